From an optimization exercise on the open Yosys and OpenROAD flow, aimed at small area and few clock cycles; shortcuts taken in it are not production practice.
At most, simulation tests tie the RTL to the original design; equivalence was not proved.
The runs stand in the order in which they began. Some may have run side by side, so a run need not build on the results above it, and the first need not be the original design.
Not every run is shown, and edits may drop behaviour that the tests do not exercise.
No functional check of the RTL was part of runs 1 to 3.
Power figures rest on the tool's default switching activity, not on a simulated workload.

File: flow/config.mk
export PLATFORM = sky130hd
export DESIGN_NAME = async_mmap
export DESIGN_NICKNAME = async_mmap
export VERILOG_FILES = /design/flow/design.v
export SDC_FILE = /design/flow/constraint.sdc
export NUM_CORES = 4
export LEC_CHECK = 0
export CAP_MARGIN = 20
export CORE_MARGIN = 2
export CORE_UTILIZATION = 35
export PLACE_DENSITY = 0.5
export SLEW_MARGIN = 20
File: flow/constraint.sdc
create_clock -name core_clock -period 8.0 [get_ports {clk}]
set_input_delay 1.6000 -clock core_clock [delete_from_list [all_inputs] [get_ports {clk}]]
set_output_delay 1.6000 -clock core_clock [all_outputs]
set_load 0.01 [all_outputs]
File: flow/design.v
`default_nettype none
module async_mmap #(
  parameter LenWidth  = 5,    
  parameter QueueLog  = 2,    
  parameter RdDepthLog = 0    
) (
  input wire clk,
  input wire rst,  
  input wire [63:0] offset,
  output wire        m_axi_AWVALID,
  input  wire        m_axi_AWREADY,
  output wire [31:0] m_axi_AWADDR,
  output wire [0:0]  m_axi_AWID,
  output wire [7:0]  m_axi_AWLEN,
  output wire [2:0]  m_axi_AWSIZE,
  output wire [1:0]  m_axi_AWBURST,
  output wire [0:0]  m_axi_AWLOCK,
  output wire [3:0]  m_axi_AWCACHE,
  output wire [2:0]  m_axi_AWPROT,
  output wire [3:0]  m_axi_AWQOS,
  output wire        m_axi_WVALID,
  input  wire        m_axi_WREADY,
  output wire [31:0] m_axi_WDATA,
  output wire [3:0]  m_axi_WSTRB,
  output wire        m_axi_WLAST,
  input  wire       m_axi_BVALID,
  output wire       m_axi_BREADY,
  input  wire [1:0] m_axi_BRESP,
  input  wire [0:0] m_axi_BID,
  output wire        m_axi_ARVALID,
  input  wire        m_axi_ARREADY,
  output wire [31:0] m_axi_ARADDR,
  output wire [0:0]  m_axi_ARID,
  output wire [7:0]  m_axi_ARLEN,
  output wire [2:0]  m_axi_ARSIZE,
  output wire [1:0]  m_axi_ARBURST,
  output wire [0:0]  m_axi_ARLOCK,
  output wire [3:0]  m_axi_ARCACHE,
  output wire [2:0]  m_axi_ARPROT,
  output wire [3:0]  m_axi_ARQOS,
  input  wire        m_axi_RVALID,
  output wire        m_axi_RREADY,
  input  wire [31:0] m_axi_RDATA,
  input  wire        m_axi_RLAST,
  input  wire [0:0]  m_axi_RID,
  input  wire [1:0]  m_axi_RRESP,
  input  wire [31:0] read_addr_din,
  input  wire        read_addr_write,
  output wire        read_addr_full_n,
  output wire [31:0] read_data_dout,
  input  wire        read_data_read,
  output wire        read_data_empty_n,
  input  wire [31:0] write_addr_din,
  input  wire        write_addr_write,
  output wire        write_addr_full_n,
  input  wire [31:0] write_data_din,
  input  wire        write_data_write,
  output wire        write_data_full_n,
  output wire [7:0] write_resp_dout,
  input  wire       write_resp_read,
  output wire       write_resp_empty_n
);
  localparam QD = 1 << QueueLog;
  wire ar_free;
  wire [29:0] ar_word;
  wire [LenWidth-1:0] ar_len;
  wire ar_valid;
  burst_former #(.LenWidth(LenWidth)) read_burst (
    .clk(clk), .rst(rst), .base(offset[31:2]),
    .din(read_addr_din[29:0]), .write(read_addr_write), .full_n(read_addr_full_n),
    .room(1'b1), .emit(), .emit_len(),
    .valid(ar_valid), .ready(m_axi_ARREADY), .word(ar_word), .len(ar_len)
  );
  assign m_axi_ARVALID = ar_valid;
  assign m_axi_ARADDR  = {ar_word, offset[1:0]};
  assign m_axi_ARID    = 1'b0;
  assign m_axi_ARLEN   = {{(8-LenWidth){1'b0}}, ar_len};
  assign m_axi_ARSIZE  = 3'd2;
  assign m_axi_ARBURST = 2'd1;
  assign m_axi_ARLOCK  = 1'b0;
  assign m_axi_ARCACHE = 4'b0011;
  assign m_axi_ARPROT  = 3'd0;
  assign m_axi_ARQOS   = 4'd0;
  generate
    if (RdDepthLog == 0) begin : rd_pass
      assign read_data_dout    = m_axi_RDATA;
      assign read_data_empty_n = m_axi_RVALID;
      assign m_axi_RREADY      = read_data_read;
    end else begin : rd_fifo
      localparam RD = 1 << RdDepthLog;
      reg [31:0] mem [0:RD-1];
      reg [RdDepthLog:0] wp, rp;
      wire [RdDepthLog:0] used = wp - rp;
      wire full  = used[RdDepthLog];
      wire push  = m_axi_RVALID && !full;
      wire pop   = read_data_read && (wp != rp);
      always @(posedge clk) begin
        if (rst) begin
          wp <= 0;
          rp <= 0;
        end else begin
          if (push) wp <= wp + 1'b1;
          if (pop)  rp <= rp + 1'b1;
        end
        if (push) mem[wp[RdDepthLog-1:0]] <= m_axi_RDATA;
      end
      assign m_axi_RREADY      = !full;
      assign read_data_empty_n = wp != rp;
      assign read_data_dout    = mem[rp[RdDepthLog-1:0]];
    end
  endgenerate
  reg  [LenWidth-1:0] q_len [0:QD-1];    
  reg  [QueueLog:0]   q_tail, q_w, q_b;   
  wire [QueueLog:0] q_used = q_tail - q_b;
  wire q_room = !q_used[QueueLog];
  wire aw_emit;
  wire [29:0] aw_word;
  wire [LenWidth-1:0] aw_len;
  wire aw_valid;
  wire [LenWidth-1:0] aw_len_next;
  burst_former #(.LenWidth(LenWidth)) write_burst (
    .clk(clk), .rst(rst), .base(offset[31:2]),
    .din(write_addr_din[29:0]), .write(write_addr_write), .full_n(write_addr_full_n),
    .room(q_room), .emit(aw_emit), .emit_len(aw_len_next),
    .valid(aw_valid), .ready(m_axi_AWREADY), .word(aw_word), .len(aw_len)
  );
  assign m_axi_AWVALID = aw_valid;
  assign m_axi_AWADDR  = {aw_word, offset[1:0]};
  assign m_axi_AWID    = 1'b0;
  assign m_axi_AWLEN   = {{(8-LenWidth){1'b0}}, aw_len};
  assign m_axi_AWSIZE  = 3'd2;
  assign m_axi_AWBURST = 2'd1;
  assign m_axi_AWLOCK  = 1'b0;
  assign m_axi_AWCACHE = 4'b0011;
  assign m_axi_AWPROT  = 3'd0;
  assign m_axi_AWQOS   = 4'd0;
  reg        wd_valid;
  reg [31:0] wd_data;
  reg [LenWidth-1:0] w_beat;
  reg        b_done;    
  wire w_known = q_w != q_tail;
  wire w_last  = w_beat == q_len[q_w[QueueLog-1:0]];
  wire w_hs    = wd_valid && w_known && m_axi_WREADY;
  wire d_push  = write_data_write;
  wire b_hs    = m_axi_BVALID && !b_done;
  wire r_pop   = write_resp_read && b_done;
  assign write_data_full_n = !wd_valid || w_hs;
  assign m_axi_WVALID = wd_valid && w_known;
  assign m_axi_WDATA  = wd_data;
  assign m_axi_WSTRB  = 4'b1111;
  assign m_axi_WLAST  = w_last;
  assign m_axi_BREADY = !b_done;
  assign write_resp_empty_n = b_done;
  assign write_resp_dout = {{(8-LenWidth){1'b0}}, q_len[q_b[QueueLog-1:0]]};
  always @(posedge clk) begin
    if (rst) begin
      wd_valid <= 1'b0;
      w_beat   <= {LenWidth{1'b0}};
      q_tail   <= {(QueueLog+1){1'b0}};
      q_w      <= {(QueueLog+1){1'b0}};
      q_b      <= {(QueueLog+1){1'b0}};
      b_done   <= 1'b0;
    end else begin
      if (d_push) wd_valid <= 1'b1;
      else if (w_hs) wd_valid <= 1'b0;
      if (w_hs) begin
        if (w_last) begin
          w_beat <= {LenWidth{1'b0}};
          q_w <= q_w + 1'b1;
        end else begin
          w_beat <= w_beat + 1'b1;
        end
      end
      if (aw_emit) q_tail <= q_tail + 1'b1;
      if (b_hs) b_done <= 1'b1;
      else if (r_pop) b_done <= 1'b0;
      if (r_pop) q_b <= q_b + 1'b1;
    end
    if (d_push) wd_data <= write_data_din;
    if (aw_emit) q_len[q_tail[QueueLog-1:0]] <= aw_len_next;
  end
  wire _unused = &{1'b0, offset[63:32], read_addr_din[31:30], write_addr_din[31:30],
                   m_axi_BRESP, m_axi_BID, m_axi_RLAST, m_axi_RID, m_axi_RRESP, 1'b0};
endmodule   
module burst_former #(
  parameter LenWidth = 5
) (
  input  wire        clk,
  input  wire        rst,
  input  wire [29:0] base,       
  input  wire [29:0] din,        
  input  wire        write,
  output wire        full_n,
  input  wire        room,       
  output wire        emit,       
  output wire [LenWidth-1:0] emit_len,
  output reg                 valid,
  input  wire                ready,
  output reg  [29:0]         word,
  output reg  [LenWidth-1:0] len
);
  reg                run;        
  reg [29:0]         run_addr;   
  reg [LenWidth-1:0] run_len;    
  wire slot   = (!valid || ready) && room;
  wire extend = run && din == run_addr + run_len + 1'b1 && ~&run_len;
  assign full_n = slot;
  assign emit   = run && slot && !(write && extend);
  assign emit_len = run_len;
  always @(posedge clk) begin
    if (rst) begin
      run   <= 1'b0;
      valid <= 1'b0;
    end else begin
      if (write) run <= 1'b1;
      else if (emit) run <= 1'b0;
      if (emit) valid <= 1'b1;
      else if (ready) valid <= 1'b0;
    end
    if (write) begin
      if (extend) begin
        run_len <= run_len + 1'b1;
      end else begin
        run_addr <= din;
        run_len  <= {LenWidth{1'b0}};
      end
    end
    if (emit) begin
      word <= base + run_addr;
      len  <= run_len;
    end
  end
endmodule   
`default_nettype wire
File: flow/run.sh
#!/bin/bash
# synth_recipe.tcl (not shown) runs the flow's synth.tcl, then flattens the netlist and writes it again
# the make line also repeats each setting of config.mk as NAME=value (left out here)
make -C /OpenROAD-flow-scripts/flow DESIGN_CONFIG=/design/flow/config.mk WORK_HOME=/design/flow/orfs CLKGATE_MAP_FILE= SYNTH_SCRIPT=/design/flow/synth_recipe.tcl finish
==> results of run 1 <==
-- cell type report --
class / count / area [um^2]
diodes: 5 / 12.5
clock buffers: 41 / 820
well taps: 468 / 586
repair buffers: 252 / 2520
multi-input cells: 816 / 5960
fillers: 3409 / 20000
flip-flops and latches: 216 / 6250
inverters: 46 / 173
clock inverters: 9 / 111
-- state kept, by name (all words and copies together) (netlist names), 3 cells and up, named ones only --
name and cells:
q_b 3, q_len 20, q_tail 3, q_w 3, read_burst.len 5, read_burst.run_addr 30
read_burst.run_len 5, read_burst.word 30, w_beat 5, wd_data 32, write_burst.len 5, write_burst.run_addr 30
write_burst.run_len 5, write_burst.word 30
-- worst min-delay path, cell delays in order (launching register included) --
cell,delay (ns)
dfxtp_1,0.35
a21oi_1,0.07
nor2_1,0.07
-- cells by family (layout without fill, tap and decap cells) --
group / after synthesis / in the layout / share of synthesized area, %
and+or+nand+nor: 294 / 294 / 11.9
adders and majority gates: 84 / 84 / 8.39
AOI/OAI and AO/OA: 211 / 211 / 10.9
other: 2 / 54 / 0.0583
buffers and inverters: 146 / 348 / 6.79
muxes: 27 / 27 / 3.18
DFF: 216 / 216 / 48.5
xor gates and xnor gates: 151 / 151 / 10.3
-- worst paths after layout --
| kind | to | slack [ns] | cells after the start |
|---|---|---|---|
| max | q_len[2][0]$_DFFE_PP_ | 2.53 | 12 |
| min | write_burst.run$_SDFFE_PP0P_ | 0.52 | 2 |
| max reg2reg | q_len[2][0]$_DFFE_PP_ | 2.75 | 15 |
| min reg2reg | write_burst.run$_SDFFE_PP0P_ | 0.52 | 2 |
-- report_power, final --
group          internal (mW)  total, mW  switching [mW]
Sequential              1.34       1.40          0.0634
Clock                  0.771       1.26           0.492
Combinational          0.349      0.697           0.348
Total                   2.46       3.36           0.903
-- cell usage in the layout, fill, tap and decap left out, types with 12 or more instances in the layout --
cell             count
conb_1              49
and3_1              13
nand4_1             16
nor3_1              13
o21a_1              13
clkdlybuf4s50_1    247
nor2_1              71
clkbuf_16           28
dfxtp_1             24
xor2_1              57
ha_1                80
a21o_1              38
xnor2_1             94
edfxtp_1           192
a21oi_1             56
o21ai_0             30
mux2i_1             12
nand3_1             28
and2_1              18
nand2_1             61
nor2b_1             13
inv_1               46
-- layer usage --
layer	GRT usage [%]	part of all wire, %	vias to the layer above
met3	3.13	5.8	55
met2	29.9	47	296
met4	6.45	3.0	0
li1	-	-	4491
met5	0	0	-
met1	21.9	44	4343
-- per-stage QoR --
step	instances	utilization, %	hold WS (ns)	area, um^2	power, mW
after floorplan	1178	-	0.461	13100	1.86
after global placement	1797	42.4	0.513	15500	2.12
after detailed placement	1797	42.4	0.514	15500	2.13
after CTS	1847	45.0	0.531	16400	3.42
after global routing	1852	45.1	0.554	16400	3.52
final	1853	45.1	0.524	16400	3.36
==> flow_metrics.env, run 1 <==
export IMPL_ioPinCount=414
export IMPL_yosys_top_cells_count="edfxtp_1 (192), xnor2_1 (94), buf_4 (87)"
export IMPL_post_cts_resized=0
export IMPL_drt_wirelength_per_cell_um=18.4
export IMPL_cts_max_path_buffers=3
export IMPL_post_synth_top_area_cell="edfxtp_1"
export IMPL_critical_path_required_ns=8.28
export IMPL_critPathBufInv=2
export IMPL_path_delay_family="simple AND/OR/NAND/NOR gates"
export IMPL_critPathKind="input pin to register"
export IMPL_clkLatencyLatePin_ns=0.55
export IMPL_synthCells=1131
export IMPL_rsz0062_at_grt="no"
export IMPL_path_cells="clkdlybuf4s50_1, xor2_1, nand4b_1, or4_1, nor4_1, o21ai_1, or4b_1, or4_4, nor4b_4, a21oi_4, buf_4, and2_1"
export IMPL_period_share_pct=68.4
export IMPL_arrival_ns=5.75
export IMPL_port_buffers=247
export IMPL_cp_max_fo=34
export IMPL_die_area_um2=38400
export IMPL_start_util_pct=35.4
export IMPL_drv_slew=0
export IMPL_fin_setup_tns_ns=0
export IMPL_drcViolationCount=0
export IMPL_max_slew_margin_rel_pct=36.1
export IMPL_grt_pass1_wl_mm=51.7
export IMPL_hp_class="register to register"
export IMPL_die_x_um=196
export IMPL_clock_fmax_ghz=0.183
export IMPL_drive_gt1_share_pct=5.72
export IMPL_cp_start_kind="input pin"
export IMPL_max_vdd_ir_drop_mv=0.159
export IMPL_grt_overflow_total=0
export IMPL_cts_sinks=216
export IMPL_end_kind="register"
export IMPL_powerDensity_nw_per_um2=205
export IMPL_yosysWarnings=2
export IMPL_finalNetCount=1654
export IMPL_synth_flop_cell="edfxtp_1"
export IMPL_grt_usage_pct=17.4
export IMPL_cpMaxStageDelayCell="nor4b_4"
export IMPL_cts_tree="yes"
export IMPL_min_from="write_burst.run$_SDFFE_PP0P_"
export IMPL_num_rows=70
export IMPL_hpwl_mm=27.0
export IMPL_synth_yosys_seq_area_share_pct=48.5
export IMPL_pre_cts_ws_ns=1.93
export IMPL_ant_nets=0
export IMPL_die_h_um=196
export IMPL_status="timing/DRC/antenna clean"
export IMPL_synth_area_leaders="edfxtp_1 (45%), ha_1 (7.8%), xnor2_1 (6.4%)"
export IMPL_synth_edf_count=192
export IMPL_hold_buffers=0
export IMPL_cts_max_level=1
export IMPL_critPathMaxStageDelay_ns=0.53
export IMPL_final_min_clock_period_ns=5.47
export IMPL_syn_area_um2=12900
export IMPL_grt_pass1_vias=9092
export IMPL_reg2reg_from="write_burst.run_len[0]$_SDFFCE_PN0P_"
export IMPL_postCtsSetupRepairBufs=0
export IMPL_gp_congestion=0.837
export IMPL_synth_cell_types=68
export IMPL_ys_async_sr_fraction_pct=0
export IMPL_first_pass_iters=4
export IMPL_antenna_found_initial=5
export IMPL_setup_violations=0
export IMPL_max_cap_viol_count=0
export IMPL_cp_startpoint="write_addr_din[0]"
export IMPL_p_leak_nw=6.23
export IMPL_fin_worst_skew_ns=0.0114
export IMPL_synth_seq_cells=216
export IMPL_tightestPinTransition_ns=0.956
export IMPL_setup_ws_ns=2.53
export IMPL_synth_area_per_cell_um2=11.4
export IMPL_yosysMostFrequentCell="edfxtp_1"
export IMPL_drtIter0Drc=391
export IMPL_routed_wl_mm=34.2
export IMPL_vias=9185
export IMPL_grt_max_degree=36
export IMPL_yosys_area_top_type_share_pct=44.7
export IMPL_ctsRootBufferMaster="clkbuf_16"
export IMPL_area_growth_pct=27.5
export IMPL_vias_per_cell=4.96
export IMPL_core_area_um2=36400
export IMPL_numCtsBuffers=27
export IMPL_hold_viol_final=0
export IMPL_clk_pin_slew_ns=0.06
==> run 2: changes to the inputs <==
--- a/flow/config.mk
+++ b/flow/config.mk
@@ -5,8 +5,10 @@
 export SDC_FILE = /design/flow/constraint.sdc
 export NUM_CORES = 4
 export LEC_CHECK = 0
+export ABC_AREA = 1
 export CAP_MARGIN = 20
 export CORE_MARGIN = 2
-export CORE_UTILIZATION = 35
-export PLACE_DENSITY = 0.5
+export CORE_UTILIZATION = 60
+export CTS_BUF_LIST = sky130_fd_sc_hd__clkbuf_4
+export PLACE_DENSITY = 0.7
 export SLEW_MARGIN = 20
==> flow_metrics.env, run 2 <==
export IMPL_drt_wirelength_per_cell_um=16.4
export IMPL_yosysWarnings=2
export IMPL_cp_start_kind="register"
export IMPL_setup_ws_ns=3.44
export IMPL_ant_nets=0
export IMPL_placed_area_um2=16700
export IMPL_die_h_um=158
export IMPL_p_int_mw=2.21
export IMPL_p_leak_nw=7.62
export IMPL_p_clk_share_pct=30.6
export IMPL_post_cts_resized=0
export IMPL_yosysMostFrequentCell="nand2_1"
export IMPL_yosys_top_cells_count="nand2_1 (361), inv_1 (207), edfxtp_1 (192)"
export IMPL_antenna_found_initial=2
export IMPL_start_util_pct=61.1
export IMPL_gp_congestion=0.981
export IMPL_ioPinCount=414
export IMPL_synth_flop_cell="edfxtp_1"
export IMPL_powerDensity_nw_per_um2=182
export IMPL_final_min_clock_period_ns=4.56
export IMPL_whs_ns=0.506
export IMPL_drive_gt1_share_pct=6.76
export IMPL_grt_pass1_vias=11673
export IMPL_post_route_util_pct=74.6
export IMPL_num_rows=56
export IMPL_synth_yosys_seq_area_share_pct=43.7
export IMPL_synth_area_leaders="edfxtp_1 (40%), nand2_1 (9.5%), ha_1 (7.0%)"
export IMPL_max_vdd_ir_drop_mv=0.165
export IMPL_largest_register_ffs=32
export IMPL_die_area_um2=25100
export IMPL_fin_setup_tns_ns=0
export IMPL_period_share_pct=57.0
export IMPL_end_kind="primary output"
export IMPL_die_x_um=158
export IMPL_max_slew_margin_rel_pct=36.1
export IMPL_critPathKind="register to primary output"
export IMPL_p_comb_share_pct=25.0
export IMPL_hpwl_mm=30.3
export IMPL_critical_path_required_ns=6.40
export IMPL_tightestPinTransition_ns=0.953
export IMPL_synth_cell_types=55
export IMPL_synth_seq_cells=216
export IMPL_grt_usage_pct=29.7
export IMPL_mostFrequentLayoutCell="nand2_1"
export IMPL_ys_async_sr_fraction_pct=0
export IMPL_synth_edf_count=192
export IMPL_cp_max_fo=11
export IMPL_status="timing/DRC/antenna clean"
export IMPL_rsz0062_at_grt="no"
export IMPL_area_growth_pct=22.2
export IMPL_cts_max_path_buffers=3
export IMPL_arrival_ns=2.96
export IMPL_postCtsSetupRepairBufs=0
export IMPL_port_buffers=247
export IMPL_drtIter0Drc=921
export IMPL_switchingPower_mw=0.978
export IMPL_routed_wl_mm=37.7
export IMPL_finalNetCount=2233
export IMPL_yosys_area_top_type_share_pct=40.3
export IMPL_cts_sinks=216
export IMPL_pre_cts_ws_ns=3.30
export IMPL_fin_worst_skew_ns=0.0395
export IMPL_max_flop_register="wd_data"
export IMPL_hp_class="register to register"
export IMPL_cts_max_level=2
export IMPL_ctsRootBufferMaster="clkbuf_4"
export IMPL_syn_area_um2=14300
export IMPL_drcViolationCount=0
export IMPL_clk_pin_slew_ns=0.06
export IMPL_hold_buffers=0
export IMPL_switching_share_pct=30.7
export IMPL_n_fill_cell=1813
export IMPL_pwr_share_seq_pct=44.4
export IMPL_core_area_um2=23400
export IMPL_grt_max_degree=36
export IMPL_most_common_layout_cells="nand2_1 (361), clkdlybuf4s50_1 (247), inv_1 (207), edfxtp_1 (192), nor2_1 (161)"
export IMPL_grt_overflow_total=0
export IMPL_grt_pass1_wl_mm=57.4
export IMPL_synthCells=1671
export IMPL_p_total_mw=3.19
export IMPL_drv_slew=0
export IMPL_dp_cells=2198
export IMPL_synth_area_per_cell_um2=8.55
export IMPL_cts_tree="yes"
export IMPL_clock_fmax_ghz=0.219
export IMPL_setup_violations=0
export IMPL_numCtsBuffers=57
export IMPL_final_cell_count_no_fill=2304
export IMPL_first_pass_iters=6
export IMPL_post_synth_top_area_cell="edfxtp_1"
export IMPL_hold_viol_final=0
export IMPL_vias=12305
export IMPL_max_cap_viol_count=0
export IMPL_clkLatencyLatePin_ns=0.70
export IMPL_vias_per_cell=5.34
export IMPL_design_area_um2=17500
## run 2: worst paths after layout
kind,from,end,slack (ns),cells after the start
setup / recovery,register,m_axi_WLAST,3.44,6
hold / removal,q_b[1]$_SDFFE_PP0P_,register,0.51,2
setup reg to reg,write_burst.run_len[0]$_SDFFCE_PN0P_,write_burst.run_addr[21]$_DFFE_PP_,3.98,18
hold reg to reg,q_b[1]$_SDFFE_PP0P_,register,0.51,2
## run 2: cells by family after synthesis
logic type                 synth area share (%)
and+or+nand+nor                            21.9
buffers and inverters                      10.4
AOI/OAI and AO/OA                          8.73
DFF                                        43.7
xor gates and xnor gates                   7.63
adders and majority gates                  7.56
other                                    0.0525
muxes                                    0.0700
## run 2: power groups by stage
| stage | Clock [mW] | Combinational, mW | Sequential (mW) |
|---|---|---|---|
| final | 0.974 | 0.797 | 1.42 |
| after CTS | 0.998 | 0.792 | 1.41 |
| after global routing | 1.05 | 0.878 | 1.42 |
| after detailed placement | 0 | 0.788 | 1.44 |
| after global placement | 0 | 0.770 | 1.44 |
| after floorplan | 0 | 0.485 | 1.44 |
## run 2: cell type report
type / count / area (um^2) / share of cell area [%]
clock inverters: 19 / 110 / 0.631
multi-input cells: 1195 / 6750 / 38.6
diodes: 3 / 7.51 / 0.0430
well taps: 319 / 399 / 2.29
flip-flops and latches: 216 / 6250 / 35.8
inverters: 216 / 811 / 4.64
repair buffers: 252 / 2510 / 14.4
clock buffers: 84 / 631 / 3.61
## run 2: critical path: stages (launching register included)
cell	delay, ns
dfxtp_1	0.55
inv_2	0.18
o21ai_0	0.20
o22ai_1	0.12
xor2_1	0.16
nor4_2	0.44
clkdlybuf4s50_1	0.62
## run 2: layer usage
layer  GRT usage [%]  vias up  part of all wire [%]
met5               0        -                     0
met4            13.3        0                   3.8
met3            5.12       98                   7.0
met2            50.9      493                    49
met1            36.9     5638                    41
li1                -     6076                     -
==> run 3: changes to the inputs <==
--- a/flow/design.v
+++ b/flow/design.v
@@ -1,8 +1,11 @@
 `default_nettype none
 module async_mmap #(
-  parameter LenWidth  = 5,    
+  parameter RdLenWidth = 5,   
+  parameter LenWidth  = 4,    
   parameter QueueLog  = 2,    
-  parameter RdDepthLog = 0    
+  parameter RdDepthLog = 0,   
+  parameter RdSplitLog = 10,  
+  parameter WrSplitLog = 4    
 ) (
   input wire clk,
   input wire rst,  
@@ -63,9 +66,9 @@
   localparam QD = 1 << QueueLog;
   wire ar_free;
   wire [29:0] ar_word;
-  wire [LenWidth-1:0] ar_len;
+  wire [RdLenWidth-1:0] ar_len;
   wire ar_valid;
-  burst_former #(.LenWidth(LenWidth)) read_burst (
+  burst_former #(.LenWidth(RdLenWidth), .SplitLog(RdSplitLog)) read_burst (
     .clk(clk), .rst(rst), .base(offset[31:2]),
     .din(read_addr_din[29:0]), .write(read_addr_write), .full_n(read_addr_full_n),
     .room(1'b1), .emit(), .emit_len(),
@@ -74,7 +77,7 @@
   assign m_axi_ARVALID = ar_valid;
   assign m_axi_ARADDR  = {ar_word, offset[1:0]};
   assign m_axi_ARID    = 1'b0;
-  assign m_axi_ARLEN   = {{(8-LenWidth){1'b0}}, ar_len};
+  assign m_axi_ARLEN   = {{(8-RdLenWidth){1'b0}}, ar_len};
   assign m_axi_ARSIZE  = 3'd2;
   assign m_axi_ARBURST = 2'd1;
   assign m_axi_ARLOCK  = 1'b0;
@@ -118,7 +121,7 @@
   wire [LenWidth-1:0] aw_len;
   wire aw_valid;
   wire [LenWidth-1:0] aw_len_next;
-  burst_former #(.LenWidth(LenWidth)) write_burst (
+  burst_former #(.LenWidth(LenWidth), .SplitLog(WrSplitLog)) write_burst (
     .clk(clk), .rst(rst), .base(offset[31:2]),
     .din(write_addr_din[29:0]), .write(write_addr_write), .full_n(write_addr_full_n),
     .room(q_room), .emit(aw_emit), .emit_len(aw_len_next),
@@ -183,7 +186,8 @@
                    m_axi_BRESP, m_axi_BID, m_axi_RLAST, m_axi_RID, m_axi_RRESP, 1'b0};
 endmodule   
 module burst_former #(
-  parameter LenWidth = 5
+  parameter LenWidth = 5,
+  parameter SplitLog = 8     
 ) (
   input  wire        clk,
   input  wire        rst,
@@ -202,8 +206,20 @@
   reg                run;        
   reg [29:0]         run_addr;   
   reg [LenWidth-1:0] run_len;    
+  wire [29:0] sum;
+  wire [30:0] carry;
+  assign carry[0] = 1'b0;
+  genvar i;
+  generate
+    for (i = 0; i < 30; i = i + 1) begin : add
+      assign sum[i] = base[i] ^ run_addr[i] ^ carry[i];
+      assign carry[i+1] = (base[i] & run_addr[i]) | (carry[i] & (base[i] ^ run_addr[i]));
+    end
+  endgenerate
   wire slot   = (!valid || ready) && room;
-  wire extend = run && din == run_addr + run_len + 1'b1 && ~&run_len;
+  wire [SplitLog:0] next_lo = run_addr[SplitLog-1:0] + run_len + 1'b1;
+  wire extend = run && din[29:SplitLog] == run_addr[29:SplitLog] &&
+                next_lo == {1'b0, din[SplitLog-1:0]} && ~&run_len;
   assign full_n = slot;
   assign emit   = run && slot && !(write && extend);
   assign emit_len = run_len;
@@ -226,7 +242,7 @@
       end
     end
     if (emit) begin
-      word <= base + run_addr;
+      word <= sum;
       len  <= run_len;
     end
   end
--- a/flow/config.mk
+++ b/flow/config.mk
@@ -5,7 +5,6 @@
 export SDC_FILE = /design/flow/constraint.sdc
 export NUM_CORES = 4
 export LEC_CHECK = 0
-export ABC_AREA = 1
 export CAP_MARGIN = 20
 export CORE_MARGIN = 2
 export CORE_UTILIZATION = 60
==> flow_metrics.env, run 3 <==
export IMPL_max_flop_register="wd_data"
export IMPL_clock_fmax_ghz=0.0819
export IMPL_largest_register_ffs=32
export IMPL_gp_congestion=0.908
export IMPL_period_share_pct=153
export IMPL_grt_overflow_total=0
export IMPL_routed_wl_mm=24.6
export IMPL_grt_pass1_wl_mm=37.1
export IMPL_numCtsBuffers=53
export IMPL_seq_area_um2=6050
export IMPL_setup_violations=25
export IMPL_area_growth_pct=32.4
export IMPL_synthCells=658
export IMPL_critPathBufInv=2
export IMPL_most_common_layout_cells="clkdlybuf4s50_1 (243), edfxtp_1 (186), clkbuf_4 (86), xnor2_1 (66), fa_2 (56)"
export IMPL_synth_area_per_cell_um2=15.6
export IMPL_pre_cts_ws_ns=-5.44
export IMPL_synth_edf_count=186
export IMPL_critPathKind="input pin to register"
export IMPL_first_pass_iters=5
export IMPL_synth_area_leaders="edfxtp_1 (54%), fa_1 (11%), buf_4 (6.6%)"
export IMPL_mostFrequentLayoutCell="clkdlybuf4s50_1"
export IMPL_cts_max_path_buffers=3
export IMPL_port_buffers=245
export IMPL_whs_ns=0.513
export IMPL_max_vdd_ir_drop_mv=0.134
export IMPL_yosys_area_top_type_share_pct=54.5
export IMPL_vias=6320
export IMPL_setup_ws_ns=-4.21
export IMPL_design_area_um2=13600
export IMPL_p_leak_nw=4.93
export IMPL_cts_tree="yes"
export IMPL_r2r_slack_ns=-3.51
export IMPL_end_kind="register"
export IMPL_yosysMostFrequentCell="edfxtp_1"
export IMPL_hpwl_mm=18.9
export IMPL_die_x_um=135
export IMPL_syn_area_um2=10300
export IMPL_synth_cell_types=62
export IMPL_reg2reg_from="read_burst.run_addr[0]$_DFFE_PP_"
export IMPL_core_area_um2=16600
export IMPL_yosys_top_cells_count="edfxtp_1 (186), buf_4 (90), xnor2_1 (67)"
export IMPL_synth_yosys_seq_area_share_pct=58.9
export IMPL_finalNetCount=1237
export IMPL_drv_slew=0
export IMPL_clkLatencyLatePin_ns=0.65
export IMPL_r2r_cells=31
export IMPL_fin_setup_tns_ns=-52.50
export IMPL_antenna_found_initial=1
export IMPL_drive_gt1_share_pct=21.4
export IMPL_multi_input_area_um2=3810
export IMPL_ant_nets=0
export IMPL_hp_class="register to register"
export IMPL_hold_buffers=0
export IMPL_tightestPinTransition_ns=1.12
export IMPL_so_faults="negative setup slack"
export IMPL_hold_viol_final=0
export IMPL_die_h_um=135
export IMPL_n_fill_cell=958
export IMPL_grt_usage_pct=27.5
export IMPL_whs_path_depth=0
export IMPL_yosysWarnings=3
export IMPL_clk_pin_slew_ns=0.06
export IMPL_drcViolationCount=0
export IMPL_cpMaxStageDelayCell="fa_2"
export IMPL_rsz0062_at_grt="yes"
export IMPL_start_util_pct=61.6
export IMPL_post_synth_top_area_cell="edfxtp_1"
export IMPL_vias_per_cell=5.24
export IMPL_fin_worst_skew_ns=0.0384
export IMPL_cpMostUsedCell="fa_2"
export IMPL_cts_max_level=2
export IMPL_p_total_mw=2.75
export IMPL_cp_start_kind="input pin"
export IMPL_critical_path_required_ns=8.37
export IMPL_cp_startpoint="offset[2]"
export IMPL_ioPinCount=414
export IMPL_grt_max_degree=40
export IMPL_synth_flop_cell="edfxtp_1"
export IMPL_powerDensity_nw_per_um2=203
export IMPL_placed_area_um2=12900
export IMPL_cts_sinks=209
export IMPL_drtIter0Drc=321
export IMPL_status="complete, but fails checks"
export IMPL_path_delay_family="adder cells"
export IMPL_final_min_clock_period_ns=12.21
export IMPL_critPathMaxStageDelay_ns=0.42
export IMPL_min_to="read_burst.len[4]$_DFFE_PP_"
export IMPL_ctsRootBufferMaster="clkbuf_4"
export IMPL_drt_wirelength_per_cell_um=20.4
export IMPL_arrival_ns=12.59
export IMPL_min_from="read_burst.run_len[4]$_SDFFCE_PN0P_"
export IMPL_r2r_end="read_burst.word[29]$_DFFE_PP_"
export IMPL_ys_async_sr_fraction_pct=0
export IMPL_max_cap_viol_count=0
export IMPL_grt_pass1_vias=6718
export IMPL_num_rows=47
export IMPL_synth_seq_cells=209
export IMPL_max_slew_margin_rel_pct=25.6
export IMPL_cp_max_fo=2
export IMPL_die_area_um2=18200
==> run 3: area by class of cell <==
cell class / instances / area share (%)
multi-input cells: 386 / 28.1
clock buffers: 86 / 4.75
diodes: 1 / 0.0184
clock inverters: 8 / 0.240
flip-flops and latches: 209 / 44.5
repair buffers: 277 / 19.9
inverters: 19 / 0.525
well taps: 220 / 2.03
==> run 3: worst max path at each step <==
stage | endpoint | slack (ns) | cells past startpoint
floorplan | write_burst.word[29]$_DFFE_PP_ | -4.55 | 31
global route | read_burst.word[29]$_DFFE_PP_ | -4.48 | 33
finish | read_burst.word[29]$_DFFE_PP_ | -4.21 | 33
CTS | read_burst.word[29]$_DFFE_PP_ | -4.50 | 33
global placement | read_burst.word[29]$_DFFE_PP_ | -5.30 | 33
detailed placement | read_burst.word[29]$_DFFE_PP_ | -5.44 | 33
==> run 3: kinds of logic (layout without fill, tap and decap cells) <==
logic type | Yosys count | in the layout | synth area share [%]
buf+inv | 112 | 390 | 7.47
simple gates | 113 | 113 | 6.65
fa+ha+maj | 80 | 80 | 14.0
mux | 15 | 15 | 2.53
flops | 209 | 209 | 58.9
compound gates | 40 | 40 | 2.76
xor+xnor | 87 | 87 | 7.58
other cells | 2 | 52 | 0.0732
==> run 3: per-stage QoR <==
step	util (%)	cells
after floorplan	-	707
after global placement	77.4	1110
after detailed placement	77.4	1110
after CTS	81.6	1204
after global routing	81.6	1206
final	81.6	1206
==> run 3: metal layers <==
| layer | wire length, um | share of wire [%] | vias up | GRT usage [%] |
|---|---|---|---|---|
| met5 | 0 | 0 | - | 0 |
| met4 | 758 | 3.1 | 0 | 10.9 |
| met3 | 1850 | 7.5 | 70 | 7.28 |
| met2 | 13200 | 54 | 290 | 50.0 |
| met1 | 8770 | 36 | 3120 | 30.8 |
| li1 | - | - | 2840 | - |
==> run 3: power by group <==
part           total [mW]  internal [mW]  switching (mW)
clock               0.902          0.482           0.420
combinational       0.499          0.269           0.230
sequential           1.35           1.30          0.0536
total                2.75           2.05           0.703
==> run 3: repair_timing <==
action,in CTS,in global routing
resized for setup,12,1
buffers inserted,0,1
setup endpoints to repair,27,25
pin swaps,57,19
==> run 4: changes to the inputs <==
--- a/flow/design.v
+++ b/flow/design.v
@@ -206,31 +206,31 @@
   reg                run;        
   reg [29:0]         run_addr;   
   reg [LenWidth-1:0] run_len;    
-  wire [29:0] sum;
-  wire [30:0] carry;
-  assign carry[0] = 1'b0;
-  genvar i;
-  generate
-    for (i = 0; i < 30; i = i + 1) begin : add
-      assign sum[i] = base[i] ^ run_addr[i] ^ carry[i];
-      assign carry[i+1] = (base[i] & run_addr[i]) | (carry[i] & (base[i] ^ run_addr[i]));
-    end
-  endgenerate
-  wire slot   = (!valid || ready) && room;
+  reg                half;       
+  reg                carry;      
+  wire slot   = (valid ? ready : !half) && room;
   wire [SplitLog:0] next_lo = run_addr[SplitLog-1:0] + run_len + 1'b1;
   wire extend = run && din[29:SplitLog] == run_addr[29:SplitLog] &&
                 next_lo == {1'b0, din[SplitLog-1:0]} && ~&run_len;
   assign full_n = slot;
   assign emit   = run && slot && !(write && extend);
   assign emit_len = run_len;
+  wire [14:0] sum_lo, sum_hi;
+  wire        carry_lo;
+  ripple_add #(.W(15)) add_lo (
+    .a(base[14:0]), .b(run_addr[14:0]), .ci(1'b0), .s(sum_lo), .co(carry_lo));
+  ripple_add #(.W(15)) add_hi (
+    .a(base[29:15]), .b(word[29:15]), .ci(carry), .s(sum_hi), .co());
   always @(posedge clk) begin
     if (rst) begin
       run   <= 1'b0;
       valid <= 1'b0;
+      half  <= 1'b0;
     end else begin
       if (write) run <= 1'b1;
       else if (emit) run <= 1'b0;
-      if (emit) valid <= 1'b1;
+      half <= emit;
+      if (half) valid <= 1'b1;
       else if (ready) valid <= 1'b0;
     end
     if (write) begin
@@ -242,9 +242,33 @@
       end
     end
     if (emit) begin
-      word <= sum;
-      len  <= run_len;
+      word  <= {run_addr[29:15], sum_lo};
+      carry <= carry_lo;
+      len   <= run_len;
+    end else if (half) begin
+      word[29:15] <= sum_hi;
     end
   end
 endmodule   
+module ripple_add #(
+  parameter W = 8
+) (
+  input  wire [W-1:0] a,
+  input  wire [W-1:0] b,
+  input  wire         ci,
+  output wire [W-1:0] s,
+  output wire         co
+);
+  wire [W:0] c;
+  assign c[0] = ci;
+  genvar i;
+  generate
+    for (i = 0; i < W; i = i + 1) begin : bit_
+      wire p = a[i] ^ b[i];
+      assign s[i]   = p ^ c[i];
+      assign c[i+1] = (a[i] & b[i]) | (p & c[i]);
+    end
+  endgenerate
+  assign co = c[W];
+endmodule   
 `default_nettype wire
--- a/flow/config.mk
+++ b/flow/config.mk
@@ -7,7 +7,7 @@
 export LEC_CHECK = 0
 export CAP_MARGIN = 20
 export CORE_MARGIN = 2
-export CORE_UTILIZATION = 60
+export CORE_UTILIZATION = 50
 export CTS_BUF_LIST = sky130_fd_sc_hd__clkbuf_4
-export PLACE_DENSITY = 0.7
+export PLACE_DENSITY = 0.6
 export SLEW_MARGIN = 20
==> flow_metrics.env, run 4 <==
export IMPL_status="timing/DRC/antenna clean"
export IMPL_pre_cts_ws_ns=-0.443
export IMPL_synth_flop_cell="edfxtp_1"
export IMPL_first_pass_iters=5
export IMPL_fin_setup_tns_ns=0
export IMPL_post_synth_top_area_cell="edfxtp_1"
export IMPL_drtIter0Drc=308
export IMPL_synth_edf_count=188
export IMPL_mostFrequentLayoutCell="clkdlybuf4s50_1"
export IMPL_start_util_pct=50.9
export IMPL_die_area_um2=22500
export IMPL_antenna_found_initial=1
export IMPL_drv_slew=0
export IMPL_hpwl_mm=19.6
export IMPL_cp_start_kind="input pin"
export IMPL_powerDensity_nw_per_um2=215
export IMPL_numCtsBuffers=55
export IMPL_drcViolationCount=0
export IMPL_path_cells="clkdlybuf4s50_1, inv_1, fa_1, inv_1, fa_1, fa_1, fa_1, fa_1, fa_1, fa_1, fa_1, fa_1, fa_1, fa_1, fa_1, fa_1, fa_1, xnor2_2, xnor2_1, mux2_2"
export IMPL_cp_max_fo=2
export IMPL_grt_pass1_vias=6910
export IMPL_drive_gt1_share_pct=13.8
export IMPL_grt_overflow_total=0
export IMPL_vias=6414
export IMPL_synth_area_leaders="edfxtp_1 (53%), fa_1 (11%), buf_4 (6.5%)"
export IMPL_p_leak_nw=5.18
export IMPL_hold_buffers=0
export IMPL_synth_cell_types=52
export IMPL_cts_tree="yes"
export IMPL_yosys_area_top_type_share_pct=53.0
export IMPL_synth_area_per_cell_um2=15.0
export IMPL_tightestPinTransition_ns=1.01
export IMPL_postCtsSetupRepairBufs=0
export IMPL_num_rows=53
export IMPL_critPathKind="input pin to register"
export IMPL_drt_wirelength_per_cell_um=19.6
export IMPL_setup_violations=0
export IMPL_port_buffers=245
export IMPL_gp_congestion=0.856
export IMPL_ioPinCount=414
export IMPL_grt_pass1_wl_mm=38.1
export IMPL_ys_async_sr_fraction_pct=0
export IMPL_critPathMaxStageDelay_ns=0.43
export IMPL_cts_max_path_buffers=3
export IMPL_core_area_um2=21000
export IMPL_cts_sinks=213
export IMPL_grt_usage_pct=22.6
export IMPL_routed_wl_mm=25.3
export IMPL_max_slew_margin_rel_pct=32.7
export IMPL_syn_area_um2=10700
export IMPL_max_vdd_ir_drop_mv=0.107
export IMPL_vias_per_cell=4.96
export IMPL_clk_pin_slew_ns=0.07
export IMPL_end_kind="register"
export IMPL_post_route_util_pct=65.3
export IMPL_whs_ns=0.505
export IMPL_synth_yosys_seq_area_share_pct=57.7
export IMPL_area_growth_pct=28.3
export IMPL_clkLatencyLatePin_ns=0.66
export IMPL_most_common_layout_cells="clkdlybuf4s50_1 (245), edfxtp_1 (188), clkbuf_4 (86), fa_1 (58), xor2_1 (57)"
export IMPL_die_x_um=150
export IMPL_ant_nets=0
export IMPL_synth_seq_cells=213
export IMPL_rsz0062_at_grt="no"
export IMPL_critical_path_required_ns=8.39
export IMPL_period_share_pct=97.8
export IMPL_max_flop_register="wd_data"
export IMPL_final_min_clock_period_ns=7.82
export IMPL_ctsRootBufferMaster="clkbuf_4"
export IMPL_clock_fmax_ghz=0.128
export IMPL_grt_max_degree=34
export IMPL_yosysMostFrequentCell="edfxtp_1"
export IMPL_synthCells=713
export IMPL_die_h_um=150
export IMPL_setup_ws_ns=0.175
export IMPL_path_delay_family="adder cells"
export IMPL_max_cap_viol_count=0
export IMPL_largest_register_ffs=32
export IMPL_arrival_ns=8.21
export IMPL_yosysWarnings=3
export IMPL_cpMostUsedCell="fa_1"
export IMPL_cpMaxStageDelayCell="fa_1"
export IMPL_finalNetCount=1263
export IMPL_critPathBufInv=3
export IMPL_hp_class="register to register"
export IMPL_fin_worst_skew_ns=0.0334
export IMPL_cts_max_level=2
export IMPL_yosys_top_cells_count="edfxtp_1 (188), buf_4 (92), fa_1 (58)"
export IMPL_hold_viol_final=0
run 4: power breakdown:
part | internal (mW) | switching [mW]
combinational | 0.326 | 0.271
sequential | 1.34 | 0.0686
clock | 0.488 | 0.440
run 4: what timing repair did:
action | CTS | global route
setup endpoints to repair | 0 | 1
endpoints found under the hold margin | 0 | 0
resized for setup | 0 | 1
run 4: metrics by stage:
stage	instances	power (mW)	instance area, um^2
after CTS	1291	2.97	13700
after global placement	1190	2.01	13000
after detailed placement	1190	2.03	13000
after global routing	1292	3.10	13700
final	1292	2.94	13700
after floorplan	762	1.76	10800
run 4: worst reg2reg max path: stages (launching register included):
cell and delay [ns]:
edfxtp_1 0.41, inv_1 0.10, fa_1 0.18, inv_1 0.05, fa_1 0.40, fa_1 0.39
fa_1 0.40, fa_1 0.40, fa_1 0.40, fa_1 0.40, fa_1 0.41, fa_1 0.43
fa_1 0.42, fa_1 0.41, fa_1 0.40, fa_1 0.39, fa_1 0.42, xnor2_2 0.16
xnor2_1 0.12, mux2_2 0.26
run 4: worst paths after layout:
kind,depth (start not counted),slack [ns],from,end
hold / removal,2,0.50,write_burst.half$_SDFF_PP0_,write_burst.valid$_SDFFE_PP0P_
hold reg to reg,2,0.50,write_burst.half$_SDFF_PP0_,write_burst.valid$_SDFFE_PP0P_
setup reg to reg,19,1.22,write_burst.word[15]$_DFFE_PP_,write_burst.word[29]$_DFFE_PP_
setup / recovery,20,0.18,offset[17],write_burst.word[29]$_DFFE_PP_
run 4: routing by layer:
layer / vias to the layer above / global-route usage [%] / routed length (um)
li1: 2934 / - / -
met1: 3111 / 27.3 / 9700
met2: 321 / 38.2 / 12700
met3: 48 / 7.62 / 2360
met4: 0 / 7.88 / 592
met5: - / 0 / 0
run 4: logic make-up (layout without fill, tap and decap cells):
group,Yosys count,in the layout,synth area share [%]
flops,213,213,57.7
buf+inv,135,389,8.09
simple gates,112,112,5.26
xor+xnor,88,88,7.23
fa+ha+maj,80,80,13.5
mux,44,44,5.62
compound gates,39,39,2.61
other cells,2,52,0.0704
run 4: final cells by class:
| type | count | area (um^2) |
|---|---|---|
| multi-input cells | 414 | 3850 |
| inverters | 38 | 143 |
| fillers | 1629 | 7280 |
| diodes | 1 | 2.50 |
| well taps | 275 | 344 |
| flip-flops and latches | 213 | 6150 |
| repair buffers | 250 | 2490 |
| clock buffers | 86 | 646 |
| clock inverters | 15 | 60.1 |
Testbench counts for the RTL of run 4, summed over its fixed seeds: cycles 7,842.
==> run 5: changes to the inputs <==
--- a/flow/config.mk
+++ b/flow/config.mk
@@ -8,6 +8,8 @@
 export CAP_MARGIN = 20
 export CORE_MARGIN = 2
 export CORE_UTILIZATION = 50
-export CTS_BUF_LIST = sky130_fd_sc_hd__clkbuf_4
+export CTS_BUF_LIST = sky130_fd_sc_hd__clkbuf_8
+export CTS_CLUSTER_DIAMETER = 50
+export CTS_CLUSTER_SIZE = 18
 export PLACE_DENSITY = 0.6
 export SLEW_MARGIN = 20
==> flow_metrics.env, run 5 <==
export IMPL_status="timing/DRC/antenna clean"
export IMPL_cts_max_level=1
export IMPL_cp_start_kind="input pin"
export IMPL_synth_flop_cell="edfxtp_1"
export IMPL_finalNetCount=1236
export IMPL_hpwl_mm=19.6
export IMPL_most_common_layout_cells="clkdlybuf4s50_1 (245), edfxtp_1 (188), fa_1 (58), xor2_1 (57), conb_1 (51)"
export IMPL_die_x_um=150
export IMPL_synth_seq_cells=213
export IMPL_drtIter0Drc=282
export IMPL_arrival_ns=8.15
export IMPL_n_fill_cell=1605
export IMPL_path_delay_family="adder cells"
export IMPL_max_cap_viol_count=0
export IMPL_synthCells=713
export IMPL_fin_worst_skew_ns=0.0334
export IMPL_ioPinCount=414
export IMPL_ys_async_sr_fraction_pct=0
export IMPL_powerDensity_nw_per_um2=215
export IMPL_first_pass_iters=4
export IMPL_num_antenna_cells=0
export IMPL_post_route_util_pct=65.0
export IMPL_max_vdd_ir_drop_mv=0.160
export IMPL_multi_input_area_um2=3850
export IMPL_die_h_um=150
export IMPL_period_share_pct=97.5
export IMPL_grt_pass1_vias=6687
export IMPL_setup_ws_ns=0.203
export IMPL_critPathMaxStageDelay_ns=0.44
export IMPL_gp_congestion=0.856
export IMPL_path_cells="clkdlybuf4s50_1, inv_2, fa_1, inv_1, fa_1, fa_1, fa_1, fa_1, fa_1, fa_1, fa_1, fa_1, fa_1, fa_1, fa_1, fa_1, fa_1, xnor2_2, xnor2_1, mux2_2"
export IMPL_seq_area_um2=6150
export IMPL_vias=6209
export IMPL_ctsRootBufferMaster="clkbuf_8"
export IMPL_grt_max_degree=34
export IMPL_cp_max_fo=2
export IMPL_max_slew_margin_rel_pct=34.0
export IMPL_end_kind="register"
export IMPL_numCtsBuffers=28
export IMPL_num_rows=53
export IMPL_die_area_um2=22500
export IMPL_critPathKind="input pin to register"
export IMPL_yosysWarnings=3
export IMPL_cpMaxStageDelayCell="clkdlybuf4s50_1"
export IMPL_hold_viol_final=0
export IMPL_grt_usage_pct=22.4
export IMPL_cts_tree="yes"
export IMPL_yosys_area_top_type_share_pct=53.0
export IMPL_cpMostUsedCell="fa_1"
export IMPL_drv_slew=0
export IMPL_fin_setup_tns_ns=0
export IMPL_synth_yosys_seq_area_share_pct=57.7
export IMPL_synth_edf_count=188
export IMPL_final_min_clock_period_ns=7.80
export IMPL_synth_area_leaders="edfxtp_1 (53%), fa_1 (11%), buf_4 (6.5%)"
export IMPL_start_util_pct=50.9
export IMPL_whs_ns=0.519
export IMPL_ant_nets=0
export IMPL_cts_max_path_buffers=3
export IMPL_clkLatencyLatePin_ns=0.59
export IMPL_syn_area_um2=10700
export IMPL_yosys_top_cells_count="edfxtp_1 (188), buf_4 (92), fa_1 (58)"
export IMPL_critical_path_required_ns=8.36
export IMPL_clk_pin_slew_ns=0.10
export IMPL_routed_wl_mm=25.2
export IMPL_drive_gt1_share_pct=10.8
export IMPL_antenna_found_initial=0
export IMPL_max_flop_register="wd_data"
export IMPL_post_synth_top_area_cell="edfxtp_1"
export IMPL_drt_wirelength_per_cell_um=20.3
export IMPL_clock_fmax_ghz=0.128
export IMPL_area_growth_pct=27.9
export IMPL_drcViolationCount=0
export IMPL_hp_class="register to register"
export IMPL_largest_register_ffs=32
export IMPL_p_leak_nw=5.08
export IMPL_grt_pass1_wl_mm=37.8
export IMPL_setup_violations=0
export IMPL_port_buffers=245
export IMPL_mostFrequentLayoutCell="clkdlybuf4s50_1"
export IMPL_core_area_um2=21000
export IMPL_rsz0062_at_grt="no"
export IMPL_pre_cts_ws_ns=-0.443
export IMPL_critPathBufInv=3
export IMPL_cts_sinks=213
export IMPL_grt_overflow_total=0
export IMPL_synth_cell_types=52
export IMPL_synth_area_per_cell_um2=15.0
export IMPL_tightestPinTransition_ns=0.989
export IMPL_yosysMostFrequentCell="edfxtp_1"
export IMPL_vias_per_cell=5.00
export IMPL_postCtsSetupRepairBufs=0
## run 5: cell counts after synthesis
No cell type changed its count.
## run 5: worst min-delay path, cell delays in order (launching register included)
cell and delay [ns]:
dfxtp_1 0.35, a21oi_1 0.07, nor2_1 0.07
## run 5: path summary, 6_finish.rpt
path / to / cells past startpoint / startpoint / slack, ns
worst max register to register: write_burst.word[29]$_DFFE_PP_ / 19 / write_burst.word[15]$_DFFE_PP_ / 1.26
worst max-delay path: write_burst.word[29]$_DFFE_PP_ / 20 / offset[17] / 0.20
worst min-delay path: read_burst.run$_SDFFE_PP0P_ / 2 / read_burst.run$_SDFFE_PP0P_ / 0.52
worst min register to register: read_burst.run$_SDFFE_PP0P_ / 2 / read_burst.run$_SDFFE_PP0P_ / 0.52
## run 5: cells by family after synthesis
| group | count (synthesis) | share of synthesized area [%] |
|---|---|---|
| buffers and inverters | 135 | 8.09 |
| and+or+nand+nor | 112 | 5.26 |
| muxes | 44 | 5.62 |
| xor gates and xnor gates | 88 | 7.23 |
| AOI/OAI and AO/OA | 39 | 2.61 |
| other | 2 | 0.0704 |
| DFF | 213 | 57.7 |
| adders and majority gates | 80 | 13.5 |
## run 5: layout make-up
cell class | instances | area share [%]
clock inverters | 24 | 2.03
multi-input cells | 414 | 28.2
inverters | 38 | 1.05
well taps | 275 | 2.52
flip-flops and latches | 213 | 45.1
repair buffers | 250 | 18.3
clock buffers | 28 | 2.83
## run 5: routing by layer
layer / part of all wire (%) / global-route usage, %
met1: 39 / 27.8
met2: 50 / 38.3
met3: 8.2 / 6.46
met4: 2.9 / 6.51
met5: 0 / 0
## run 5: through the flow
step / cells / cell area, um^2 / total power, mW
global route: 1242 / 13600 / 3.09
detailed placement: 1190 / 13000 / 2.03
finish: 1242 / 13600 / 2.94
floorplan: 762 / 10800 / 1.76
CTS: 1242 / 13600 / 2.97
global placement: 1190 / 13000 / 2.01
## run 5: power by group
part / switching, mW / leakage, nW / total [mW] / internal (mW)
Sequential: 0.0684 / 2.01 / 1.41 / 1.34
Clock: 0.515 / 0.328 / 0.929 / 0.414
Combinational: 0.271 / 2.74 / 0.596 / 0.325
## run 5: timing repair
item / 4_1_cts / 5_1_grt
setup endpoints to repair: 0 / 2
resized for setup: 0 / 2
hold buffers: 0 / 0
==> run 6: changes to the inputs <==
==> flow/flow/run.sh (new file) <==
#!/bin/bash
# The standard layout (standard.sh), except that the buffer placed on each
# input and output port is a buf_1 cell rather than the larger delay buffer
# that buffer_ports picks by default. make's full output goes to make.log.
set -euo pipefail
export BUFFER_PORTS_ARGS="-buffer_cell sky130_fd_sc_hd__buf_1"
bash standard.sh finish > make.log 2>&1
==> flow/standard.sh (new file) <==
#!/bin/bash
# synth_recipe.tcl (not shown) runs the flow's synth.tcl, then flattens the netlist and writes it again
# the make line also repeats each setting of config.mk as NAME=value (left out here)
make -C /OpenROAD-flow-scripts/flow DESIGN_CONFIG=/design/flow/config.mk WORK_HOME=/design/flow/orfs CLKGATE_MAP_FILE= SYNTH_SCRIPT=/design/flow/synth_recipe.tcl "${@:-finish}"
--- a/flow/config.mk
+++ b/flow/config.mk
@@ -8,8 +8,6 @@
 export CAP_MARGIN = 20
 export CORE_MARGIN = 2
 export CORE_UTILIZATION = 50
-export CTS_BUF_LIST = sky130_fd_sc_hd__clkbuf_8
-export CTS_CLUSTER_DIAMETER = 50
-export CTS_CLUSTER_SIZE = 18
+export CTS_BUF_LIST = sky130_fd_sc_hd__clkbuf_4
 export PLACE_DENSITY = 0.6
 export SLEW_MARGIN = 20
removed: flow/run.sh
==> flow_metrics.env, run 6 <==
export IMPL_fin_setup_tns_ns=0
export IMPL_antenna_found_initial=2
export IMPL_critPathMaxStageDelay_ns=0.45
export IMPL_drive_gt1_share_pct=13.3
export IMPL_r2r_end="read_burst.word[29]$_DFFE_PP_"
export IMPL_syn_area_um2=10700
export IMPL_reg2reg_from="read_burst.word[15]$_DFFE_PP_"
export IMPL_yosys_area_top_type_share_pct=53.0
export IMPL_grt_pass1_wl_mm=36.7
export IMPL_synth_edf_count=188
export IMPL_grt_max_degree=34
export IMPL_die_x_um=150
export IMPL_hold_buffers=0
export IMPL_drt_wirelength_per_cell_um=18.8
export IMPL_arrival_ns=7.79
export IMPL_cpMostUsedCell="fa_1"
export IMPL_cp_max_fo=2
export IMPL_most_common_layout_cells="buf_1 (244), edfxtp_1 (188), clkbuf_4 (83), fa_1 (58), xor2_1 (57)"
export IMPL_numCtsBuffers=55
export IMPL_r2r_slack_ns=1.32
export IMPL_grt_pass1_vias=6789
export IMPL_ctsRootBufferMaster="clkbuf_4"
export IMPL_drv_slew=0
export IMPL_hpwl_mm=18.9
export IMPL_grt_usage_pct=21.8
export IMPL_cp_start_kind="input pin"
export IMPL_post_synth_top_area_cell="edfxtp_1"
export IMPL_rsz0062_at_grt="no"
export IMPL_vias_per_cell=4.90
export IMPL_num_rows=53
export IMPL_area_growth_pct=13.9
export IMPL_cts_max_path_buffers=3
export IMPL_die_h_um=150
export IMPL_cts_max_level=2
export IMPL_finalNetCount=1261
export IMPL_vias=6326
export IMPL_ys_async_sr_fraction_pct=0
export IMPL_yosysWarnings=3
export IMPL_yosys_top_cells_count="edfxtp_1 (188), buf_4 (92), fa_1 (58)"
export IMPL_clkLatencyLatePin_ns=0.66
export IMPL_end_kind="register"
export IMPL_first_pass_iters=4
export IMPL_setup_ws_ns=0.617
export IMPL_max_slew_margin_rel_pct=33.4
export IMPL_cts_sinks=213
export IMPL_die_area_um2=22500
export IMPL_critical_path_required_ns=8.40
export IMPL_synth_flop_cell="edfxtp_1"
export IMPL_p_total_mw=2.82
export IMPL_max_cap_viol_count=0
export IMPL_post_cts_resized=0
export IMPL_endpoint="write_burst.word[29]$_DFFE_PP_"
export IMPL_cpMaxStageDelayCell="fa_1"
export IMPL_postCtsSetupRepairBufs=0
export IMPL_synth_yosys_seq_area_share_pct=57.7
export IMPL_synth_seq_cells=213
export IMPL_grt_overflow_total=0
export IMPL_max_flop_register="wd_data"
export IMPL_critPathKind="input pin to register"
export IMPL_ioPinCount=414
export IMPL_powerDensity_nw_per_um2=232
export IMPL_grt_use_met3_pct=8.11
export IMPL_grtUsageMet2_pct=37.2
export IMPL_port_buffers=245
export IMPL_design_area_um2=12100
export IMPL_status="timing/DRC/antenna clean"
export IMPL_top_usage_layer="met2"
export IMPL_start_util_pct=50.9
export IMPL_drtIter0Drc=207
export IMPL_hp_class="register to register"
export IMPL_r2r_cells=19
export IMPL_gp_congestion=0.875
export IMPL_drcViolationCount=0
export IMPL_clk_pin_slew_ns=0.06
export IMPL_p_leak_nw=4.49
export IMPL_fin_worst_skew_ns=0.0255
export IMPL_mostFrequentLayoutCell="buf_1"
export IMPL_final_min_clock_period_ns=7.38
export IMPL_path_cells="buf_1, inv_1, fa_1, inv_1, fa_1, fa_1, fa_1, fa_1, fa_1, fa_1, fa_1, fa_1, fa_1, fa_1, fa_1, fa_1, fa_1, xnor2_1, xnor2_1, mux2_2"
export IMPL_whs_ns=0.492
export IMPL_synth_area_leaders="edfxtp_1 (53%), fa_1 (11%), buf_4 (6.5%)"
export IMPL_routed_wl_mm=24.3
export IMPL_clock_fmax_ghz=0.135
export IMPL_synth_cell_types=52
export IMPL_placed_area_um2=11400
export IMPL_cp_startpoint="offset[17]"
export IMPL_core_area_um2=21000
export IMPL_synthCells=713
export IMPL_ant_nets=0
export IMPL_tightestPinTransition_ns=0.993
export IMPL_cts_tree="yes"
export IMPL_yosysMostFrequentCell="edfxtp_1"
export IMPL_hold_viol_final=0
export IMPL_met1_usage_pct=25.6
export IMPL_synth_area_per_cell_um2=15.0
export IMPL_largest_register_ffs=32
export IMPL_max_vdd_ir_drop_mv=0.142
export IMPL_period_share_pct=92.3
export IMPL_setup_violations=0
export IMPL_pre_cts_ws_ns=-0.0460
==> run 6: routing by layer <==
| metal | vias to the layer above | wire (um) |
|---|---|---|
| met3 | 40 | 2290 |
| met4 | 2 | 469 |
| li1 | 2929 | - |
| met5 | - | 10 |
| met1 | 3053 | 9220 |
| met2 | 302 | 12300 |
==> run 6: how the worst min path moves through the flow <==
stage                                start                        endpoint  slack, ns  cells past startpoint
6_report       write_burst.half$_SDFF_PP0_  write_burst.valid$_SDFFE_PP0P_       0.49                      2
5_1_grt                q_b[1]$_SDFFE_PP0P_             q_b[1]$_SDFFE_PP0P_       0.54                      2
4_1_cts        write_burst.half$_SDFF_PP0_  write_burst.valid$_SDFFE_PP0P_       0.50                      2
3_5_place_dp   write_burst.half$_SDFF_PP0_  write_burst.valid$_SDFFE_PP0P_       0.48                      2
3_3_place_gp   write_burst.half$_SDFF_PP0_  write_burst.valid$_SDFFE_PP0P_       0.47                      2
2_1_floorplan  write_burst.half$_SDFF_PP0_  write_burst.valid$_SDFFE_PP0P_       0.44                      2
==> run 6: metrics by stage <==
step / cells / util [%]
detailed placement: 1188 / 54.5
global route: 1289 / 57.9
finish: 1290 / 57.9
global placement: 1188 / 54.5
CTS: 1287 / 57.9
floorplan: 762 / -
==> run 6: kinds of logic after synthesis <==
group | count (synthesis) | share of synthesized area, %
DFF | 213 | 57.7
buffers and inverters | 135 | 8.09
and+or+nand+nor | 112 | 5.26
xor gates and xnor gates | 88 | 7.23
adders and majority gates | 80 | 13.5
muxes | 44 | 5.62
AOI/OAI and AO/OA | 39 | 2.61
other | 2 | 0.0704
==> run 6: cell type report <==
class                   instances  area (um^2)
flip-flops and latches        213         6150
repair buffers                248          943
clock buffers                  83          623
inverters                      38          143
fillers                      1783         8820
multi-input cells             414         3840
well taps                     275          344
diodes                          3         7.51
clock inverters                16         87.6
==> run 6: critical path: cells and delay by family <==
family | cells | cell delay, ns
multiplexers | 1 | 0.26
buffers and inverters | 3 | 0.26
XOR/XNOR | 2 | 0.29
adder cells (fa/ha/maj) | 14 | 5.38
==> run 6: report_power, final <==
part	leakage, nW	switching, mW	internal, mW
logic	2.06	0.267	0.205
clock network	0.425	0.434	0.504
registers	2.01	0.0671	1.34
total	4.49	0.769	2.05
==> run 7: changes to the inputs <==
--- a/flow/config.mk
+++ b/flow/config.mk
@@ -7,7 +7,9 @@
 export LEC_CHECK = 0
 export CAP_MARGIN = 20
 export CORE_MARGIN = 2
-export CORE_UTILIZATION = 50
-export CTS_BUF_LIST = sky130_fd_sc_hd__clkbuf_4
-export PLACE_DENSITY = 0.6
+export CORE_UTILIZATION = 65
+export CTS_BUF_LIST = sky130_fd_sc_hd__clkbuf_8
+export CTS_CLUSTER_DIAMETER = 50
+export CTS_CLUSTER_SIZE = 18
+export PLACE_DENSITY = 0.72
 export SLEW_MARGIN = 20
==> flow_metrics.env, run 7 <==
export IMPL_arrival_ns=7.94
export IMPL_end_kind="register"
export IMPL_clock_fmax_ghz=0.131
export IMPL_r2r_slack_ns=1.19
export IMPL_vias_per_cell=5.34
export IMPL_finalNetCount=1226
export IMPL_rsz0062_at_grt="no"
export IMPL_clkLatencyLatePin_ns=0.53
export IMPL_yosys_area_share_simple_pct=5.26
export IMPL_core_area_um2=15900
export IMPL_cts_max_level=1
export IMPL_die_h_um=132
export IMPL_min_from="q_b[1]$_SDFFE_PP0P_"
export IMPL_fin_setup_tns_ns=0
export IMPL_drtIter0Drc=393
export IMPL_postCtsSetupRepairBufs=0
export IMPL_r2r_end="write_burst.word[29]$_DFFE_PP_"
export IMPL_area_growth_pct=10.8
export IMPL_whs_ns=0.523
export IMPL_most_common_layout_cells="buf_1 (244), edfxtp_1 (188), fa_1 (58), xor2_1 (57), conb_1 (51)"
export IMPL_synth_flop_cell="edfxtp_1"
export IMPL_r2r_cells=19
export IMPL_synth_edf_count=188
export IMPL_seq_area_um2=6150
export IMPL_grt_overflow_total=0
export IMPL_cts_max_path_buffers=3
export IMPL_synth_xor_xnor_area_share_pct=7.23
export IMPL_grt_pass1_vias=6514
export IMPL_max_flop_register="wd_data"
export IMPL_critPathKind="input pin to register"
export IMPL_max_vdd_ir_drop_mv=0.145
export IMPL_n_fill_cell=1092
export IMPL_port_buffers=245
export IMPL_critical_path_required_ns=8.28
export IMPL_ys_async_sr_fraction_pct=0
export IMPL_yosys_top_cells_count="edfxtp_1 (188), buf_4 (92), fa_1 (58)"
export IMPL_drv_slew=0
export IMPL_die_x_um=132
export IMPL_drive_gt1_share_pct=8.64
export IMPL_period_share_pct=95.8
export IMPL_synth_yosys_seq_area_share_pct=57.7
export IMPL_ctsRootBufferMaster="clkbuf_8"
export IMPL_grt_pass1_wl_mm=35.7
export IMPL_synthCells=713
export IMPL_routed_wl_mm=23.5
export IMPL_yosysWarnings=3
export IMPL_drcViolationCount=0
export IMPL_syn_area_um2=10700
export IMPL_synth_top_family_by_area="adder cells"
export IMPL_yosysMostFrequentCell="edfxtp_1"
export IMPL_synth_area_per_cell_um2=15.0
export IMPL_hold_buffers=0
export IMPL_synth_seq_cells=213
export IMPL_hp_class="register to register"
export IMPL_post_cts_resized=0
export IMPL_cts_sinks=213
export IMPL_grt_usage_pct=26.9
export IMPL_powerDensity_nw_per_um2=222
export IMPL_cp_max_fo=2
export IMPL_hpwl_mm=18.6
export IMPL_cts_tree="yes"
export IMPL_synthAdderAreaFrac_pct=13.5
export IMPL_die_area_um2=17400
export IMPL_numCtsBuffers=20
export IMPL_synth_cell_types=52
export IMPL_largest_register_ffs=32
export IMPL_yosys_area_top_type_share_pct=53.0
export IMPL_synth_area_leaders="edfxtp_1 (53%), fa_1 (11%), buf_4 (6.5%)"
export IMPL_mostFrequentLayoutCell="buf_1"
export IMPL_reg2reg_from="write_burst.word[15]$_DFFE_PP_"
export IMPL_clk_pin_slew_ns=0.10
export IMPL_grt_max_degree=34
export IMPL_start_util_pct=66.9
export IMPL_gp_congestion=0.873
export IMPL_drt_wirelength_per_cell_um=20.1
export IMPL_multi_input_area_um2=3840
export IMPL_hold_viol_final=0
export IMPL_ioPinCount=414
export IMPL_max_slew_margin_rel_pct=32.8
export IMPL_synthMuxAreaShare_pct=5.62
export IMPL_fin_worst_skew_ns=0.0250
export IMPL_vias=6239
export IMPL_first_pass_iters=4
export IMPL_final_min_clock_period_ns=7.66
export IMPL_tightestPinTransition_ns=1.01
export IMPL_p_leak_nw=4.31
export IMPL_setup_violations=0
export IMPL_cp_start_kind="input pin"
export IMPL_num_rows=46
export IMPL_max_cap_viol_count=0
export IMPL_post_synth_top_area_cell="edfxtp_1"
export IMPL_status="timing/DRC/antenna clean"
export IMPL_ant_nets=0
export IMPL_whs_path_depth=2
export IMPL_synth_compound_area_share_pct=2.61
export IMPL_antenna_found_initial=3
## run 7: cell counts after synthesis
No cell type changed its count.
## run 7: power breakdown
group / switching (mW) / internal [mW] / leakage [nW]
Combinational: 0.265 / 0.208 / 2.06
Sequential: 0.0684 / 1.34 / 2.01
Clock: 0.409 / 0.334 / 0.241
Total: 0.742 / 1.88 / 4.31
## run 7: routing by layer
layer  vias to the layer above  share of wire [%]  GRT usage (%)
li1                       2822                  -              -
met1                      3084                 38           33.1
met2                       273                 49           45.6
met3                        58                8.9           7.54
met4                         2                3.8           10.1
met5                         -              0.047              0
## run 7: cell families (layout without fill, tap and decap cells)
group                      count (synthesis)  after routing
AOI/OAI and AO/OA                         39             39
xor gates and xnor gates                  88             88
adders and majority gates                 80             80
buffers and inverters                    135            322
DFF                                      213            213
muxes                                     44             44
other                                      2             54
and+or+nand+nor                          112            112
## run 7: critical path, cell delays in order
cell	delay, ns
buf_1	0.07
inv_1	0.17
fa_1	0.22
inv_1	0.05
fa_1	0.41
fa_1	0.42
fa_1	0.40
fa_1	0.39
fa_1	0.40
fa_1	0.40
fa_1	0.40
fa_1	0.39
fa_1	0.41
fa_1	0.40
fa_1	0.40
fa_1	0.41
fa_1	0.40
xnor2_1	0.23
xnor2_1	0.08
mux2_2	0.27
## run 7: cell type report
class	instances	area share [%]
antenna	3	0.0635
clock buffer	21	2.45
clock inverter	15	1.49
inverter	38	1.21
multi-input combinational	414	32.5
sequential	213	52.0
tap	216	2.29
timing repair buffer	248	7.99
## run 7: worst max path at each step
stage | from | endpoint
floorplan | offset[17] | write_burst.word[29]$_DFFE_PP_
global placement | offset[17] | write_burst.word[29]$_DFFE_PP_
detailed placement | offset[17] | write_burst.word[29]$_DFFE_PP_
CTS | offset[17] | write_burst.word[29]$_DFFE_PP_
global route | offset[17] | write_burst.word[29]$_DFFE_PP_
finish | offset[17] | write_burst.word[29]$_DFFE_PP_
## run 7: per-stage QoR
| step | setup WS (ns) | total power [mW] | cells | area, um^2 | util [%] |
|---|---|---|---|---|---|
| 6_report | 0.338 | 2.63 | 1168 | 11800 | 74.1 |
| 5_1_grt | 0.158 | 2.74 | 1166 | 11800 | 74.1 |
| 4_1_cts | 0.378 | 2.64 | 1165 | 11800 | 74.1 |
| 3_5_place_dp | -0.149 | 1.90 | 1129 | 11300 | 71.1 |
| 3_3_place_gp | 0.0248 | 1.88 | 1129 | 11300 | 71.1 |
| 2_1_floorplan | 0.401 | 1.76 | 762 | 10800 | - |
==> run 8: changes to the inputs <==
==> flow/flow/run.sh (replaced) <==
#!/bin/bash
# The standard layout (standard.sh), except that the buffer placed on each
# input and output port is a buf_1 cell rather than the larger delay buffer
# that buffer_ports picks by default, and constant outputs share their tie
# cells. make's full output goes to make.log.
set -euo pipefail
export BUFFER_PORTS_ARGS="-buffer_cell sky130_fd_sc_hd__buf_1"
export SKIP_REPAIR_TIE_FANOUT=1
bash standard.sh finish > make.log 2>&1
--- a/flow/config.mk
+++ b/flow/config.mk
@@ -7,9 +7,9 @@
 export LEC_CHECK = 0
 export CAP_MARGIN = 20
 export CORE_MARGIN = 2
-export CORE_UTILIZATION = 65
+export CORE_UTILIZATION = 50
 export CTS_BUF_LIST = sky130_fd_sc_hd__clkbuf_8
 export CTS_CLUSTER_DIAMETER = 50
 export CTS_CLUSTER_SIZE = 18
-export PLACE_DENSITY = 0.72
+export PLACE_DENSITY = 0.6
 export SLEW_MARGIN = 20
==> flow_metrics.env, run 8 <==
export IMPL_die_h_um=150
export IMPL_ys_async_sr_fraction_pct=0
export IMPL_synthCells=713
export IMPL_area_growth_pct=11.1
export IMPL_p_int_mw=1.98
export IMPL_status="timing/DRC/antenna clean"
export IMPL_clk_pin_slew_ns=0.09
export IMPL_max_slew_margin_rel_pct=33.9
export IMPL_routed_wl_mm=23.0
export IMPL_clock_fmax_ghz=0.133
export IMPL_synth_cell_types=52
export IMPL_first_pass_iters=5
export IMPL_cp_max_fo=2
export IMPL_critical_path_required_ns=8.31
export IMPL_final_min_clock_period_ns=7.54
export IMPL_max_flop_register="wd_data"
export IMPL_grt_usage_pct=20.4
export IMPL_yosys_area_top_type_share_pct=53.0
export IMPL_max_cap_viol_count=0
export IMPL_post_synth_top_area_cell="edfxtp_1"
export IMPL_post_cts_resized=0
export IMPL_drcViolationCount=0
export IMPL_finalNetCount=1182
export IMPL_hold_buffers=0
export IMPL_p_leak_nw=4.23
export IMPL_p_clk_share_pct=32.3
export IMPL_synth_area_leaders="edfxtp_1 (53%), fa_1 (11%), buf_4 (6.5%)"
export IMPL_critPathKind="input pin to register"
export IMPL_vias=6047
export IMPL_grtUsageMet2_pct=35.6
export IMPL_powerDensity_nw_per_um2=235
export IMPL_grt_max_degree=40
export IMPL_synth_yosys_seq_area_share_pct=57.7
export IMPL_port_buffers=245
export IMPL_yosys_top_cells_count="edfxtp_1 (188), buf_4 (92), fa_1 (58)"
export IMPL_drv_slew=0
export IMPL_numCtsBuffers=25
export IMPL_met1_usage_pct=25.1
export IMPL_synth_flop_cell="edfxtp_1"
export IMPL_drtIter0Drc=200
export IMPL_hold_viol_final=0
export IMPL_drt_wirelength_per_cell_um=19.4
export IMPL_p_total_mw=2.78
export IMPL_rsz0062_at_grt="no"
export IMPL_tightestPinTransition_ns=0.992
export IMPL_gp_congestion=0.857
export IMPL_clkLatencyLatePin_ns=0.55
export IMPL_cp_start_kind="input pin"
export IMPL_yosysWarnings=3
export IMPL_yosysMostFrequentCell="edfxtp_1"
export IMPL_hpwl_mm=17.9
export IMPL_syn_area_um2=10700
export IMPL_postCtsSetupRepairBufs=0
export IMPL_cts_max_level=1
export IMPL_mostFrequentLayoutCell="buf_1"
export IMPL_grt_pass1_wl_mm=34.6
export IMPL_die_x_um=150
export IMPL_placed_area_um2=11200
export IMPL_most_common_layout_cells="buf_1 (244), edfxtp_1 (188), fa_1 (58), xor2_1 (57), inv_1 (39)"
export IMPL_switching_share_pct=28.8
export IMPL_core_area_um2=21000
export IMPL_period_share_pct=94.2
export IMPL_fin_worst_skew_ns=0.0165
export IMPL_synth_edf_count=188
export IMPL_vias_per_cell=5.11
export IMPL_synth_seq_cells=213
export IMPL_grt_overflow_total=0
export IMPL_ant_nets=0
export IMPL_fin_setup_tns_ns=0
export IMPL_grt_use_met3_pct=5.34
export IMPL_cts_max_path_buffers=3
export IMPL_ctsRootBufferMaster="clkbuf_8"
export IMPL_cts_tree="yes"
export IMPL_p_comb_share_pct=17.0
export IMPL_start_util_pct=50.9
export IMPL_top_usage_layer="met2"
export IMPL_grt_pass1_vias=6382
export IMPL_cts_sinks=213
export IMPL_setup_violations=0
export IMPL_antenna_found_initial=1
export IMPL_ioPinCount=414
export IMPL_num_rows=53
export IMPL_die_area_um2=22500
export IMPL_r2r_slack_ns=1.33
export IMPL_design_area_um2=11800
export IMPL_largest_register_ffs=32
export IMPL_max_vdd_ir_drop_mv=0.112
export IMPL_synth_area_per_cell_um2=15.0
export IMPL_arrival_ns=7.84
export IMPL_drive_gt1_share_pct=10.2
export IMPL_end_kind="register"
export IMPL_pwr_share_seq_pct=50.7
export IMPL_num_antenna_cells=0
export IMPL_switchingPower_mw=0.800
export IMPL_hp_class="register to register"
-- run 8: cell counts after synthesis --
No cell type changed its count.
-- run 8: cell families after synthesis --
group	share of synthesized area, %
buf+inv	8.09
fa+ha+maj	13.5
compound gates	2.61
other cells	0.0704
mux	5.62
simple gates	5.26
flops	57.7
xor+xnor	7.23
-- run 8: area by class of cell --
| type | count | area, um^2 |
|---|---|---|
| fillers | 1794 | 9110 |
| flip-flops and latches | 213 | 6150 |
| multi-input cells | 365 | 3650 |
| repair buffers | 248 | 943 |
| clock buffers | 25 | 344 |
| well taps | 275 | 344 |
| clock inverters | 20 | 272 |
| inverters | 38 | 143 |
-- run 8: stage by stage --
stage               worst slack [ns]  cells  hold slack, ns  util [%]
floorplan                      0.401    713           0.445         -
global placement             0.00217   1139           0.469      53.6
detailed placement            -0.103   1139           0.472      53.6
CTS                            0.486   1184           0.493      56.5
global route                   0.271   1184           0.540      56.5
finish                         0.465   1184           0.492      56.5
-- run 8: path summary, 6_finish.rpt --
check | from | end | cells after the start
worst max-delay path | offset[17] | write_burst.word[29]$_DFFE_PP_ | 20
worst min-delay path | write_burst.half$_SDFF_PP0_ | write_burst.valid$_SDFFE_PP0P_ | 2
worst max register to register | write_burst.word[15]$_DFFE_PP_ | write_burst.word[29]$_DFFE_PP_ | 19
worst min register to register | write_burst.half$_SDFF_PP0_ | write_burst.valid$_SDFFE_PP0P_ | 2
-- run 8: routing by layer --
metal	vias to the layer above	share of wire, %
met2	226	51
met1	2987	38
met4	2	2.2
met5	-	0.052
li1	2783	-
met3	49	8.3
-- run 8: worst max-delay path, stage by stage --
cell	delay (ns)
buf_1	0.08
inv_1	0.17
fa_1	0.22
inv_1	0.05
fa_1	0.40
fa_1	0.40
fa_1	0.39
fa_1	0.38
fa_1	0.38
fa_1	0.39
fa_1	0.39
fa_1	0.40
fa_1	0.43
fa_1	0.41
fa_1	0.40
fa_1	0.40
fa_1	0.40
xnor2_1	0.22
xnor2_1	0.08
mux2_2	0.26
-- run 8: power by group through the flow --
stage	Combinational (mW)	Clock, mW	Sequential (mW)
floorplan	0.308	0	1.45
global placement	0.456	0	1.43
global route	0.528	0.965	1.42
finish	0.472	0.897	1.41
CTS	0.478	0.919	1.41
detailed placement	0.472	0	1.44
==> run 9: changes to the inputs <==
--- a/flow/design.v
+++ b/flow/design.v
@@ -5,7 +5,7 @@
   parameter QueueLog  = 2,    
   parameter RdDepthLog = 0,   
   parameter RdSplitLog = 10,  
-  parameter WrSplitLog = 4    
+  parameter WrSplitLog = 5    
 ) (
   input wire clk,
   input wire rst,  
--- a/flow/config.mk
+++ b/flow/config.mk
@@ -7,9 +7,9 @@
 export LEC_CHECK = 0
 export CAP_MARGIN = 20
 export CORE_MARGIN = 2
-export CORE_UTILIZATION = 50
+export CORE_UTILIZATION = 65
 export CTS_BUF_LIST = sky130_fd_sc_hd__clkbuf_8
 export CTS_CLUSTER_DIAMETER = 50
 export CTS_CLUSTER_SIZE = 18
-export PLACE_DENSITY = 0.6
+export PLACE_DENSITY = 0.72
 export SLEW_MARGIN = 20
==> flow_metrics.env, run 9 <==
export IMPL_critPathKind="input pin to register"
export IMPL_area_growth_pct=8.96
export IMPL_most_common_layout_cells="buf_1 (244), edfxtp_1 (188), fa_1 (58), xor2_1 (46), xnor2_1 (43)"
export IMPL_cts_sinks=213
export IMPL_synth_yosys_seq_area_share_pct=56.8
export IMPL_clkLatencyLatePin_ns=0.54
export IMPL_max_vdd_ir_drop_mv=0.182
export IMPL_critPathBufInv=3
export IMPL_synth_edf_count=188
export IMPL_grt_overflow_total=0
export IMPL_final_min_clock_period_ns=7.50
export IMPL_cts_max_path_buffers=3
export IMPL_path_delay_family="adder cells"
export IMPL_gp_congestion=0.977
export IMPL_largest_register_ffs=32
export IMPL_hpwl_mm=18.7
export IMPL_cpMaxStageDelayCell="fa_1"
export IMPL_max_slew_margin_rel_pct=39.0
export IMPL_drcViolationCount=0
export IMPL_yosysWarnings=3
export IMPL_num_rows=47
export IMPL_r2r_cells=19
export IMPL_seq_area_um2=6150
export IMPL_fin_worst_skew_ns=0.0199
export IMPL_arrival_ns=7.80
export IMPL_hold_viol_final=0
export IMPL_period_share_pct=93.8
export IMPL_cp_start_kind="input pin"
export IMPL_ys_async_sr_fraction_pct=0
export IMPL_cp_max_fo=2
export IMPL_grt_pass1_wl_mm=36.0
export IMPL_reg2reg_from="write_burst.word[15]$_DFFE_PP_"
export IMPL_yosys_top_cells_count="edfxtp_1 (188), buf_4 (90), fa_1 (58)"
export IMPL_route_met2_wl_mm=11.8
export IMPL_vias=6489
export IMPL_powerDensity_nw_per_um2=223
export IMPL_clk_pin_slew_ns=0.11
export IMPL_cp_num_cells=20
export IMPL_drtIter0Drc=306
export IMPL_r2r_end="write_burst.word[29]$_DFFE_PP_"
export IMPL_drv_slew=0
export IMPL_max_flop_register="wd_data"
export IMPL_routed_wl_mm=23.4
export IMPL_synth_flop_cell="edfxtp_1"
export IMPL_routed_top_layer="met4"
export IMPL_post_cts_resized=0
export IMPL_syn_area_um2=10800
export IMPL_cts_tree="yes"
export IMPL_die_area_um2=17700
export IMPL_hold_buffers=0
export IMPL_numCtsBuffers=21
export IMPL_p_total_mw=2.63
export IMPL_end_kind="register"
export IMPL_tightestPinTransition_ns=0.914
export IMPL_port_buffers=245
export IMPL_grt_pass1_vias=6890
export IMPL_yosys_area_top_type_share_pct=52.1
export IMPL_met3_length_mm=1.79
export IMPL_rsz0062_at_grt="no"
export IMPL_setup_violations=0
export IMPL_synth_cell_types=53
export IMPL_die_x_um=133
export IMPL_drive_gt1_share_pct=9.35
export IMPL_synthCells=741
export IMPL_cp_startpoint="offset[17]"
export IMPL_vias_per_cell=5.64
export IMPL_path_cells="buf_1, inv_1, fa_1, inv_1, fa_1, fa_1, fa_1, fa_1, fa_1, fa_1, fa_1, fa_1, fa_1, fa_1, fa_1, fa_1, fa_1, xnor2_1, xnor2_1, mux2_2"
export IMPL_antenna_found_initial=1
export IMPL_drt_wirelength_per_cell_um=20.4
export IMPL_cts_max_level=1
export IMPL_ant_nets=0
export IMPL_ioPinCount=414
export IMPL_start_util_pct=66.0
export IMPL_endpoint="write_burst.word[29]$_DFFE_PP_"
export IMPL_critPathMaxStageDelay_ns=0.42
export IMPL_clock_fmax_ghz=0.133
export IMPL_finalNetCount=1206
export IMPL_max_cap_viol_count=0
export IMPL_n_fill_cell=1151
export IMPL_hp_class="register to register"
export IMPL_core_area_um2=16400
export IMPL_first_pass_iters=4
export IMPL_synth_area_leaders="edfxtp_1 (52%), fa_1 (11%), buf_4 (6.2%)"
export IMPL_multi_input_area_um2=3800
export IMPL_fin_setup_tns_ns=0
export IMPL_wl_met1_mm=8.80
export IMPL_yosysMostFrequentCell="edfxtp_1"
export IMPL_grt_usage_pct=26.6
export IMPL_postCtsSetupRepairBufs=0
export IMPL_post_synth_top_area_cell="edfxtp_1"
export IMPL_setup_ws_ns=0.500
export IMPL_r2r_slack_ns=1.30
export IMPL_cpMostUsedCell="fa_1"
export IMPL_p_leak_nw=4.20
export IMPL_critical_path_required_ns=8.30
export IMPL_die_h_um=133
export IMPL_mostFrequentLayoutCell="buf_1"
export IMPL_grt_max_degree=40
export IMPL_synth_seq_cells=213
export IMPL_pre_cts_ws_ns=-0.0689
export IMPL_status="timing/DRC/antenna clean"
export IMPL_synth_area_per_cell_um2=14.6
export IMPL_ctsRootBufferMaster="clkbuf_8"
## run 9: changes by cell type after synthesis, moves of 5 or more
cell,previous run,this run
xnor2_1,31,43
nand4_1,6,13
nor4_1,13,18
a21oi_1,12,17
nor2b_1,5,0
xor2_1,57,46
## run 9: where the power goes
group | switching, mW | internal [mW]
clock network | 0.423 | 0.310
logic | 0.273 | 0.209
registers | 0.0696 | 1.34
total | 0.765 | 1.86
## run 9: worst min-delay path by stage
stage | from | end | cells past startpoint
after floorplan | read_burst.half$_SDFF_PP0_ | read_burst.valid$_SDFFE_PP0P_ | 2
after global placement | read_burst.half$_SDFF_PP0_ | read_burst.valid$_SDFFE_PP0P_ | 2
after detailed placement | read_burst.half$_SDFF_PP0_ | read_burst.valid$_SDFFE_PP0P_ | 2
after CTS | write_burst.half$_SDFF_PP0_ | write_burst.valid$_SDFFE_PP0P_ | 2
after global routing | read_burst.run$_SDFFE_PP0P_ | read_burst.run$_SDFFE_PP0P_ | 2
final | write_burst.half$_SDFF_PP0_ | write_burst.valid$_SDFFE_PP0P_ | 2
## run 9: cell type report
cell class | count | area share (%)
well taps | 220 | 2.33
diodes | 1 | 0.0212
multi-input cells | 392 | 32.2
flip-flops and latches | 213 | 52.1
inverters | 39 | 1.30
clock inverters | 17 | 1.53
clock buffers | 21 | 2.45
repair buffers | 248 | 8.03
## run 9: metal layers
layer | track usage, % | vias up
met1 | 32.5 | 3210
li1 | - | 2901
met4 | 11.8 | 0
met2 | 45.8 | 293
met3 | 5.67 | 85
met5 | 0 | -
## run 9: kinds of logic (layout without fill, tap and decap cells)
| group | Yosys count | count (layout) | share of synthesized area [%] |
|---|---|---|---|
| adder cells (fa/ha/maj) | 80 | 80 | 13.3 |
| buffers and inverters | 136 | 325 | 8.14 |
| multiplexers | 43 | 43 | 5.36 |
| flip-flops | 213 | 213 | 56.8 |
| other | 2 | 3 | 0.0694 |
| XOR/XNOR | 89 | 89 | 7.20 |
| AO/OA/AOI/OAI | 41 | 41 | 2.45 |
| AND/OR/NAND/NOR | 137 | 137 | 6.74 |
## run 9: tightest hold or removal path: cells and delay by family (launching register included)
family	cells	cell delay, ns
flops	1	0.36
compound gates	1	0.05
simple gates	1	0.08
## run 9: per-stage QoR
step / cell area, um^2 / util (%) / hold slack (ns) / instances
after CTS: 11800 / 71.8 / 0.516 / 1149
after global placement: 11300 / 68.9 / 0.464 / 1111
final: 11800 / 71.9 / 0.511 / 1151
after detailed placement: 11300 / 68.9 / 0.487 / 1111
after floorplan: 10800 / - / 0.445 / 741
after global routing: 11800 / 71.9 / 0.551 / 1151
Testbench counts for the RTL of run 9, summed over its fixed seeds: cycles 7,805.
==> run 10: changes to the inputs <==
--- a/flow/config.mk
+++ b/flow/config.mk
@@ -7,9 +7,9 @@
 export LEC_CHECK = 0
 export CAP_MARGIN = 20
 export CORE_MARGIN = 2
-export CORE_UTILIZATION = 65
+export CORE_UTILIZATION = 70
 export CTS_BUF_LIST = sky130_fd_sc_hd__clkbuf_8
 export CTS_CLUSTER_DIAMETER = 50
 export CTS_CLUSTER_SIZE = 18
-export PLACE_DENSITY = 0.72
+export PLACE_DENSITY = 0.8
 export SLEW_MARGIN = 20
==> flow_metrics.env, run 10 <==
export IMPL_critical_path_required_ns=8.28
export IMPL_grt_pass1_wl_mm=35.7
export IMPL_first_pass_iters=4
export IMPL_pwr_share_seq_pct=54.7
export IMPL_arrival_ns=7.80
export IMPL_largest_register_ffs=32
export IMPL_p_clk_share_pct=26.4
export IMPL_end_kind="register"
export IMPL_post_cts_resized=0
export IMPL_critPathMaxStageDelay_ns=0.43
export IMPL_core_area_um2=15100
export IMPL_synthCells=741
export IMPL_setup_violations=0
export IMPL_setup_ws_ns=0.481
export IMPL_cts_sinks=213
export IMPL_gp_congestion=0.954
export IMPL_synth_flop_cell="edfxtp_1"
export IMPL_cp_start_kind="input pin"
export IMPL_die_area_um2=16500
export IMPL_pre_cts_ws_ns=-0.0226
export IMPL_final_cell_count_no_fill=1113
export IMPL_synth_area_leaders="edfxtp_1 (52%), fa_1 (11%), buf_4 (6.2%)"
export IMPL_yosysWarnings=3
export IMPL_max_cap_viol_count=0
export IMPL_hp_class="register to register"
export IMPL_hold_viol_final=0
export IMPL_yosys_top_cells_count="edfxtp_1 (188), buf_4 (90), fa_1 (58)"
export IMPL_num_rows=45
export IMPL_cp_max_fo=2
export IMPL_post_route_util_pct=77.1
export IMPL_fin_worst_skew_ns=0.0419
export IMPL_p_int_mw=1.84
export IMPL_rsz0062_at_grt="no"
export IMPL_mostFrequentLayoutCell="buf_1"
export IMPL_post_synth_top_area_cell="edfxtp_1"
export IMPL_ant_nets=0
export IMPL_cp_startpoint="offset[17]"
export IMPL_status="timing/DRC/antenna clean"
export IMPL_cts_max_level=1
export IMPL_drtIter0Drc=404
export IMPL_hold_buffers=0
export IMPL_cts_tree="yes"
export IMPL_cts_max_path_buffers=3
export IMPL_die_x_um=128
export IMPL_cpMostUsedCell="fa_1"
export IMPL_grt_pass1_vias=6638
export IMPL_powerDensity_nw_per_um2=221
export IMPL_switchingPower_mw=0.744
export IMPL_routed_wl_mm=23.9
export IMPL_switching_share_pct=28.8
export IMPL_ctsRootBufferMaster="clkbuf_8"
export IMPL_final_min_clock_period_ns=7.52
export IMPL_ys_async_sr_fraction_pct=0
export IMPL_p_comb_share_pct=18.9
export IMPL_synth_yosys_seq_area_share_pct=56.8
export IMPL_max_flop_register="wd_data"
export IMPL_antenna_found_initial=0
export IMPL_vias=6440
export IMPL_clock_fmax_ghz=0.133
export IMPL_tightestPinTransition_ns=1.05
export IMPL_start_util_pct=71.5
export IMPL_grt_max_degree=40
export IMPL_critPathBufInv=3
export IMPL_drcViolationCount=0
export IMPL_port_buffers=245
export IMPL_yosys_area_top_type_share_pct=52.1
export IMPL_max_vdd_ir_drop_mv=0.171
export IMPL_max_slew_margin_rel_pct=30.3
export IMPL_synth_seq_cells=213
export IMPL_critPathKind="input pin to register"
export IMPL_path_cells="buf_1, inv_1, fa_1, inv_1, fa_1, fa_1, fa_1, fa_1, fa_1, fa_1, fa_1, fa_1, fa_1, fa_1, fa_1, fa_1, fa_1, xnor2_1, xnor2_1, mux2_2"
export IMPL_postCtsSetupRepairBufs=0
export IMPL_finalNetCount=1203
export IMPL_cpMaxStageDelayCell="fa_1"
export IMPL_area_growth_pct=7.85
export IMPL_path_delay_family="adder cells"
export IMPL_n_fill_cell=949
export IMPL_min_from="write_burst.half$_SDFF_PP0_"
export IMPL_ioPinCount=414
export IMPL_die_h_um=128
export IMPL_reg2reg_from="write_burst.word[15]$_DFFE_PP_"
export IMPL_clkLatencyLatePin_ns=0.54
export IMPL_vias_per_cell=5.79
export IMPL_grt_usage_pct=29.0
export IMPL_syn_area_um2=10800
export IMPL_yosysMostFrequentCell="edfxtp_1"
export IMPL_numCtsBuffers=19
export IMPL_p_leak_nw=4.18
export IMPL_drv_slew=0
export IMPL_grt_overflow_total=0
export IMPL_drive_gt1_share_pct=8.66
export IMPL_synth_area_per_cell_um2=14.6
export IMPL_synth_edf_count=188
export IMPL_drt_wirelength_per_cell_um=21.4
export IMPL_period_share_pct=94.0
export IMPL_most_common_layout_cells="buf_1 (244), edfxtp_1 (188), fa_1 (58), xor2_1 (46), xnor2_1 (43)"
export IMPL_synth_cell_types=53
export IMPL_hpwl_mm=18.8
export IMPL_dp_cells=1079
export IMPL_clk_pin_slew_ns=0.11
[run 10: cell counts after synthesis]
Identical to the previous run, type by type.
[run 10: kinds of logic after synthesis]
group | share of synthesized area (%)
buffers and inverters | 8.14
muxes | 5.36
other | 0.0694
and+or+nand+nor | 6.74
DFF | 56.8
xor gates and xnor gates | 7.20
adders and majority gates | 13.3
AOI/OAI and AO/OA | 2.45
[run 10: power groups by stage]
| stage | clock [mW] | combinational, mW | sequential (mW) |
|---|---|---|---|
| 6_report | 0.681 | 0.487 | 1.41 |
| 5_1_grt | 0.734 | 0.541 | 1.42 |
| 4_1_cts | 0.692 | 0.490 | 1.41 |
| 3_5_place_dp | 0 | 0.485 | 1.44 |
| 3_3_place_gp | 0 | 0.461 | 1.43 |
| 2_1_floorplan | 0 | 0.318 | 1.45 |
[run 10: per-stage QoR]
step	hold slack, ns	TNS (ns)	total power [mW]	area (um^2)
floorplan	0.445	0	1.77	10800
detailed placement	0.494	-0.0226	1.92	11300
global placement	0.466	0	1.89	11300
CTS	0.519	0	2.59	11700
global route	0.550	0	2.70	11700
finish	0.512	0	2.58	11700
[run 10: layer usage]
metal	vias up	track usage [%]	share of wire (%)
met5	-	0	0
met2	330	47.6	49
met1	3160	37.3	38
met3	70	8.07	9.4
li1	2880	-	-
met4	0	11.3	3.9
[run 10: area by class of cell]
class	count	area (um^2)	area share (%)
inverter	39	154	1.32
clock buffer	20	275	2.36
clock inverter	13	125	1.07
sequential	213	6150	52.6
multi-input combinational	392	3800	32.6
tap	188	235	2.01
timing repair buffer	247	936	8.02
antenna	1	2.50	0.0214
[run 10: tightest hold or removal path: stages, from the launching register on]
cell and delay [ns]:
dfxtp_1 0.36, a21oi_1 0.05, nor2_1 0.07
[run 10: path summary, 6_finish.rpt]
path | cells past startpoint | end | slack (ns)
max | 20 | write_burst.word[29]$_DFFE_PP_ | 0.48
min | 2 | write_burst.valid$_SDFFE_PP0P_ | 0.51
max reg2reg | 19 | write_burst.word[29]$_DFFE_PP_ | 1.29
min reg2reg | 2 | write_burst.valid$_SDFFE_PP0P_ | 0.51
==> run 11: changes to the inputs <==
==> flow/flow/run.sh (replaced) <==
#!/bin/bash
# The standard layout (standard.sh), except that:
# - the buffer placed on each input and output port is a buf_1 cell rather
#   than the larger delay buffer that buffer_ports picks by default;
# - constant outputs share their tie cells;
# - clock tree synthesis inserts no dummy loads.
# make's full output goes to make.log.
set -euo pipefail
export BUFFER_PORTS_ARGS="-buffer_cell sky130_fd_sc_hd__buf_1"
export SKIP_REPAIR_TIE_FANOUT=1
export CTS_ARGS="-sink_clustering_enable -repair_clock_nets -dont_use_dummy_load -buf_list sky130_fd_sc_hd__clkbuf_8 -sink_clustering_size 18 -sink_clustering_max_diameter 50"
bash standard.sh finish > make.log 2>&1
--- a/flow/config.mk
+++ b/flow/config.mk
@@ -8,8 +8,5 @@
 export CAP_MARGIN = 20
 export CORE_MARGIN = 2
 export CORE_UTILIZATION = 70
-export CTS_BUF_LIST = sky130_fd_sc_hd__clkbuf_8
-export CTS_CLUSTER_DIAMETER = 50
-export CTS_CLUSTER_SIZE = 18
 export PLACE_DENSITY = 0.8
 export SLEW_MARGIN = 20
==> flow_metrics.env, run 11 <==
export IMPL_clk_pin_slew_ns=0.10
export IMPL_max_vdd_ir_drop_mv=0.165
export IMPL_max_flop_register="wd_data"
export IMPL_post_cts_resized=0
export IMPL_core_area_um2=15100
export IMPL_design_area_um2=11500
export IMPL_mostFrequentLayoutCell="buf_1"
export IMPL_cts_max_level=1
export IMPL_pre_cts_ws_ns=-0.0226
export IMPL_area_growth_pct=6.57
export IMPL_cp_startpoint="offset[17]"
export IMPL_tightestPinTransition_ns=1.04
export IMPL_die_h_um=128
export IMPL_ant_nets=0
export IMPL_p_leak_nw=4.10
export IMPL_synth_seq_cells=213
export IMPL_setup_violations=0
export IMPL_path_delay_family="adder cells"
export IMPL_p_total_mw=2.44
export IMPL_cp_max_fo=2
export IMPL_clock_fmax_ghz=0.133
export IMPL_ctsRootBufferMaster="clkbuf_8"
export IMPL_fin_worst_skew_ns=0.0590
export IMPL_cp_start_kind="input pin"
export IMPL_yosys_area_top_type_share_pct=52.1
export IMPL_postCtsSetupRepairBufs=0
export IMPL_cpMostUsedCell="fa_1"
export IMPL_cpMaxStageDelayCell="fa_1"
export IMPL_hold_viol_final=0
export IMPL_r2r_cells=19
export IMPL_wl_met1_mm=9.01
export IMPL_synth_flop_cell="edfxtp_1"
export IMPL_endpoint="write_burst.word[29]$_DFFE_PP_"
export IMPL_multi_input_area_um2=3800
export IMPL_synth_edf_count=188
export IMPL_powerDensity_nw_per_um2=212
export IMPL_drv_slew=0
export IMPL_routed_wl_mm=23.6
export IMPL_r2r_slack_ns=1.32
export IMPL_synth_cell_types=53
export IMPL_whs_ns=0.513
export IMPL_critPathKind="input pin to register"
export IMPL_arrival_ns=7.79
export IMPL_antenna_found_initial=0
export IMPL_cts_tree="yes"
export IMPL_grt_usage_pct=28.7
export IMPL_seq_area_um2=6150
export IMPL_period_share_pct=94.0
export IMPL_path_cells="buf_1, inv_1, fa_1, inv_1, fa_1, fa_1, fa_1, fa_1, fa_1, fa_1, fa_1, fa_1, fa_1, fa_1, fa_1, fa_1, fa_1, xnor2_1, xnor2_1, mux2_2"
export IMPL_synth_area_leaders="edfxtp_1 (52%), fa_1 (11%), buf_4 (6.2%)"
export IMPL_die_x_um=128
export IMPL_end_kind="register"
export IMPL_syn_area_um2=10800
export IMPL_grt_max_degree=40
export IMPL_finalNetCount=1203
export IMPL_critPathBufInv=3
export IMPL_drive_gt1_share_pct=7.47
export IMPL_synth_yosys_seq_area_share_pct=56.8
export IMPL_vias_per_cell=5.85
export IMPL_hold_buffers=0
export IMPL_port_buffers=245
export IMPL_synthCells=741
export IMPL_max_cap_viol_count=0
export IMPL_drtIter0Drc=470
export IMPL_rsz0062_at_grt="no"
export IMPL_placed_area_um2=11300
export IMPL_max_slew_margin_rel_pct=30.7
export IMPL_clkLatencyLatePin_ns=0.52
export IMPL_grt_pass1_vias=6611
export IMPL_grt_overflow_total=0
export IMPL_cts_sinks=213
export IMPL_hp_class="register to register"
export IMPL_numCtsBuffers=19
export IMPL_hpwl_mm=18.8
export IMPL_setup_ws_ns=0.479
export IMPL_ioPinCount=414
export IMPL_yosys_top_cells_count="edfxtp_1 (188), buf_4 (90), fa_1 (58)"
export IMPL_drcViolationCount=0
export IMPL_r2r_end="write_burst.word[29]$_DFFE_PP_"
export IMPL_reg2reg_from="write_burst.word[15]$_DFFE_PP_"
export IMPL_final_min_clock_period_ns=7.52
export IMPL_ys_async_sr_fraction_pct=0
export IMPL_yosysMostFrequentCell="edfxtp_1"
export IMPL_num_rows=45
export IMPL_first_pass_iters=5
export IMPL_die_area_um2=16500
export IMPL_synth_area_per_cell_um2=14.6
export IMPL_largest_register_ffs=32
export IMPL_routed_top_layer="met4"
export IMPL_grt_pass1_wl_mm=35.4
export IMPL_status="timing/DRC/antenna clean"
export IMPL_cp_num_cells=20
export IMPL_vias=6424
export IMPL_n_fill_cell=975
export IMPL_critPathMaxStageDelay_ns=0.42
export IMPL_post_synth_top_area_cell="edfxtp_1"
export IMPL_drt_wirelength_per_cell_um=21.5
export IMPL_route_met2_wl_mm=11.5
export IMPL_met3_length_mm=2.26
export IMPL_start_util_pct=71.5
export IMPL_gp_congestion=0.954
export IMPL_post_route_util_pct=76.2
export IMPL_cts_max_path_buffers=3
export IMPL_yosysWarnings=3
export IMPL_most_common_layout_cells="buf_1 (244), edfxtp_1 (188), fa_1 (58), xor2_1 (46), xnor2_1 (43)"
export IMPL_critical_path_required_ns=8.27
[run 11: cell count changes in the layout (fill, tap and decap cells not counted), sizes merged]
cell,change
inv,-7
clkinv,-3
clkinvlp,-2
bufinv,-1
clkbuf,-1
[run 11: kinds of logic after synthesis]
| group | synth area share (%) |
|---|---|
| compound gates | 2.45 |
| xor+xnor | 7.20 |
| fa+ha+maj | 13.3 |
| buf+inv | 8.14 |
| flops | 56.8 |
| mux | 5.36 |
| other cells | 0.0694 |
| simple gates | 6.74 |
[run 11: stage by stage]
| stage | TNS [ns] | std cells |
|---|---|---|
| floorplan | 0 | 741 |
| global placement | 0 | 1079 |
| detailed placement | -0.0226 | 1079 |
| CTS | 0 | 1098 |
| global route | 0 | 1098 |
| finish | 0 | 1099 |
[run 11: worst register-to-register path: cells and delay by family, from the launching register on]
| family | cells | cell delay (ns) |
|---|---|---|
| XOR/XNOR | 2 | 0.28 |
| adder cells (fa/ha/maj) | 14 | 5.35 |
| buffers and inverters | 2 | 0.14 |
| flip-flops | 1 | 0.40 |
| multiplexers | 1 | 0.27 |
[run 11: worst min path at each step]
| stage | start | to | slack (ns) | depth (start not counted) |
|---|---|---|---|---|
| finish | write_burst.half$_SDFF_PP0_ | write_burst.valid$_SDFFE_PP0P_ | 0.51 | 2 |
| global placement | write_burst.half$_SDFF_PP0_ | write_burst.valid$_SDFFE_PP0P_ | 0.47 | 2 |
| floorplan | read_burst.half$_SDFF_PP0_ | read_burst.valid$_SDFFE_PP0P_ | 0.44 | 2 |
| global route | read_burst.half$_SDFF_PP0_ | read_burst.valid$_SDFFE_PP0P_ | 0.55 | 2 |
| detailed placement | read_burst.half$_SDFF_PP0_ | read_burst.valid$_SDFFE_PP0P_ | 0.49 | 2 |
| CTS | q_b[1]$_SDFFE_PP0P_ | register | 0.52 | 2 |
[run 11: per-layer routing]
metal / up-vias / global-route usage (%)
li1: 2862 / -
met4: 0 / 11.2
met3: 62 / 7.78
met5: - / 0
met1: 3166 / 37.4
met2: 334 / 46.9
[run 11: cell type report]
| class | instances | share of cell area, % |
|---|---|---|
| sequential | 213 | 53.3 |
| antenna | 1 | 0.0217 |
| inverter | 39 | 1.33 |
| timing repair buffer | 247 | 8.11 |
| tap | 188 | 2.04 |
| multi-input combinational | 392 | 33.0 |
| clock buffer | 19 | 2.27 |
[run 11: where the power goes]
part | switching (mW) | internal (mW) | total, mW
Sequential | 0.0690 | 1.34 | 1.41
Clock | 0.334 | 0.213 | 0.547
Combinational | 0.276 | 0.210 | 0.486
Total | 0.679 | 1.77 | 2.44
==> run 12: changes to the inputs <==
==> flow/flow/run.sh (replaced) <==
#!/bin/bash
# The standard layout (standard.sh), with these changes:
# - after the standard synthesis, its combinational cells (all but the
#   flip-flops, adders and tie cells, which are kept as they are) are mapped
#   again by ABC for area (flow/remap.abc); registers keep their names and
#   cells;
# - the buffer placed on each input and output port is a buf_1 cell rather
#   than the larger delay buffer that buffer_ports picks by default;
# - constant outputs share their tie cells;
# - clock tree synthesis inserts no dummy loads.
# Each tool's output goes to a log file here: make_synth.log, remap.log,
# make.log (ORFS's own step logs are under orfs/logs).
set -euo pipefail
export BUFFER_PORTS_ARGS="-buffer_cell sky130_fd_sc_hd__buf_1"
export SKIP_REPAIR_TIE_FANOUT=1
export CTS_ARGS="-sink_clustering_enable -repair_clock_nets -dont_use_dummy_load -buf_list sky130_fd_sc_hd__clkbuf_8 -sink_clustering_size 18 -sink_clustering_max_diameter 50"

plat=${FLOW_PLATFORM:-sky130hd}
res=orfs/results/$plat/async_mmap/base
lib=$FLOW_HOME/platforms/$plat/lib/sky130_fd_sc_hd__tt_025C_1v80.lib

bash standard.sh synth > make_synth.log 2>&1

# abc's arguments of the standard synthesis: its don't-use cells and constraints
abc_line=$(grep -m1 '^abc -script' orfs/logs/$plat/async_mmap/base/1_2_yosys.log)
dont_use=$(grep -o -- '-dont_use [^ ]*' <<< "$abc_line" | tr '\n' ' ')
constr=$(grep -o -- '-constr [^ ]*' <<< "$abc_line")

python3 flow/gen_unmap.py "$lib" unmap.v > gen_unmap.log 2>&1
cp $res/1_2_yosys.v 1_2_yosys_standard.v
cat > remap.ys <<EOY
read_liberty -lib $lib
read_verilog 1_2_yosys_standard.v
hierarchy -top $FLOW_TOP
techmap -map unmap.v
opt -purge
simplemap
opt -purge
abc -script flow/remap.abc -liberty $lib $dont_use $constr
hilomap -singleton -hicell sky130_fd_sc_hd__conb_1 HI -locell sky130_fd_sc_hd__conb_1 LO
splitnets
opt_clean -purge
stat -liberty $lib
write_verilog -noattr -nohex -nodec $res/1_2_yosys.v
EOY
yosys -s remap.ys > remap.log 2>&1
rm -f $res/1_synth.odb $res/1_synth.sdc

bash standard.sh finish > make.log 2>&1
==> flow/flow/gen_unmap.py (new file) <==
#!/usr/bin/env python3
# Writes unmap.v: a techmap file turning each combinational sky130hd cell
# (except the adders fa/ha and the tie cell) back into plain logic.
import re, sys
lib = open(sys.argv[1]).read()
out = []
for m in re.finditer(r'\n    cell \("(sky130_fd_sc_hd__\w+)"\) \{', lib):
    name = m.group(1)
    start = m.end()
    nxt = lib.find('\n    cell (', start)
    body = lib[start:nxt if nxt > 0 else len(lib)]
    if re.search(r'\b(ff|latch|statetable)\s*\(', body): continue
    short = name[len('sky130_fd_sc_hd__'):]
    if short.startswith(('fa_', 'ha_', 'conb', 'tap', 'fill', 'decap', 'diode', 'lpflow', 'probe', 'macro')): continue
    pins = re.findall(r'\n        pin \("(\w+)"\) \{(.*?)\n        \}', body, re.S)
    ins, outs = [], []
    for p, pb in pins:
        d = re.search(r'direction : "(\w+)"', pb).group(1)
        if d == 'input': ins.append(p)
        elif d == 'output':
            f = re.search(r'function : "([^"]*)"', pb)
            if not f: break
            outs.append((p, f.group(1)))
    else:
        if not outs or not ins: continue
        def conv(f):
            f = f.replace('!', '~').replace('+', '|').replace('*', '&')
            return f
        ports = ', '.join(ins + [o for o, _ in outs])
        s = f"module \\$__unmap_{short} ({ports});\n"
        s = f"(* techmap_celltype = \"{name}\" *)\nmodule _unmap_{short} ({ports});\n"
        for i in ins: s += f"  input {i};\n"
        for o, f in outs: s += f"  output {o};\n  assign {o} = {conv(f)};\n"
        s += "endmodule\n"
        out.append(s)
open(sys.argv[2], 'w').write('\n'.join(out))

==> flow/flow/remap.abc (new file) <==
strash
&get -n
&st
&dch
&nf -R 1000
&put
==> flow_metrics.env, run 12 <==
export IMPL_antenna_found_initial=15
export IMPL_hold_viol_final=0
export IMPL_tightestPinTransition_ns=1.13
export IMPL_cts_sinks=213
export IMPL_drt_wirelength_per_cell_um=26.0
export IMPL_synthCells=607
export IMPL_core_area_um2=13800
export IMPL_critical_path_required_ns=8.38
export IMPL_min_from="q_b[1]$_SDFFE_PP0P_"
export IMPL_vias_per_cell=5.99
export IMPL_cts_max_path_buffers=3
export IMPL_grt_pass1_wl_mm=38.2
export IMPL_cp_start_kind="input pin"
export IMPL_r2r_end="write_burst.word[28]$_DFFE_PP_"
export IMPL_status="timing/DRC/antenna clean"
export IMPL_p_leak_nw=3.79
export IMPL_clkLatencyLatePin_ns=0.52
export IMPL_cpMaxStageDelayCell="fa_1"
export IMPL_clock_fmax_ghz=0.137
export IMPL_first_pass_iters=5
export IMPL_cp_max_fo=2
export IMPL_die_h_um=122
export IMPL_syn_area_um2=9760
export IMPL_port_buffers=245
export IMPL_grt_use_met3_pct=16.1
export IMPL_multi_input_area_um2=3470
export IMPL_cts_tree="yes"
export IMPL_final_cell_count_no_fill=1070
export IMPL_cts_max_level=1
export IMPL_drive_gt1_share_pct=3.99
export IMPL_period_share_pct=91.6
export IMPL_max_flop_register="wd_data"
export IMPL_mostFrequentLayoutCell="buf_1"
export IMPL_yosysWarnings=3
export IMPL_whs_path_depth=2
export IMPL_n_fill_cell=775
export IMPL_fin_worst_skew_ns=0.0435
export IMPL_seq_area_um2=6150
export IMPL_hp_class="register to register"
export IMPL_ctsRootBufferMaster="clkbuf_8"
export IMPL_drtIter0Drc=549
export IMPL_drcViolationCount=0
export IMPL_powerDensity_nw_per_um2=217
export IMPL_design_area_um2=11300
export IMPL_area_growth_pct=15.4
export IMPL_post_cts_resized=0
export IMPL_grt_pass1_vias=6358
export IMPL_final_min_clock_period_ns=7.33
export IMPL_numCtsBuffers=20
export IMPL_gp_congestion=0.892
export IMPL_r2r_slack_ns=1.42
export IMPL_max_cap_viol_count=0
export IMPL_start_util_pct=70.8
export IMPL_hpwl_mm=22.2
export IMPL_postCtsSetupRepairBufs=0
export IMPL_synth_area_per_cell_um2=16.1
export IMPL_cpMostUsedCell="fa_1"
export IMPL_largest_register_ffs=32
export IMPL_clk_pin_slew_ns=0.11
export IMPL_pre_cts_ws_ns=0.132
export IMPL_reg2reg_from="write_burst.word[15]$_DFFE_PP_"
export IMPL_die_area_um2=14900
export IMPL_met1_usage_pct=46.2
export IMPL_ant_nets=0
export IMPL_setup_violations=0
export IMPL_max_vdd_ir_drop_mv=0.176
export IMPL_setup_ws_ns=0.675
export IMPL_arrival_ns=7.71
export IMPL_num_rows=43
export IMPL_finalNetCount=1170
export IMPL_hold_buffers=0
export IMPL_top_usage_layer="met2"
export IMPL_grt_max_degree=41
export IMPL_routed_wl_mm=27.8
export IMPL_vias=6405
export IMPL_max_slew_margin_rel_pct=24.5
export IMPL_whs_ns=0.523
export IMPL_dp_cells=1037
export IMPL_end_kind="register"
export IMPL_critPathMaxStageDelay_ns=0.44
export IMPL_r2r_cells=17
export IMPL_placed_area_um2=11000
export IMPL_ioPinCount=414
export IMPL_die_x_um=122
export IMPL_critPathKind="input pin to register"
export IMPL_grt_usage_pct=37.1
export IMPL_most_common_layout_cells="buf_1 (244), edfxtp_1 (188), fa_1 (58), xnor2_1 (51), clkinv_1 (42)"
export IMPL_grtUsageMet2_pct=55.4
export IMPL_fin_setup_tns_ns=0
export IMPL_grt_overflow_total=0
export IMPL_path_cells="buf_1, ha_1, fa_1, fa_1, fa_1, fa_1, fa_1, fa_1, fa_1, fa_1, fa_1, fa_1, fa_1, fa_1, fa_1, clkinv_1, fa_1, clkinv_1"
export IMPL_drv_slew=0
export IMPL_rsz0062_at_grt="no"
==> run 12: worst max path at each step <==
stage | from | end | depth (start not counted)
finish | offset[2] | read_burst.word[14]$_DFFE_PP_ | 18
global route | offset[17] | write_burst.word[28]$_DFFE_PP_ | 18
floorplan | offset[17] | read_burst.word[28]$_DFFE_PP_ | 17
global placement | offset[2] | read_burst.word[14]$_DFFE_PP_ | 18
detailed placement | offset[17] | read_burst.word[28]$_DFFE_PP_ | 18
CTS | offset[2] | write_burst.word[14]$_DFFE_PP_ | 18
==> run 12: per-layer routing <==
layer	part of all wire, %	routed length, um
met1	34	9480
met2	48	13200
met3	13	3670
met4	5.0	1390
met5	0.23	65
==> run 12: layout make-up <==
class	count	share of cell area, %
Sequential cell	213	54.6
Multi-Input combinational cell	352	30.8
Timing Repair Buffer	250	8.51
Clock buffer	20	2.44
Tap cell	180	2.00
Inverter	42	1.40
Antenna cell	13	0.289
==> run 12: power by group <==
part | total (mW) | switching, mW | internal [mW]
combinational | 0.465 | 0.274 | 0.191
clock | 0.565 | 0.341 | 0.224
sequential | 1.42 | 0.0739 | 1.35
total | 2.45 | 0.689 | 1.76
==> run 12: worst max-delay path, delay by kind of cell <==
kind	cells	cell delay, ns
adder cells (fa/ha/maj)	15	5.89
buffers and inverters	3	0.22
==> run 12: per-stage QoR <==
stage | power [mW] | utilization [%]
floorplan | 1.69 | -
global placement | 1.87 | 79.5
detailed placement | 1.90 | 79.5
CTS | 2.44 | 81.5
global route | 2.54 | 81.7
finish | 2.45 | 81.8
==> run 13: changes to the inputs <==
--- a/flow/flow/run.sh
+++ b/flow/flow/run.sh
@@ -13,7 +13,7 @@
 set -euo pipefail
 export BUFFER_PORTS_ARGS="-buffer_cell sky130_fd_sc_hd__buf_1"
 export SKIP_REPAIR_TIE_FANOUT=1
-export CTS_ARGS="-sink_clustering_enable -repair_clock_nets -dont_use_dummy_load -buf_list sky130_fd_sc_hd__clkbuf_8 -sink_clustering_size 18 -sink_clustering_max_diameter 50"
+export CTS_ARGS="-sink_clustering_enable -repair_clock_nets -dont_use_dummy_load -buf_list {sky130_fd_sc_hd__clkbuf_2 sky130_fd_sc_hd__clkbuf_4} -sink_clustering_size 10 -sink_clustering_max_diameter 40"
 
 plat=${FLOW_PLATFORM:-sky130hd}
 res=orfs/results/$plat/async_mmap/base
--- a/flow/config.mk
+++ b/flow/config.mk
@@ -8,5 +8,6 @@
 export CAP_MARGIN = 20
 export CORE_MARGIN = 2
 export CORE_UTILIZATION = 70
+export GPL_TIMING_DRIVEN = 0
 export PLACE_DENSITY = 0.8
 export SLEW_MARGIN = 20
==> flow_metrics.env, run 13 <==
export IMPL_area_growth_pct=14.8
export IMPL_grt_pass1_vias=6652
export IMPL_cp_max_fo=2
export IMPL_grt_max_degree=46
export IMPL_max_cap_viol_count=0
export IMPL_setup_violations=0
export IMPL_cts_sinks=213
export IMPL_switchingPower_mw=0.701
export IMPL_critPathMaxStageDelay_ns=0.44
export IMPL_path_cells="buf_1, clkinv_1, fa_1, clkinv_1, fa_1, fa_1, fa_1, fa_1, fa_1, fa_1, fa_1, fa_1, fa_1, fa_1, fa_1, fa_1, fa_1, mux2_1"
export IMPL_p_comb_share_pct=19.6
export IMPL_grt_pass1_wl_mm=40.4
export IMPL_multi_input_area_um2=3480
export IMPL_p_clk_share_pct=21.2
export IMPL_cp_num_cells=18
export IMPL_n_fill_cell=806
export IMPL_hold_viol_final=0
export IMPL_pre_cts_ws_ns=0.0467
export IMPL_die_area_um2=14900
export IMPL_max_flop_register="wd_data"
export IMPL_syn_area_um2=9760
export IMPL_ant_nets=0
export IMPL_clkLatencyLatePin_ns=0.68
export IMPL_fin_setup_tns_ns=0
export IMPL_drtIter0Drc=564
export IMPL_fin_worst_skew_ns=0.0683
export IMPL_critical_path_required_ns=8.41
export IMPL_ioPinCount=414
export IMPL_start_util_pct=70.8
export IMPL_grt_usage_pct=39.1
export IMPL_most_common_layout_cells="buf_1 (244), edfxtp_1 (188), fa_1 (58), xnor2_1 (51), clkinv_1 (42)"
export IMPL_final_min_clock_period_ns=7.26
export IMPL_vias=6620
export IMPL_powerDensity_nw_per_um2=214
export IMPL_first_pass_iters=5
export IMPL_drcViolationCount=0
export IMPL_whs_path_depth=0
export IMPL_p_leak_nw=3.77
export IMPL_cpMaxStageDelayCell="fa_1"
export IMPL_drt_wirelength_per_cell_um=27.3
export IMPL_ctsRootBufferMaster="clkbuf_4"
export IMPL_hold_buffers=0
export IMPL_core_area_um2=13800
export IMPL_port_buffers=245
export IMPL_num_rows=43
export IMPL_period_share_pct=90.7
export IMPL_largest_register_ffs=32
export IMPL_clock_fmax_ghz=0.138
export IMPL_yosysWarnings=3
export IMPL_r2r_cells=17
export IMPL_postCtsSetupRepairBufs=0
export IMPL_design_area_um2=11200
export IMPL_placed_area_um2=11000
export IMPL_antenna_found_initial=10
export IMPL_critPathBufInv=3
export IMPL_finalNetCount=1175
export IMPL_cpMostUsedCell="fa_1"
export IMPL_post_cts_resized=0
export IMPL_drive_gt1_share_pct=4.88
export IMPL_setup_ws_ns=0.744
export IMPL_tightestPinTransition_ns=1.16
export IMPL_routed_wl_mm=29.3
export IMPL_vias_per_cell=6.16
export IMPL_rsz0062_at_grt="no"
export IMPL_cts_max_path_buffers=3
export IMPL_end_kind="register"
export IMPL_pwr_share_seq_pct=59.2
export IMPL_cts_max_level=1
export IMPL_p_total_mw=2.40
export IMPL_final_cell_count_no_fill=1075
export IMPL_drv_slew=0
export IMPL_numCtsBuffers=29
export IMPL_post_route_util_pct=81.4
export IMPL_arrival_ns=7.67
export IMPL_mostFrequentLayoutCell="buf_1"
export IMPL_p_int_mw=1.70
export IMPL_die_x_um=122
export IMPL_status="timing/DRC/antenna clean"
export IMPL_synth_area_per_cell_um2=16.1
export IMPL_max_slew_margin_rel_pct=22.9
export IMPL_switching_share_pct=29.2
export IMPL_gp_congestion=0.887
export IMPL_seq_area_um2=6150
export IMPL_cts_tree="yes"
export IMPL_synthCells=607
export IMPL_die_h_um=122
export IMPL_cp_start_kind="input pin"
export IMPL_critPathKind="input pin to register"
export IMPL_grt_overflow_total=0
export IMPL_hpwl_mm=22.9
export IMPL_path_delay_family="adder cells"
export IMPL_hp_class="register to register"
export IMPL_dp_cells=1033
export IMPL_max_vdd_ir_drop_mv=0.133
export IMPL_clk_pin_slew_ns=0.11
export IMPL_whs_ns=0.493
[run 13: cell types whose count changed in the layout (fill, tap and decap cells not counted), sizes merged]
| cell | previous run | this run |
|---|---|---|
| clkbuf | 21 | 29 |
| buf | 249 | 246 |
[run 13: final timing paths]
kind	slack, ns	startpoint	end
hold reg to reg	0.49	read_burst.run_len[4]$_SDFFCE_PN0P_	read_burst.len[4]$_DFFE_PP_
setup / recovery	0.74	offset[17]	write_burst.word[28]$_DFFE_PP_
hold / removal	0.49	read_burst.run_len[4]$_SDFFCE_PN0P_	read_burst.len[4]$_DFFE_PP_
setup reg to reg	1.36	write_burst.word[15]$_DFFE_PP_	write_burst.word[28]$_DFFE_PP_
[run 13: cell type report]
cell class / instances / area share, %
Sequential cell: 213 / 54.8
Multi-Input combinational cell: 352 / 31.0
Timing Repair Buffer: 246 / 8.46
Tap cell: 180 / 2.01
Clock buffer: 29 / 1.94
Inverter: 42 / 1.41
Antenna cell: 13 / 0.290
[run 13: metal layers]
layer	global-route usage, %	wire length [um]	up-vias
met2	58.3	13800	527
met5	3.82	76	-
met3	16.2	3720	113
met4	22.0	1820	6
met1	48.7	9930	3216
li1	-	-	2758
[run 13: worst register-to-register path: stages, from the launching register on]
cell and delay, ns:
edfxtp_1 0.42, clkinv_1 0.09, fa_1 0.17, clkinv_1 0.08, fa_1 0.40, fa_1 0.40, fa_1 0.41, fa_1 0.41
fa_1 0.40, fa_1 0.40, fa_1 0.39, fa_1 0.40, fa_1 0.42, fa_1 0.41, fa_1 0.43, fa_1 0.42
fa_1 0.44, mux2_1 0.29
[run 13: power groups by stage]
| stage | sequential [mW] | clock (mW) | combinational [mW] |
|---|---|---|---|
| global route | 1.43 | 0.551 | 0.520 |
| global placement | 1.44 | 0 | 0.427 |
| floorplan | 1.45 | 0 | 0.240 |
| detailed placement | 1.44 | 0 | 0.462 |
| finish | 1.42 | 0.509 | 0.471 |
| CTS | 1.42 | 0.506 | 0.467 |
==> run 14: changes to the inputs <==
--- a/flow/config.mk
+++ b/flow/config.mk
@@ -7,7 +7,6 @@
 export LEC_CHECK = 0
 export CAP_MARGIN = 20
 export CORE_MARGIN = 2
-export CORE_UTILIZATION = 70
-export GPL_TIMING_DRIVEN = 0
-export PLACE_DENSITY = 0.8
+export CORE_UTILIZATION = 80
+export PLACE_DENSITY = 0.88
 export SLEW_MARGIN = 20
==> flow_metrics.env, run 14 <==
export IMPL_syn_area_um2=9760
export IMPL_num_rows=40
export IMPL_die_x_um=114
export IMPL_start_util_pct=81.6
export IMPL_lastStage="I/O pin placement (3_2_place_iop)"
export IMPL_synth_area_per_cell_um2=16.1
export IMPL_status="aborted with a tool error"
export IMPL_synthCells=607
export IMPL_tool_error="[ERROR PPL-0024] Number of IO pins (414) exceeds maximum number of available positions (406). Increase the die perimeter from 457.74um to 563.04um."
export IMPL_die_h_um=114
export IMPL_yosysWarnings=3
==> run 15: changes to the inputs <==
--- a/flow/config.mk
+++ b/flow/config.mk
@@ -7,6 +7,6 @@
 export LEC_CHECK = 0
 export CAP_MARGIN = 20
 export CORE_MARGIN = 2
-export CORE_UTILIZATION = 80
-export PLACE_DENSITY = 0.88
+export CORE_UTILIZATION = 70
+export PLACE_DENSITY = 0.8
 export SLEW_MARGIN = 20
==> flow_metrics.env, run 15 <==
export IMPL_grt_overflow_total=0
export IMPL_cts_sinks=213
export IMPL_r2r_slack_ns=1.44
export IMPL_drtIter0Drc=621
export IMPL_max_vdd_ir_drop_mv=0.150
export IMPL_r2r_cells=17
export IMPL_min_from="q_b[1]$_SDFFE_PP0P_"
export IMPL_path_delay_family="adder cells"
export IMPL_p_leak_nw=3.78
export IMPL_postCtsSetupRepairBufs=0
export IMPL_first_pass_iters=7
export IMPL_most_common_layout_cells="buf_1 (244), edfxtp_1 (188), fa_1 (58), xnor2_1 (51), clkinv_1 (42)"
export IMPL_fin_setup_tns_ns=0
export IMPL_post_route_util_pct=81.4
export IMPL_drcViolationCount=0
export IMPL_cpMaxStageDelayCell="fa_1"
export IMPL_grt_use_met3_pct=15.8
export IMPL_core_area_um2=13800
export IMPL_status="timing/DRC/antenna clean"
export IMPL_pre_cts_ws_ns=0.132
export IMPL_fin_worst_skew_ns=0.0702
export IMPL_critPathMaxStageDelay_ns=0.45
export IMPL_top_usage_layer="met2"
export IMPL_clock_fmax_ghz=0.139
export IMPL_cp_start_kind="input pin"
export IMPL_p_total_mw=2.39
export IMPL_post_cts_resized=0
export IMPL_ctsRootBufferMaster="clkbuf_4"
export IMPL_die_x_um=122
export IMPL_whs_path_depth=2
export IMPL_hold_buffers=0
export IMPL_start_util_pct=70.8
export IMPL_dp_cells=1037
export IMPL_n_fill_cell=791
export IMPL_clk_pin_slew_ns=0.09
export IMPL_tightestPinTransition_ns=1.11
export IMPL_gp_congestion=0.892
export IMPL_synth_area_per_cell_um2=16.1
export IMPL_min_to="q_b[1]$_SDFFE_PP0P_"
export IMPL_cpMostUsedCell="fa_1"
export IMPL_die_h_um=122
export IMPL_reg2reg_from="write_burst.run_addr[0]$_DFFE_PP_"
export IMPL_grt_pass1_vias=6444
export IMPL_max_slew_margin_rel_pct=25.7
export IMPL_mostFrequentLayoutCell="buf_1"
export IMPL_critical_path_required_ns=8.55
export IMPL_port_buffers=245
export IMPL_vias_per_cell=6.01
export IMPL_ant_nets=0
export IMPL_ioPinCount=414
export IMPL_cp_max_fo=2
export IMPL_arrival_ns=7.72
export IMPL_hold_viol_final=0
export IMPL_design_area_um2=11200
export IMPL_placed_area_um2=11000
export IMPL_grtUsageMet2_pct=55.6
export IMPL_yosysWarnings=3
export IMPL_finalNetCount=1179
export IMPL_vias=6494
export IMPL_cts_max_path_buffers=3
export IMPL_r2r_end="write_burst.word[14]$_DFFE_PP_"
export IMPL_die_area_um2=14900
export IMPL_largest_register_ffs=32
export IMPL_critPathBufInv=3
export IMPL_num_rows=43
export IMPL_area_growth_pct=14.9
export IMPL_grt_pass1_wl_mm=38.3
export IMPL_drt_wirelength_per_cell_um=25.7
export IMPL_max_flop_register="wd_data"
export IMPL_cts_tree="yes"
export IMPL_numCtsBuffers=29
export IMPL_hpwl_mm=22.2
export IMPL_cts_max_level=1
export IMPL_period_share_pct=89.6
export IMPL_drive_gt1_share_pct=4.97
export IMPL_path_cells="buf_1, ha_1, fa_1, fa_1, fa_1, fa_1, fa_1, fa_1, fa_1, fa_1, fa_1, fa_1, fa_1, fa_1, fa_1, clkinv_1, fa_1, clkinv_1"
export IMPL_max_cap_viol_count=0
export IMPL_antenna_found_initial=16
export IMPL_final_cell_count_no_fill=1080
export IMPL_grt_usage_pct=37.2
export IMPL_synthCells=607
export IMPL_end_kind="register"
export IMPL_seq_area_um2=6150
export IMPL_syn_area_um2=9760
export IMPL_drv_slew=0
export IMPL_met1_usage_pct=46.2
export IMPL_multi_input_area_um2=3470
export IMPL_powerDensity_nw_per_um2=213
export IMPL_routed_wl_mm=27.7
export IMPL_whs_ns=0.512
export IMPL_hp_class="register to register"
export IMPL_rsz0062_at_grt="no"
export IMPL_setup_ws_ns=0.830
export IMPL_clkLatencyLatePin_ns=0.67
export IMPL_setup_violations=0
export IMPL_final_min_clock_period_ns=7.17
export IMPL_critPathKind="input pin to register"
export IMPL_grt_max_degree=41
==> run 15: how the worst max path moves through the flow <==
| stage | from | endpoint | slack, ns | depth (start not counted) |
|---|---|---|---|---|
| 2_1_floorplan | offset[17] | read_burst.word[28]$_DFFE_PP_ | 0.60 | 17 |
| 3_3_place_gp | offset[2] | read_burst.word[14]$_DFFE_PP_ | 0.28 | 18 |
| 3_5_place_dp | offset[17] | read_burst.word[28]$_DFFE_PP_ | 0.13 | 18 |
| 4_1_cts | offset[2] | write_burst.word[14]$_DFFE_PP_ | 0.86 | 18 |
| 5_1_grt | offset[17] | write_burst.word[28]$_DFFE_PP_ | 0.67 | 18 |
| 6_report | offset[2] | write_burst.word[14]$_DFFE_PP_ | 0.83 | 18 |
==> run 15: worst min-delay path: stages, from the launching register on <==
cell and delay (ns):
dfxtp_1 0.33, clkinv_1 0.07, a211oi_1 0.07
==> run 15: layer usage <==
metal	wire, um	up-vias
li1	-	2766
met1	9520	3150
met2	12900	502
met3	3700	72
met4	1600	4
met5	65	-
==> run 15: area by class of cell <==
class / count / share of cell area (%)
repair buffers: 250 / 8.55
multi-input cells: 352 / 30.9
diodes: 14 / 0.313
well taps: 180 / 2.01
inverters: 42 / 1.41
flip-flops and latches: 213 / 54.8
clock buffers: 29 / 1.94
==> run 15: power breakdown <==
part           leakage (nW)  switching (mW)  total [mW]  internal [mW]
Sequential             2.01          0.0734        1.42           1.34
Clock                 0.134           0.338       0.504          0.166
Combinational          1.64           0.274       0.464          0.190
Total                  3.78           0.686        2.39           1.70
==> run 16: changes to the inputs <==
--- a/flow/design.v
+++ b/flow/design.v
@@ -3,7 +3,6 @@
   parameter RdLenWidth = 5,   
   parameter LenWidth  = 4,    
   parameter QueueLog  = 2,    
-  parameter RdDepthLog = 0,   
   parameter RdSplitLog = 10,  
   parameter WrSplitLog = 5    
 ) (
@@ -64,7 +63,6 @@
   output wire       write_resp_empty_n
 );
   localparam QD = 1 << QueueLog;
-  wire ar_free;
   wire [29:0] ar_word;
   wire [RdLenWidth-1:0] ar_len;
   wire ar_valid;
@@ -84,34 +82,9 @@
   assign m_axi_ARCACHE = 4'b0011;
   assign m_axi_ARPROT  = 3'd0;
   assign m_axi_ARQOS   = 4'd0;
-  generate
-    if (RdDepthLog == 0) begin : rd_pass
-      assign read_data_dout    = m_axi_RDATA;
-      assign read_data_empty_n = m_axi_RVALID;
-      assign m_axi_RREADY      = read_data_read;
-    end else begin : rd_fifo
-      localparam RD = 1 << RdDepthLog;
-      reg [31:0] mem [0:RD-1];
-      reg [RdDepthLog:0] wp, rp;
-      wire [RdDepthLog:0] used = wp - rp;
-      wire full  = used[RdDepthLog];
-      wire push  = m_axi_RVALID && !full;
-      wire pop   = read_data_read && (wp != rp);
-      always @(posedge clk) begin
-        if (rst) begin
-          wp <= 0;
-          rp <= 0;
-        end else begin
-          if (push) wp <= wp + 1'b1;
-          if (pop)  rp <= rp + 1'b1;
-        end
-        if (push) mem[wp[RdDepthLog-1:0]] <= m_axi_RDATA;
-      end
-      assign m_axi_RREADY      = !full;
-      assign read_data_empty_n = wp != rp;
-      assign read_data_dout    = mem[rp[RdDepthLog-1:0]];
-    end
-  endgenerate
+  assign read_data_dout    = m_axi_RDATA;
+  assign read_data_empty_n = m_axi_RVALID;
+  assign m_axi_RREADY      = read_data_read;
   reg  [LenWidth-1:0] q_len [0:QD-1];    
   reg  [QueueLog:0]   q_tail, q_w, q_b;   
   wire [QueueLog:0] q_used = q_tail - q_b;
==> flow_metrics.env, run 16 <==
export IMPL_status="timing/DRC/antenna clean"
export IMPL_syn_area_um2=9760
export IMPL_grt_max_degree=41
export IMPL_ant_nets=0
export IMPL_num_rows=43
export IMPL_largest_register_ffs=32
export IMPL_most_common_layout_cells="buf_1 (244), edfxtp_1 (188), fa_1 (58), xnor2_1 (51), clkinv_1 (42)"
export IMPL_end_kind="register"
export IMPL_clkLatencyLatePin_ns=0.67
export IMPL_antenna_found_initial=16
export IMPL_clk_pin_slew_ns=0.09
export IMPL_path_cells="buf_1, ha_1, fa_1, fa_1, fa_1, fa_1, fa_1, fa_1, fa_1, fa_1, fa_1, fa_1, fa_1, fa_1, fa_1, clkinv_1, fa_1, clkinv_1"
export IMPL_cts_max_path_buffers=3
export IMPL_cts_tree="yes"
export IMPL_core_area_um2=13800
export IMPL_die_x_um=122
export IMPL_seq_area_um2=6150
export IMPL_hpwl_mm=22.2
export IMPL_drcViolationCount=0
export IMPL_grt_pass1_wl_mm=38.3
export IMPL_routed_wl_mm=27.7
export IMPL_tightestPinTransition_ns=1.11
export IMPL_drt_wirelength_per_cell_um=25.7
export IMPL_final_cell_count_no_fill=1080
export IMPL_final_min_clock_period_ns=7.17
export IMPL_drtIter0Drc=621
export IMPL_vias_per_cell=6.01
export IMPL_synthCells=607
export IMPL_powerDensity_nw_per_um2=213
export IMPL_first_pass_iters=7
export IMPL_cts_max_level=1
export IMPL_mostFrequentLayoutCell="buf_1"
export IMPL_setup_violations=0
export IMPL_gp_congestion=0.892
export IMPL_max_cap_viol_count=0
export IMPL_vias=6494
export IMPL_fin_worst_skew_ns=0.0702
export IMPL_grt_usage_pct=37.2
export IMPL_max_flop_register="wd_data"
export IMPL_ioPinCount=414
export IMPL_critical_path_required_ns=8.55
export IMPL_rsz0062_at_grt="no"
export IMPL_ctsRootBufferMaster="clkbuf_4"
export IMPL_max_vdd_ir_drop_mv=0.150
export IMPL_clock_fmax_ghz=0.139
export IMPL_drv_slew=0
export IMPL_critPathKind="input pin to register"
export IMPL_grt_overflow_total=0
export IMPL_period_share_pct=89.6
export IMPL_post_cts_resized=0
export IMPL_synth_area_per_cell_um2=16.1
export IMPL_area_growth_pct=14.9
export IMPL_critPathMaxStageDelay_ns=0.45
export IMPL_yosysWarnings=3
export IMPL_grt_pass1_vias=6444
export IMPL_finalNetCount=1179
export IMPL_cpMaxStageDelayCell="fa_1"
export IMPL_port_buffers=245
export IMPL_cpMostUsedCell="fa_1"
export IMPL_die_h_um=122
export IMPL_drive_gt1_share_pct=4.97
export IMPL_start_util_pct=70.8
export IMPL_hold_viol_final=0
export IMPL_fin_setup_tns_ns=0
export IMPL_cp_max_fo=2
export IMPL_max_slew_margin_rel_pct=25.7
export IMPL_cp_start_kind="input pin"
export IMPL_die_area_um2=14900
export IMPL_n_fill_cell=791
export IMPL_postCtsSetupRepairBufs=0
export IMPL_hp_class="register to register"
export IMPL_dp_cells=1037
export IMPL_numCtsBuffers=29
export IMPL_arrival_ns=7.72
export IMPL_p_leak_nw=3.78
export IMPL_cts_sinks=213
export IMPL_multi_input_area_um2=3470
export IMPL_hold_buffers=0
## run 16: stage by stage
step / utilization (%) / total power, mW / hold WS [ns] / setup slack (ns) / area [um^2]
3_3_place_gp: 79.5 / 1.87 / 0.475 / 0.277 / 11000
4_1_cts: 81.1 / 2.39 / 0.517 / 0.860 / 11200
3_5_place_dp: 79.5 / 1.90 / 0.499 / 0.132 / 11000
2_1_floorplan: - / 1.69 / 0.453 / 0.596 / 9760
6_report: 81.4 / 2.39 / 0.512 / 0.830 / 11200
5_1_grt: 81.3 / 2.49 / 0.550 / 0.666 / 11200
## run 16: cell type report
class,instances,share of cell area [%]
antenna,14,0.313
multi-input combinational,352,30.9
sequential,213,54.8
tap,180,2.01
clock buffer,29,1.94
timing repair buffer,250,8.55
inverter,42,1.41
## run 16: metal layers
| layer | routed length (um) | global-route usage (%) | vias up |
|---|---|---|---|
| li1 | - | - | 2766 |
| met2 | 12900 | 55.6 | 502 |
| met1 | 9520 | 46.2 | 3150 |
| met3 | 3700 | 15.8 | 72 |
| met4 | 1600 | 19.7 | 4 |
| met5 | 65 | 3.82 | - |
## run 16: worst max-delay path, delay by kind of cell
family / cells / cell delay [ns]
adders and majority gates: 15 / 5.87
buffers and inverters: 3 / 0.22
## run 16: where the power goes
group	leakage (nW)	internal (mW)	switching, mW	total, mW
sequential	2.01	1.34	0.0734	1.42
combinational	1.64	0.190	0.274	0.464
clock	0.134	0.166	0.338	0.504
## run 16: worst paths after layout
check	from	to	slack, ns	depth (start not counted)
max	offset[2]	write_burst.word[14]$_DFFE_PP_	0.83	18
min	q_b[1]$_SDFFE_PP0P_	q_b[1]$_SDFFE_PP0P_	0.51	2
max reg2reg	write_burst.run_addr[0]$_DFFE_PP_	write_burst.word[14]$_DFFE_PP_	1.44	17
min reg2reg	q_b[1]$_SDFFE_PP0P_	q_b[1]$_SDFFE_PP0P_	0.51	2
Testbench counts for the RTL of run 16, summed over its fixed seeds: cycles 7,805.

[separate check: timing with driven ports]
Ports are ideal in the flow. The routed layouts listed here were re-timed in OpenROAD. Step 1 (the two cells are an assumption about what drives the block):
set clk [get_ports {clk}]
set_driving_cell -lib_cell sky130_fd_sc_hd__clkbuf_16 $clk
set_driving_cell -lib_cell sky130_fd_sc_hd__buf_2 [delete_from_list [all_inputs] $clk]
Step 2, shift: input delay + t, output delay - t, t = (earliest + latest rising clock arrival at the registers) / 2. This alone moves slack from input paths to output paths. Three values: ideal, step 1, step 2; two values: the first two.
| run | t, ns | setup WS [ns] | worst hold slack (ns) | worst register clock-pin slew, ns | worst slew at a driven data input, ns |
|---|---|---|---|---|---|
| run 1 | 0.597 | 2.526 / 2.530 / 1.933 | 0.524 / 0.524 / 0.524 | 0.06 / 0.06 | 0.11 |
| run 2 | 0.722 | 3.439 / 3.395 / 3.262 | 0.506 / 0.506 / 0.506 | 0.08 / 0.08 | 0.11 |
| run 3 | 0.669 | -4.213 / -4.216 / -4.886 | 0.513 / 0.513 / 0.513 | 0.08 / 0.08 | 0.12 |
| run 4 | 0.681 | 0.175 / 0.194 / -0.487 | 0.505 / 0.505 / 0.505 | 0.08 / 0.08 | 0.11 |
| run 5 | 0.615 | 0.203 / 0.224 / -0.391 | 0.519 / 0.519 / 0.519 | 0.10 / 0.10 | 0.11 |
| run 6 | 0.686 | 0.617 / 0.627 / -0.060 | 0.492 / 0.492 / 0.492 | 0.07 / 0.07 | 0.11 |
| run 7 | 0.560 | 0.338 / 0.350 / -0.210 | 0.523 / 0.523 / 0.523 | 0.11 / 0.11 | 0.12 |
| run 8 | 0.587 | 0.465 / 0.482 / -0.105 | 0.492 / 0.492 / 0.492 | 0.10 / 0.10 | 0.11 |
| run 9 | 0.570 | 0.500 / 0.515 / -0.055 | 0.511 / 0.511 / 0.511 | 0.11 / 0.11 | 0.17 |
| run 10 | 0.558 | 0.481 / 0.495 / -0.063 | 0.512 / 0.512 / 0.512 | 0.12 / 0.12 | 0.20 |
| run 11 | 0.530 | 0.478 / 0.492 / -0.038 | 0.513 / 0.513 / 0.513 | 0.11 / 0.11 | 0.20 |
| run 12 | 0.544 | 0.675 / 0.679 / 0.135 | 0.523 / 0.523 / 0.523 | 0.11 / 0.11 | 0.18 |
| run 13 | 0.685 | 0.744 / 0.758 / 0.073 | 0.493 / 0.493 / 0.493 | 0.11 / 0.11 | 0.20 |
| run 15 | 0.677 | 0.830 / 0.833 / 0.155 | 0.512 / 0.512 / 0.512 | 0.11 / 0.11 | 0.19 |
| run 16 | 0.677 | 0.830 / 0.833 / 0.155 | 0.512 / 0.512 / 0.512 | 0.11 / 0.11 | 0.19 |
With both steps, setup timing fails in 8 of these runs, where it was met with ideal ports. For run 6, which loses most, drivers alone change the setup slack by +0.010 ns; drivers and shift together by -0.677 ns.
